Background: an optimization exercise with open tools, aiming at small area. Do not read the settings as production practice.
Function was checked by simulation only, so behaviour that the tests miss may differ from the original.
Runs are listed by start time; runs that overlapped did not see each other's results, and the first one shown may already differ from the original design.
Some runs may be left out. An edit can pass the tests and still lose a function that they never use.
The clock cells of runs 6 to 8 come from the design's own scripts or RTL, not from TritonCTS.
The flow treats the clock pin as an ideal source. Dropping or thinning the clock tree relies on that and would not hold on a real chip.
Power figures rest on the tool's default switching activity, not on a simulated workload.

**design/flow/run.sh**
```bash
#!/bin/bash
# synth_recipe.tcl (not shown) runs the flow's synth.tcl, then flattens the netlist and writes it again
# the make line also repeats each setting of config.mk as NAME=value (left out here)
make -C /OpenROAD-flow-scripts/flow DESIGN_CONFIG=/design/flow/config.mk WORK_HOME=/design/flow/orfs CLKGATE_MAP_FILE= SYNTH_SCRIPT=/design/flow/synth_recipe.tcl finish
```
**design/flow/config.mk**
```make
export PLATFORM = sky130hd
export DESIGN_NAME = alarm_clock_pv
export DESIGN_NICKNAME = alarm_clock_pv
export VERILOG_FILES = /design/flow/design.v
export SDC_FILE = /design/flow/constraint.sdc
export NUM_CORES = 4
export LEC_CHECK = 0
export CAP_MARGIN = 20
export CORE_MARGIN = 2
export CORE_UTILIZATION = 40
export SLEW_MARGIN = 20
```
**design/flow/constraint.sdc**
```tcl
create_clock -name core_clock -period 10.0 [get_ports {clk}]
set_input_delay 2.0000 -clock core_clock [delete_from_list [all_inputs] [get_ports {clk}]]
set_output_delay 2.0000 -clock core_clock [all_outputs]
set_load 0.01 [all_outputs]
```
**design/flow/design.v**
```verilog
module alarm_clock(input clk, tick, reset, time_set, alarm_set, sthrs1min0, run,
	activate_alarm, alarm_reset, output logic [7:0] sec, min, hrs, sec_alarm,
	min_alarm, hrs_alarm, output logic alarm);
logic clk_1Hz, tick_c, tick_a, run_c, run_a, match, match_q;  
fdivby2 #(1) f2(clk, tick, reset, clk_1Hz);
timer clockt(clk, tick_c, reset, run_c, time_set, sthrs1min0, sec, min, hrs);  
timer alarmt(clk, tick_a, reset, run_a, alarm_set, sthrs1min0, sec_alarm, min_alarm, hrs_alarm);  
always_comb begin
	tick_c = tick & ~clk_1Hz;  
	tick_a = 1'b0;
	run_c = run;
	run_a = 1'b0;  
	if(alarm_set == 1'b1) begin  
		tick_a = tick;
		tick_c = 1'b0;
		run_c = 1'b0;
	end
	else if(time_set == 1'b1)begin  
		tick_a = 1'b0;
		tick_c = tick;
		run_c = 1'b0;
	end
end
assign match = (min==min_alarm)&&(hrs==hrs_alarm);
always_ff @(posedge clk)  
	if(reset)
		match_q <= 1'b1;  
	else
		match_q <= match;
D_ff D1(clk, match & ~match_q, reset|alarm_reset, activate_alarm, 1'b1, alarm);  
endmodule
module timer(input clk, tick, reset, run, set, hrs1_min0, output [7:0] Seconds, Minutes, Hours);
logic enable_Sec, enable_Min, enable_Hrs, Min_in, Hr_in, Days_in;  
logic [7:0] fiftynine, twentythree;
assign fiftynine = 8'd59;
assign twentythree = 8'd23;
clocktime secclock(clk, enable_Sec, reset, fiftynine, Seconds, Min_in); 
clocktime minclock(clk, enable_Min, reset, fiftynine, Minutes, Hr_in); 
clocktime hrclock(clk, enable_Hrs, reset, twentythree, Hours, Days_in);
always_comb begin
	enable_Sec = 1'b0; enable_Min=1'b0; enable_Hrs=1'b0;
	if(run) begin  
		enable_Sec = tick; enable_Min = Min_in; enable_Hrs = Hr_in; 
	end
	else if(set) begin  
		if(hrs1_min0)
			enable_Hrs = tick;  
		else
			enable_Min = tick;  
		end
	end
endmodule
module clocktime(input clk, enable, reset, input [7:0] Maxval, output logic [7:0] Count, output logic clkout);  
localparam Zero = 8'd0, One = 8'd1;  
assign clkout = enable && !(Count<Maxval);  
always_ff @ (posedge clk) begin
	if(reset)
		Count <= Zero;
	else if(enable)
		if(Count<Maxval)
			Count <= Count + One;
		else
			Count <= Zero;
	end
endmodule
module D_ff (input clk, Trig, Reset, Enable, D, output reg Q);  
always_ff@ (posedge clk)
	if(Reset)
		Q <= 1'b0;
	else if(Enable && Trig)
		Q <= D;
endmodule
module fdivby2 #(parameter size = 7) (input clk, enable, reset, output logic clkout);  
always_ff @ (posedge clk)
	if(reset)
		clkout <= 1'b0;
	else if(enable)
		clkout <= ~clkout;
endmodule
module pmcntr #(parameter size = 5) (input clk, reset, input [size-1:0] count_max,  
	output logic [size-1:0] count, output logic clkout, output logic rise);
assign rise = !(count < count_max) && !clkout;  
always_ff @ (posedge clk) begin
	if(reset) begin
		count <= {size{1'b0}};
		clkout <= 1'b0;
	end
	else if (count < count_max) begin
		count <= count + {{(size-1){1'b0}}, 1'b1};
	end
	else begin
		count <= {size{1'b0}};
		clkout <= ~clkout;
	end
end
endmodule
module find_msb_lsb(input [7:0] T, output [7:0] msb, lsb);  
assign msb = T/8'd10;
assign lsb = T - msb*8'd10;
endmodule
module alarm_clock_pv(input clk, SW5, SW4,SW3,SW2,SW1,SW0, KEY1,KEY0,
	output logic [6:0] SEC_LSD, SEC_MSD, MIN_LSD,
	MIN_MSD, HR_LSD, HR_MSD,
	output logic LED7, LED5, LED4,LED3,LED2,LED1,LED0);
logic s0, s1, s2, s3,s4, s5, clk_2Hz, tick;  
logic [7:0] sec, min, hrs,sec_alarm, min_alarm, hrs_alarm;  
logic [7:0] sec_c, min_c, hrs_c, sec_a, min_a, hrs_a;   
logic [7:0] sec_c_msb, sec_c_lsb, min_c_msb, min_c_lsb, hrs_c_msb, hrs_c_lsb;   
logic [7:0] sec_a_msb, sec_a_lsb, min_a_msb, min_a_lsb, hrs_a_msb, hrs_a_lsb;  
logic alarm, button0;  
logic [2:0] count;  
logic [7:0] display [5:0];  
find_msb_lsb sec_cl(sec_c, sec_c_msb, sec_c_lsb);  
find_msb_lsb min_cl(min_c, min_c_msb, min_c_lsb);  
find_msb_lsb hrs_cl(hrs_c, hrs_c_msb, hrs_c_lsb);  
find_msb_lsb sec_al(sec_a, sec_a_msb, sec_a_lsb);  
find_msb_lsb min_al(min_a, min_a_msb, min_a_lsb);  
find_msb_lsb hrs_al(hrs_a, hrs_a_msb, hrs_a_lsb);  
pmcntr #(3) p1 (clk, s0, 3'd4, count, clk_2Hz, tick);
alarm_clock a1(clk, tick, s0, s2, s1, s3, s5, s4, button0, sec, min, hrs,sec_alarm, min_alarm, hrs_alarm, alarm);  
ASCII_D d5(display[5], HR_MSD);
ASCII_D d4(display[4], HR_LSD);
ASCII_D d3(display[3], MIN_MSD);
ASCII_D d2(display[2], MIN_LSD);
ASCII_D d1(display[1], SEC_MSD);
ASCII_D d0(display[0], SEC_LSD);
always_ff @(posedge clk) begin
	if(s0) begin
		display[5] <= 8'b0;
		display[4] <= 8'b0;
		display[3] <= 8'b0;
		display[2] <= 8'b0;
		display[1] <= 8'b0;
		display[0] <= 8'b0;
		LED7 <= 1'b0;
	end
	else if(tick) begin
		if(SW1) begin
			display[5] <= hrs_a_msb;  
			display[4] <= hrs_a_lsb;
			display[3] <= min_a_msb;
			display[2] <= min_a_lsb;
			display[1] <= 8'b0;
			display[0] <= 8'b0;
		end
		else begin
			display[5] <= hrs_c_msb;  
			display[4] <= hrs_c_lsb;
			display[3] <= min_c_msb;
			display[2] <= min_c_lsb;
			display[1] <= sec_c_msb;
			display[0] <= sec_c_lsb;
		end
		LED7 <= alarm;
	end
end
always_comb begin
	s0 = SW0;  
	s1 = 1'b0;
	s2 = 1'b0;
	button0 = 1'b0;
	s3 = SW3;
	s4 = SW4;
	s5 = SW5;
	sec_c = sec;
	min_c = min;
	hrs_c = hrs;
	sec_a = sec_alarm;
	min_a = min_alarm;
	hrs_a = hrs_alarm;
	if (KEY0 == 1'b0) begin
		button0 = 1'b1;
	end
	if((KEY1==1'b0) & (SW1 == 1'b1)) begin  
		s1 = 1'b1;
	end
	if((KEY1==1'b0) & (SW2 == 1'b1)) begin   
		s2 = 1'b1;
	end
	if((SW1 == 1'b1) | (SW2 == 1'b1)) begin  
		s5 = 1'b0;
	end
end
always_comb begin
	LED0 = 1'b0;  
	LED1 = 1'b0;
	LED2 = 1'b0;
	LED3 = 1'b0;
	LED4 = 1'b0;
	LED5 = 1'b0;
	if(SW0)
		LED0 = 1'b1;
	else
		LED0 = 1'b0;
	if(SW1)
		LED1 = 1'b1;
	else
		LED1 = 1'b0;
	if(SW2)
		LED2 = 1'b1;
	else
		LED2 = 1'b0;
	if(SW3)
		LED3 = 1'b1;
	else
		LED3 = 1'b0;
	if(SW4)
		LED4 = 1'b1;
	else
		LED4 = 1'b0;
	if(SW5)
		LED5 = 1'b1;
	else
		LED5 = 1'b0;
end
endmodule
module ASCII_D(input [7:0] Decimal, output reg [6:0] HexSeg);
	always @ (*) begin
		HexSeg = 7'd0;
		case(Decimal)
			8'h0 : HexSeg = 7'b1000000;
			8'h1 : HexSeg = 7'b1111001;
			8'h2 : HexSeg = 7'b0100100;  
			8'h3 : HexSeg = 7'b0110000;  
			8'h4 : HexSeg = 7'b0011001;  
			8'h5 : HexSeg = 7'b0010010;  
			8'h6 : HexSeg = 7'b0000010;  
			8'h7 : HexSeg = 7'b1111000;  
			8'h8 : HexSeg = 7'b0000000;  
			8'h9 : HexSeg = 7'b0010000;  
		endcase
	end
endmodule
```
==> results_dict.tcl, run 1 <==
set metrics [dict create \
    cts_inserted_buffers 17 \
    track_usage 0.190 \
    fmax_ghz 0.182 \
    post_drt_via_cell_ratio 5.32 \
    rsz0062_at_grt "no" \
    synth_common_cells "dfxtp_1 (129), nor2_1 (116), ha_1 (108)" \
    worst_slew_pin_slew_ps 843 \
    initial_core_util 0.408 \
    cts_max_path_buffers 2 \
    grt-ovfl-total 0 \
    yosys_most_used_dff "dfxtp_1" \
    final.setup.tns_ps 0 \
    routed_wl_um 24200 \
    layout.nets 1377 \
    first_global_vias 8077 \
    crit_required_ps 10350 \
    place_hpwl_um 17500 \
    cts_sinks 129 \
    drtIter0Drc 476 \
    ant_nets 0 \
    critPathArrivalTime_ps 5840 \
    cts_hold_buf 0 \
    tritoncts "built" \
    synth-edff-count 0 \
    area_growth_pct 13.4 \
    route.detailed.drc 0 \
    ys_ff_latch 129 \
    gp_congestion 0.894 \
    rows 57 \
    antenna_found_initial 0 \
    hold_viol_final 0 \
    die_w_um 162 \
    yosys_warnings 10 \
    status "complete, no violations" \
    yosys.area.top_type "dfxtp_1" \
    fill_cells 2428 \
    wl_per_cell_um 15.2 \
    clock_latency_ps 430 \
    dr.pass1.iters 5 \
    die_h_um 162 \
    synth_most_common_cell "dfxtp_1" \
    peakVddDrop_mv 0.117 \
    drive_above_1_share 0.0483 \
    h-tree-depth 4 \
    grt_max_degree 69 \
    relSlewSlack 0.438 \
    cp_max_fo 12 \
    grt_pass1_wl_um 40400 \
    max_cap_viol_count 0 \
    path_clk_slew_ps 70 \
    core_area_um2 24400 \
    finalCritPeriodShare 0.550 \
    ios 58 \
    maxSlewViolCount 0 \
    async_reset_ff_frac 0 \
    syn_area_per_cell_um2 8.03 \
    via_count 8441 \
    leakagePower_nw 4.62 \
    die_area_um2 26200 \
    port_buffers 57 \
    critPathKind "flip-flop to flip-flop" \
    cp-start-kind "flip-flop" \
    antenna_cells 0 \
    p_total_mw 1.24 \
    cts-resized-gates 0 \
    post_cts_buffers 0 \
    fin_crit_ps 5500 \
    netlist_instances 1241 \
    synth_area_leaders "dfxtp_1 (26%), ha_1 (14%), xnor2_1 (5.0%)" \
    synth_area_um2 9960 \
    clockRootBuffer "clkbuf_16" \
    worstHoldPathType "flip-flop to flip-flop" \
    r2r_slack_ps 4500 \
    setup_viol 0 \
    syn-num-nets 1368 \
    ys_seq_area_frac 0.259 \
    powerDensity_nw_per_um2 110 \
    synth.top_cell.area_share 0.259 \
    end_kind "flip-flop" \
    ys_types 82 \
    fin_worst_skew_ps 14.5 \
]
[layout make-up]
class | count | area (µm²) | share of cell area
well taps | 324 | 405 | 0.0359
flip-flops and latches | 129 | 2580 | 0.229
inverters | 81 | 304 | 0.0269
multi-input cells | 959 | 6760 | 0.598
repair buffers | 62 | 603 | 0.0534
clock inverters | 14 | 203 | 0.0179
clock buffers | 18 | 439 | 0.0389
[cell families after synthesis]
kind of cell,Yosys count,share of synthesized area
and+or+nand+nor,427,0.220
AOI/OAI and AO/OA,308,0.205
buffers and inverters,153,0.0629
DFF,129,0.259
adders and majority gates,120,0.158
xor gates and xnor gates,77,0.0677
muxes,27,0.0275
[final timing paths]
check,endpoint,from,cells past startpoint
worst max-delay path,flip-flop,a1.alarmt.minclock.Count[5]$_SDFFE_PP0P_,19
worst min-delay path,p1.count[0]$_SDFF_PP0_,p1.count[0]$_SDFF_PP0_,1
worst max register to register,flip-flop,a1.alarmt.minclock.Count[5]$_SDFFE_PP0P_,19
worst min register to register,p1.count[0]$_SDFF_PP0_,p1.count[0]$_SDFF_PP0_,1
[layer usage]
metal / up-vias / part of all wire / track usage
met5: - / 0 / 0
met4: 0 / 0.017 / 0.0559
met1: 3945 / 0.49 / 0.249
met3: 24 / 0.025 / 0.0304
met2: 134 / 0.47 / 0.321
li1: 4338 / - / -
[critical path: stages (launching register included)]
cell and delay [ps]:
dfxtp_1 580, nand2b_1 390, nor2_1 170, a22oi_1 230, o21ai_0 100, a211o_1 330, inv_1 160, ha_1 170
or3b_2 490, a2111oi_0 390, o22ai_1 150, o2111a_1 190, ha_1 310, mux2i_1 290, nand2_1 120, a21oi_1 370
inv_1 140, ha_1 310, or3_1 370, a21oi_1 140
[where the power goes]
part / total [mW] / internal [mW] / switching (mW)
Clock: 0.679 / 0.429 / 0.251
Sequential: 0.520 / 0.517 / 0.00224
Combinational: 0.0421 / 0.0151 / 0.0270
Total: 1.24 / 0.961 / 0.280
[layout by cell type (no fill, tap or decap), types with 8 or more instances in the layout]
cell type	synthesis	routed
a22oi_1	12	12
and2_1	32	32
o211ai_1	8	8
clkdlybuf4s50_1	0	56
nand3_1	21	21
a21oi_1	98	98
o21a_1	9	9
dfxtp_1	129	129
xnor2_1	57	57
nor2b_1	42	41
and3_1	15	15
nor2_1	116	116
ha_1	108	108
nor3_1	18	18
nand4_1	13	13
nor3b_1	11	11
a31oi_1	11	11
inv_1	80	80
fa_1	10	10
a211oi_1	16	16
nand3b_1	9	9
nand2_1	88	88
xor2_1	20	20
a21o_1	33	33
clkbuf_16	0	17
nand2b_1	26	25
o21ai_0	40	40
mux2i_1	24	24
a211o_1	8	8
[through the flow]
stage / utilization / area [µm²] / hold WS, ps / setup WS [ps] / cells
4_1_cts: 0.463 / 11300 / 429 / 4490 / 1587
3_5_place_dp: 0.437 / 10700 / 415 / 4510 / 1555
3_3_place_gp: 0.437 / 10700 / 414 / 4510 / 1555
6_report: 0.463 / 11300 / 431 / 4500 / 1587
2_1_floorplan: - / 9960 / 398 / 5280 / 1241
5_1_grt: 0.463 / 11300 / 436 / 3980 / 1587
==> run 2, diff against run 1 <==
==> design/flow/design.v (replaced) <==
module alarm_clock_pv(input clk, SW5, SW4, SW3, SW2, SW1, SW0, KEY1, KEY0,
	output logic [6:0] SEC_LSD, SEC_MSD, MIN_LSD,
	MIN_MSD, HR_LSD, HR_MSD,
	output logic LED7, LED5, LED4, LED3, LED2, LED1, LED0);
localparam [1:0] OP_NONE = 2'd0, OP_MIN = 2'd1, OP_HRS = 2'd2, OP_RUN = 2'd3;
logic [4:0] pc;
logic tick, tick_run;
assign tick = (pc == 5'd4) | (pc == 5'd14);
assign tick_run = (pc == 5'd4);
logic [3:0] s0, m0, h0, am0, ah0;
logic [2:0] s1, m1, am1;
logic [1:0] h1, ah1;
logic sel;
logic [1:0] op;
logic [3:0] s0n, m0n, h0n, am0n, ah0n;
logic [2:0] s1n, m1n, am1n;
logic [1:0] h1n, ah1n;
logic inc_s, c_s0, c_s1, inc_m, c_m0, c_m1, inc_h, inc_am, inc_ah;
logic s0_9, s1_5, m0_9, m1_5, am0_9, am1_5;
assign s0_9 = (s0 == 4'd9);
assign s1_5 = (s1 == 3'd5);
assign m0_9 = (m0 == 4'd9);
assign m1_5 = (m1 == 3'd5);
assign am0_9 = (am0 == 4'd9);
assign am1_5 = (am1 == 3'd5);
assign inc_s = (op == OP_RUN);
assign c_s0 = inc_s & s0_9;
assign c_s1 = c_s0 & s1_5;
assign inc_m = (~sel & (op == OP_MIN)) | c_s1;
assign c_m0 = inc_m & m0_9;
assign c_m1 = c_s1 & m0_9 & m1_5;
assign inc_h = (~sel & (op == OP_HRS)) | c_m1;
assign inc_am = sel & (op == OP_MIN);
assign inc_ah = sel & (op == OP_HRS);
always_comb begin
	s0n = inc_s ? (s0_9 ? 4'd0 : s0 + 4'd1) : s0;
	s1n = c_s0 ? (s1_5 ? 3'd0 : s1 + 3'd1) : s1;
	m0n = inc_m ? (m0_9 ? 4'd0 : m0 + 4'd1) : m0;
	m1n = c_m0 ? (m1_5 ? 3'd0 : m1 + 3'd1) : m1;
	h0n = h0; h1n = h1;
	if (inc_h) begin
		if (h1 == 2'd2 && h0 == 4'd3) begin h0n = 4'd0; h1n = 2'd0; end
		else if (h0 == 4'd9) begin h0n = 4'd0; h1n = h1 + 2'd1; end
		else h0n = h0 + 4'd1;
	end
	am0n = inc_am ? (am0_9 ? 4'd0 : am0 + 4'd1) : am0;
	am1n = (inc_am & am0_9) ? (am1_5 ? 3'd0 : am1 + 3'd1) : am1;
	ah0n = ah0; ah1n = ah1;
	if (inc_ah) begin
		if (ah1 == 2'd2 && ah0 == 4'd3) begin ah0n = 4'd0; ah1n = 2'd0; end
		else if (ah0 == 4'd9) begin ah0n = 4'd0; ah1n = ah1 + 2'd1; end
		else ah0n = ah0 + 4'd1;
	end
end
logic alarm_set, time_set, run;
logic [1:0] op_new;
assign alarm_set = SW1 & ~KEY1;
assign time_set = SW2 & ~KEY1 & ~SW1;
assign run = SW5 & ~SW1 & ~SW2;
assign op_new = (alarm_set | time_set) ? (SW3 ? OP_HRS : OP_MIN) :
	((run & tick_run) ? OP_RUN : OP_NONE);
always_ff @(posedge clk) begin
	if (SW0) begin
		pc <= 5'd0;
		s0 <= 4'd0; s1 <= 3'd0; m0 <= 4'd0; m1 <= 3'd0; h0 <= 4'd0; h1 <= 2'd0;
		am0 <= 4'd0; am1 <= 3'd0; ah0 <= 4'd0; ah1 <= 2'd0;
		sel <= 1'b0; op <= OP_NONE;
	end
	else begin
		pc <= (pc == 5'd19) ? 5'd0 : pc + 5'd1;
		if (tick) begin
			s0 <= s0n; s1 <= s1n; m0 <= m0n; m1 <= m1n; h0 <= h0n; h1 <= h1n;
			am0 <= am0n; am1 <= am1n; ah0 <= ah0n; ah1 <= ah1n;
			sel <= SW1; op <= op_new;
		end
	end
end
logic match, match_q, alarm;
assign match = (m0n == am0n) && (m1n == am1n) && (h0n == ah0n) && (h1n == ah1n);
always_ff @(posedge clk) begin
	if (SW0) match_q <= 1'b1;
	else match_q <= match;
	if (SW0 | ~KEY0) alarm <= 1'b0;
	else if (SW4 & match & ~match_q) alarm <= 1'b1;
	if (SW0) LED7 <= 1'b0;
	else if (tick) LED7 <= alarm;
end
logic [3:0] d_hl, d_ml, d_sl;
logic [2:0] d_mm, d_sm;
logic [1:0] d_hm;
assign d_hm = sel ? ah1 : h1;
assign d_hl = sel ? ah0 : h0;
assign d_mm = sel ? am1 : m1;
assign d_ml = sel ? am0 : m0;
assign d_sm = sel ? 3'd0 : s1;
assign d_sl = sel ? 4'd0 : s0;
seg7 g5({2'b00, d_hm}, HR_MSD);
seg7 g4(d_hl, HR_LSD);
seg7 g3({1'b0, d_mm}, MIN_MSD);
seg7 g2(d_ml, MIN_LSD);
seg7 g1({1'b0, d_sm}, SEC_MSD);
seg7 g0(d_sl, SEC_LSD);
assign {LED5, LED4, LED3, LED2, LED1, LED0} = {SW5, SW4, SW3, SW2, SW1, SW0};
endmodule
module seg7(input [3:0] d, output logic [6:0] seg);
always_comb
	case (d)
		4'd0: seg = 7'b1000000;
		4'd1: seg = 7'b1111001;
		4'd2: seg = 7'b0100100;
		4'd3: seg = 7'b0110000;
		4'd4: seg = 7'b0011001;
		4'd5: seg = 7'b0010010;
		4'd6: seg = 7'b0000010;
		4'd7: seg = 7'b1111000;
		4'd8: seg = 7'b0000000;
		4'd9: seg = 7'b0010000;
		default: seg = 7'bxxxxxxx;
	endcase
endmodule
==> results_dict.tcl, run 2 <==
set metrics [dict create \
    status "complete, no violations" \
    ys_ff_latch 44 \
    clock_latency_ps 310 \
    post-place-ws_ps 4960 \
    ant_nets 0 \
    crit_path_top_delay_cell "clkdlybuf4s50_1" \
    cts_hold_buf 0 \
    cp_num_buf_inv 2 \
    layout.nets 601 \
    first_global_vias 3392 \
    synth_area_um2 3910 \
    largest_register_ffs 5 \
    cp-start-kind "input port" \
    ys_seq_area_frac 0.225 \
    finalCritPeriodShare 0.505 \
    grt_pass1_wl_um 16000 \
    post_cts_buffers 0 \
    track_usage 0.187 \
    p_total_mw 0.363 \
    fin_crit_ps 5050 \
    tritoncts "built" \
    drtIter0Drc 202 \
    place_hpwl_um 6900 \
    antenna_cells 0 \
    crit_chain "clkdlybuf4s50_1 -> clkdlybuf4s50_1" \
    route.detailed.drc 0 \
    peakVddDrop_mv 0.0497 \
    syn-num-nets 575 \
    post_drt_via_cell_ratio 5.37 \
    cts_inserted_buffers 5 \
    final_common_cell "nand2_1" \
    h-tree-depth 2 \
    setup_viol 0 \
    cpMostUsedCell "clkdlybuf4s50_1" \
    syn_area_per_cell_um2 7.38 \
    rsz0062_at_grt "no" \
    initial_core_util 0.405 \
    yosys_warnings 2 \
    synth_area_leaders "dfxtp_1 (23%), ha_1 (12%), nand2_1 (6.3%)" \
    drive_above_1_share 0.0468 \
    synth.top_cell.area_share 0.225 \
    yosys_most_used_dff "dfxtp_1" \
    cp_max_fo 3 \
    core_area_um2 9640 \
    relSlewSlack 0.498 \
    cpPeakStageDelay_ps 550 \
    powerDensity_nw_per_um2 79.7 \
    final.setup.tns_ps 0 \
    leakagePower_nw 1.77 \
    critPathArrivalTime_ps 3050 \
    regArea_um2 881 \
    dr.pass1.iters 4 \
    port_buffers 56 \
    critical-path-top-delay-family "buffers and inverters" \
    synth-edff-count 0 \
    clockRootBuffer "clkbuf_8" \
    worstHoldPathType "flip-flop to flip-flop" \
    worst_slew_pin_slew_ps 752 \
    worst_slack_ps 4950 \
    cts_sinks 44 \
    max_cap_viol_count 0 \
    cts-resized-gates 0 \
    crit_required_ps 8000 \
    cts_max_path_buffers 2 \
    yosys.area.top_type "dfxtp_1" \
    final_cell_mix "nand2_1 (66), clkdlybuf4s50_1 (56), nor2_1 (55)" \
    netlist_instances 529 \
    fill_cells 1011 \
    via_count 3697 \
    fin_worst_skew_ps 9.47 \
    ios 58 \
    die_h_um 103 \
    wl_per_cell_um 13.7 \
    critPathKind "input port to output pin" \
    end_kind "output pin" \
    ys_types 64 \
    antenna_found_initial 0 \
    synth_common_cells "nand2_1 (66), nor2_1 (55), dfxtp_1 (44)" \
    path_clk_slew_ps 100 \
    grt-ovfl-total 0 \
    fmax_ghz 0.198 \
    area_growth_pct 16.6 \
    routed_wl_um 9430 \
    multi_input_area_um2 2700 \
    rows 36 \
    gp_congestion 0.901 \
    maxSlewViolCount 0 \
    grt_max_degree 42 \
    die_area_um2 10600 \
    top_register "pc" \
    die_w_um 103 \
    async_reset_ff_frac 0 \
    hold_viol_final 0 \
    synth_most_common_cell "nand2_1" \
]
[run 2: cell count changes after synthesis, sizes merged, moves of 35 or more]
cell,change
xnor2,-50
ha,-71
a21oi,-56
inv,-50
nor2,-62
dfxtp,-85
nor2b,-35
[run 2: path summary, 6_finish.rpt]
check                      from            endpoint  slack, ps  cells after the start
max                         SW3                LED3       4950                      2
min          alarm$_SDFFE_PP0P_   LED7$_SDFFE_PP0N_        450                      2
max reg2reg    sel$_SDFFE_PP0N_  alarm$_SDFFE_PP0P_       6990                      9
min reg2reg  alarm$_SDFFE_PP0P_   LED7$_SDFFE_PP0N_        450                      2
[run 2: through the flow]
stage / hold slack [ps] / util / cells / instance area (µm²)
3_3_place_gp: 446 / 0.461 / 681 / 4440
4_1_cts: 463 / 0.472 / 689 / 4550
5_1_grt: 484 / 0.472 / 689 / 4550
6_report: 454 / 0.472 / 689 / 4550
3_5_place_dp: 454 / 0.461 / 681 / 4440
2_1_floorplan: 432 / - / 529 / 3910
[run 2: final cells by class]
class	instances	area share
Clock buffer	5	0.0151
Clock inverter	3	0.0102
Inverter	30	0.0247
Multi-Input combinational cell	415	0.592
Sequential cell	44	0.193
Tap cell	133	0.0365
Timing Repair Buffer	59	0.128
[run 2: layer usage]
layer,vias up,GRT usage,part of all wire
li1,1899,-,-
met1,1694,0.252,0.48
met3,12,0.0237,0.039
met2,92,0.313,0.46
met5,-,0,0
met4,0,0.0577,0.015
[run 2: cells by family after synthesis]
family                   share of synthesized area
other                                     0.000960
buffers and inverters                       0.0842
AO/OA/AOI/OAI                                0.201
multiplexers                                0.0682
XOR/XNOR                                    0.0336
AND/OR/NAND/NOR                              0.268
adder cells (fa/ha/maj)                      0.119
flip-flops                                   0.225
[run 2: report_power, final]
group          internal (mW)  switching (mW)
Clock                 0.0754          0.0710
Combinational         0.0151          0.0189
Sequential             0.178         0.00451
==> run 3, diff against run 2 <==
==> design/flow/flow/run.sh (new file) <==
#!/bin/bash
# Layout flow: the standard synthesis, then the combinational logic between
# the (unchanged) registers is re-mapped with ABC for area, then the standard
# ORFS layout from floorplan to finish, with port buffers of the smallest size.
set -euo pipefail
W=$(pwd)
R=$W/orfs/results/$FLOW_PLATFORM/alarm_clock_pv/base
LIB=$FLOW_HOME/platforms/$FLOW_PLATFORM/lib/sky130_fd_sc_hd__tt_025C_1v80.lib
YOSYS=$FLOW_HOME/../tools/install/yosys/bin/yosys
[[ -x $YOSYS ]] || YOSYS=$(command -v yosys)

bash standard.sh synth > $W/log_1_standard_synth.txt 2>&1
cp $R/1_2_yosys.v $W/synth_standard.v

sed -e "s#@LIB@#$LIB#g" -e "s#@IN@#$W/synth_standard.v#g" -e "s#@OUT@#$W/synth_remap.v#g" \
    -e "s#@TOP@#$FLOW_TOP#g" -e "s#@FLOW@#$W/flow#g" $W/flow/remap.ys.in > $W/remap.ys
$YOSYS -s $W/remap.ys > $W/log_2_remap.txt 2>&1

cp $W/synth_remap.v $R/1_2_yosys.v
rm -f $R/1_synth.odb $R/1_synth.sdc
bash standard.sh "BUFFER_PORTS_ARGS=-buffer_cell sky130_fd_sc_hd__buf_1" finish > $W/log_3_layout.txt 2>&1
==> design/flow/flow/remap.abc (new file) <==
strash
dc2
dc2
&get -n
&dch -f
&nf
&put
strash
dch -f
amap
==> design/flow/flow/remap.ys.in (new file) <==
read_liberty -ignore_miss_func @LIB@
delete sky130_fd_sc_hd__dfxtp_1
read_verilog @FLOW@/stub.v
read_verilog @IN@
hierarchy -top @TOP@
flatten
opt -purge
abc -script @FLOW@/remap.abc -liberty @LIB@ -dont_use *lpflow* -dont_use *probe*
opt_clean -purge
hilomap -singleton -hicell sky130_fd_sc_hd__conb_1 HI -locell sky130_fd_sc_hd__conb_1 LO
insbuf -buf sky130_fd_sc_hd__buf_1 A X
splitnets
opt_clean -purge
stat -liberty @LIB@
select @TOP@
write_verilog -noattr -nohex -nodec -selected @OUT@
==> design/flow/flow/stub.v (new file) <==
(* blackbox *)
module sky130_fd_sc_hd__dfxtp_1(input CLK, input D, output Q);
endmodule
==> design/flow/standard.sh (new file) <==
#!/bin/bash
# synth_recipe.tcl (not shown) runs the flow's synth.tcl, then flattens the netlist and writes it again
# the make line also repeats each setting of config.mk as NAME=value (left out here)
make -C /OpenROAD-flow-scripts/flow DESIGN_CONFIG=/design/flow/config.mk WORK_HOME=/design/flow/orfs CLKGATE_MAP_FILE= SYNTH_SCRIPT=/design/flow/synth_recipe.tcl "${@:-finish}"
removed: design/flow/run.sh
==> results_dict.tcl, run 3 <==
set metrics [dict create \
    status "complete, no violations" \
    fill_cells 716 \
    finalCritPeriodShare 0.535 \
    ant_nets 0 \
    area_growth_pct 14.9 \
    rsz0062_at_grt "no" \
    rows 30 \
    drive_above_1_share 0.0207 \
    syn_area_per_cell_um2 6.58 \
    top_register "pc" \
    grt_pass1_wl_um 12600 \
    grt-ovfl-total 0 \
    syn-num-nets 435 \
    largest_register_ffs 5 \
    synth_area_um2 2810 \
    final_common_cell "nor2_1" \
    yosys_warnings 2 \
    via_count 3144 \
    die_area_um2 7700 \
    worstHoldPathType "flip-flop to flip-flop" \
    maxSlewViolCount 0 \
    cts_sinks 44 \
    post-place-ws_ps 4950 \
    cts_inserted_buffers 5 \
    cts-resized-gates 0 \
    fmax_ghz 0.187 \
    first_global_vias 2794 \
    cts_hold_buf 0 \
    worst_slack_ps 4650 \
    powerDensity_nw_per_um2 104 \
    path_clk_slew_ps 80 \
    max_cap_viol_count 0 \
    fin_worst_skew_ps 5.79 \
    die_h_um 87.7 \
    crit_required_ps 8000 \
    dpl-instance-area_um2 3130 \
    crit_chain "clkinv_1 -> o22ai_1 -> clkinv_1 -> o21ai_0 -> clkinv_1 -> nor3_1 -> buf_1" \
    drtIter0Drc 167 \
    cpPeakStageDelay_ps 830 \
    critical-path-top-delay-family "buffers and inverters" \
    critPathArrivalTime_ps 3350 \
    h-tree-depth 2 \
    routed_wl_um 7500 \
    crit_path_top_delay_cell "dfxtp_1" \
    die_w_um 87.7 \
    grt_max_degree 36 \
    worst_slew_pin_slew_ps 841 \
    initial_core_util 0.413 \
    relSlewSlack 0.440 \
    gp_congestion 0.905 \
    antenna_cells 0 \
    critPathKind "flip-flop to output pin" \
    final_cell_mix "nor2_1 (88), clkinv_1 (69), buf_1 (56)" \
    setup_viol 0 \
    cpMostUsedCell "clkinv_1" \
    place_hpwl_um 5610 \
    wl_per_cell_um 12.9 \
    cp_max_fo 22 \
    clock_latency_ps 290 \
    peakVddDrop_mv 0.0467 \
    stdcell_area_um2 3220 \
    ios 58 \
    cts_max_path_buffers 2 \
    dr.pass1.iters 4 \
    leakagePower_nw 1.00 \
    clockRootBuffer "clkbuf_8" \
    layout.nets 493 \
    cp-start-kind "flip-flop" \
    netlist_instances 426 \
    cp_num_buf_inv 4 \
    port_buffers 56 \
    fin_crit_ps 5350 \
    route.detailed.drc 0 \
    post_cts_buffers 0 \
    end_kind "output pin" \
    final.setup.tns_ps 0 \
    antenna_found_initial 0 \
    p_total_mw 0.337 \
    core_area_um2 6790 \
    tritoncts "built" \
    track_usage 0.203 \
    post_drt_via_cell_ratio 5.42 \
    hold_viol_final 0 \
]
==> run 3: routing by layer <==
layer	vias up	wire length, µm	track usage
met4	0	68	0.0517
li1	1641	-	-
met1	1438	3510	0.262
met5	-	0	0
met2	58	3660	0.353
met3	7	258	0.0292
==> run 3: worst register-to-register path: cells and delay by family, from the launching register on <==
| family | cells | cell delay (ps) |
|---|---|---|
| AND/OR/NAND/NOR | 6 | 1360 |
| flip-flops | 1 | 830 |
| AO/OA/AOI/OAI | 4 | 1390 |
| buffers and inverters | 2 | 1040 |
==> run 3: final cells by class <==
class                   instances  area (µm²)  share of cell area
well taps                      96         120              0.0373
repair buffers                 59         233              0.0722
multi-input cells             305        1640               0.507
flip-flops and latches         44         881               0.273
inverters                      69         259              0.0803
clock buffers                   7        96.3              0.0299
==> run 3: final timing paths <==
path | from | to | slack [ps] | cells past startpoint
worst max-delay path | sel$_SDFFE_PP0N_ | HR_LSD[5] | 4650 | 7
worst min-delay path | pc[0]$_SDFF_PP0_ | pc[0]$_SDFF_PP0_ | 470 | 1
worst max register to register | sel$_SDFFE_PP0N_ | alarm$_SDFFE_PP0P_ | 5310 | 12
worst min register to register | pc[0]$_SDFF_PP0_ | pc[0]$_SDFF_PP0_ | 470 | 1
==> run 3: stage by stage <==
stage / instances / hold slack, ps / utilization
after detailed placement: 573 / 452 / 0.460
after CTS: 580 / 471 / 0.475
after floorplan: 426 / 426 / -
final: 580 / 469 / 0.475
after global placement: 573 / 436 / 0.460
after global routing: 580 / 514 / 0.475
==> run 3: where the power goes <==
part | internal, mW | switching [mW]
Combinational | 0.0105 | 0.0219
Sequential | 0.179 | 0.00346
Clock | 0.0617 | 0.0606
==> run 4, diff against run 3 <==
==> design/flow/design.v (replaced) <==
module alarm_clock_pv(input clk, SW5, SW4, SW3, SW2, SW1, SW0, KEY1, KEY0,
	output logic [6:0] SEC_LSD, SEC_MSD, MIN_LSD,
	MIN_MSD, HR_LSD, HR_MSD,
	output logic LED7, LED5, LED4, LED3, LED2, LED1, LED0);
localparam [1:0] OP_NONE = 2'd0, OP_MIN = 2'd1, OP_HRS = 2'd2, OP_RUN = 2'd3;
localparam [2:0] T5 = 3'b010;  
logic [4:0] pc, pc_n;
logic tick, tick_run, post_tick;
assign tick = (pc == 5'd4) | (pc == 5'd14);
assign tick_run = (pc == 5'd4);
assign post_tick = (pc == 5'd5) | (pc == 5'd15);
assign pc_n = (pc == 5'd19) ? 5'd0 : pc + 5'd1;
logic [3:0] s0, m0, h0, am0, ah0;
logic [2:0] s1, m1, am1;
logic [1:0] h1, ah1;
logic sel;
logic [1:0] op;
logic [3:0] s0n, m0n, h0n, am0n, ah0n;
logic [2:0] s1n, m1n, am1n;
logic [1:0] h1n, ah1n;
function automatic [3:0] inc10(input [3:0] d);
	inc10 = (d == 4'd9) ? 4'd0 : d + 4'd1;
endfunction
function automatic [2:0] inc6(input [2:0] t);
	inc6 = {~t[1] | (t[2] & t[0]), ~t[1] | (t[0] ^ t[2]), ~t[0] & ~(t[2] ^ t[1])};
endfunction
logic inc_s, c_s0, c_s1, inc_m, c_m0, c_m1, inc_h, inc_am, inc_ah;
logic s0_9, s1_5, m0_9, m1_5, am0_9, am1_5;
assign s0_9 = (s0 == 4'd9);
assign s1_5 = (s1 == T5);
assign m0_9 = (m0 == 4'd9);
assign m1_5 = (m1 == T5);
assign am0_9 = (am0 == 4'd9);
assign am1_5 = (am1 == T5);
assign inc_s = (op == OP_RUN);
assign c_s0 = inc_s & s0_9;
assign c_s1 = c_s0 & s1_5;
assign inc_m = (~sel & (op == OP_MIN)) | c_s1;
assign c_m0 = inc_m & m0_9;
assign c_m1 = c_s1 & m0_9 & m1_5;
assign inc_h = (~sel & (op == OP_HRS)) | c_m1;
assign inc_am = sel & (op == OP_MIN);
assign inc_ah = sel & (op == OP_HRS);
logic [3:0] s0_i, m0_i, h0_i, am0_i, ah0_i;
logic [2:0] s1_i, m1_i, am1_i;
assign s0_i = inc10(s0);
assign m0_i = inc10(m0);
assign h0_i = inc10(h0);
assign am0_i = inc10(am0);
assign ah0_i = inc10(ah0);
assign s1_i = inc6(s1);
assign m1_i = inc6(m1);
assign am1_i = inc6(am1);
always_comb begin
	s0n = inc_s ? s0_i : s0;
	s1n = c_s0 ? s1_i : s1;
	m0n = inc_m ? m0_i : m0;
	m1n = c_m0 ? m1_i : m1;
	h0n = h0; h1n = h1;
	if (inc_h) begin
		if (h1 == 2'd2 && h0 == 4'd3) begin h0n = 4'd0; h1n = 2'd0; end
		else begin h0n = h0_i; if (h0 == 4'd9) h1n = {h1[0], ~h1[0]}; end
	end
	am0n = inc_am ? am0_i : am0;
	am1n = (inc_am & am0_9) ? am1_i : am1;
	ah0n = ah0; ah1n = ah1;
	if (inc_ah) begin
		if (ah1 == 2'd2 && ah0 == 4'd3) begin ah0n = 4'd0; ah1n = 2'd0; end
		else begin ah0n = ah0_i; if (ah0 == 4'd9) ah1n = {ah1[0], ~ah1[0]}; end
	end
end
logic alarm_set, time_set, run;
logic [1:0] op_new;
assign alarm_set = SW1 & ~KEY1;
assign time_set = SW2 & ~KEY1 & ~SW1;
assign run = SW5 & ~SW1 & ~SW2;
assign op_new = (alarm_set | time_set) ? (SW3 ? OP_HRS : OP_MIN) :
	((run & tick_run) ? OP_RUN : OP_NONE);
always_ff @(posedge clk) begin
	if (SW0) begin
		pc <= 5'd0;
		s0 <= 4'd0; s1 <= 3'd0; m0 <= 4'd0; m1 <= 3'd0; h0 <= 4'd0; h1 <= 2'd0;
		am0 <= 4'd0; am1 <= 3'd0; ah0 <= 4'd0; ah1 <= 2'd0;
		sel <= 1'b0; op <= OP_NONE;
	end
	else begin
		pc <= pc_n;
		if (tick) begin
			s0 <= s0n; s1 <= s1n; m0 <= m0n; m1 <= m1n; h0 <= h0n; h1 <= h1n;
			am0 <= am0n; am1 <= am1n; ah0 <= ah0n; ah1 <= ah1n;
			sel <= SW1; op <= op_new;
		end
	end
end
logic match, rise, alarm;
assign match = (m0n == am0n) && (m1n == am1n) && (h0n == ah0n) && (h1n == ah1n);
assign rise = post_tick & match & (op[1] ^ op[0] | c_s1);
always_ff @(posedge clk) begin
	if (SW0 | ~KEY0) alarm <= 1'b0;
	else if (SW4 & rise) alarm <= 1'b1;
	if (SW0) LED7 <= 1'b0;
	else if (tick) LED7 <= alarm;
end
logic [3:0] d_hl, d_ml, d_sl;
logic [2:0] d_mm, d_sm;
logic [1:0] d_hm;
assign d_hm = sel ? ah1 : h1;
assign d_hl = sel ? ah0 : h0;
assign d_mm = sel ? am1 : m1;
assign d_ml = sel ? am0 : m0;
assign d_sm = sel ? 3'd0 : s1;
assign d_sl = sel ? 4'd0 : s0;
seg_h g5(d_hm, HR_MSD);
seg_d g4(d_hl, HR_LSD);
seg_t g3(d_mm, MIN_MSD);
seg_d g2(d_ml, MIN_LSD);
seg_t g1(d_sm, SEC_MSD);
seg_d g0(d_sl, SEC_LSD);
assign {LED5, LED4, LED3, LED2, LED1, LED0} = {SW5, SW4, SW3, SW2, SW1, SW0};
endmodule
module seg_d(input [3:0] d, output logic [6:0] seg);
always_comb
	case (d)
		4'd0: seg = 7'b1000000;
		4'd1: seg = 7'b1111001;
		4'd2: seg = 7'b0100100;
		4'd3: seg = 7'b0110000;
		4'd4: seg = 7'b0011001;
		4'd5: seg = 7'b0010010;
		4'd6: seg = 7'b0000010;
		4'd7: seg = 7'b1111000;
		4'd8: seg = 7'b0000000;
		4'd9: seg = 7'b0010000;
		default: seg = 7'b1111111;
	endcase
endmodule
module seg_t(input [2:0] t, output logic [6:0] seg);
logic f, e, d;
assign {f, e, d} = t;
assign seg = {~(f ^ e) & ~(e ^ d), f, e, d, f & ~e, ~f & e & ~d, d};
endmodule
module seg_h(input [1:0] h, output logic [6:0] seg);
assign seg = {~h[1], h[1] | h[0], h[0], h[0], h[1], 1'b0, h[0]};
endmodule
==> results_dict.tcl, run 4 <==
set metrics [dict create \
    crit_required_ps 8000 \
    largest_register_ffs 5 \
    cp.depth 8 \
    status "complete, no violations" \
    cts_hold_buf 0 \
    cts-resized-gates 0 \
    fin_crit_ps 5690 \
    cpMostUsedCell "clkinv_1" \
    wl_met3_um 259 \
    clock_latency_ps 310 \
    layout.nets 494 \
    ios 58 \
    p_total_mw 0.383 \
    peakVddDrop_mv 0.0686 \
    critPathArrivalTime_ps 3690 \
    syn-num-nets 439 \
    core_area_um2 6790 \
    routed_wl_um 7590 \
    synth_area_um2 2800 \
    leakagePower_nw 1.01 \
    fmax_ghz 0.176 \
    finalCritPeriodShare 0.569 \
    cpPeakStageDelay_ps 970 \
    end_kind "output pin" \
    tritoncts "built" \
    cp_num_buf_inv 3 \
    met2_length_um 3430 \
    layout.cells.non_filler 582 \
    final_common_cell "nor2_1" \
    max_cap_viol_count 0 \
    path_clk_slew_ps 90 \
    netlist_instances 430 \
    initial_core_util 0.412 \
    fin_worst_skew_ps 11.1 \
    die_area_um2 7680 \
    drtIter0Drc 136 \
    cts_max_path_buffers 2 \
    ant_nets 0 \
    setup_viol 0 \
    area_growth_pct 16.0 \
    place_hpwl_um 5570 \
    first_global_vias 2865 \
    cts_sinks 43 \
    crit_chain "clkinv_1 -> o22ai_1 -> clkinv_1 -> o21ai_0 -> or2_0 -> nor2_1 -> nor3_1 -> buf_1" \
    powerDensity_nw_per_um2 118 \
    die_h_um 87.6 \
    top_register "pc" \
    rsz0062_at_grt "no" \
    dr.pass1.iters 4 \
    worstHoldPathType "flip-flop to flip-flop" \
    final.setup.tns_ps 0 \
    die_w_um 87.6 \
    clockRootBuffer "clkbuf_8" \
    yosys_warnings 2 \
    rows 30 \
    place_inst 574 \
    relSlewSlack 0.352 \
    port_buffers 56 \
    final_cell_mix "nor2_1 (89), clkinv_1 (66), buf_1 (56)" \
    finalCoreUtilization 0.478 \
    post_drt_via_cell_ratio 5.39 \
    grt_pass1_wl_um 12700 \
    track_usage 0.206 \
    drive_above_1_share 0.0226 \
    hold_depth 1 \
    via_count 3139 \
    antenna_found_initial 0 \
    route.detailed.drc 0 \
    gp_congestion 0.824 \
    reg2reg_depth 9 \
    wl_met1_um 3800 \
    antenna_cells 0 \
    routed.top_layer "met4" \
    h-tree-depth 2 \
    maxSlewViolCount 0 \
    grt-ovfl-total 0 \
    hold_viol_final 0 \
    worst_slew_pin_slew_ps 971 \
    post_cts_buffers 0 \
    cts_inserted_buffers 5 \
    critical-path-top-delay-family "buffers and inverters" \
    syn_area_per_cell_um2 6.50 \
    cp_max_fo 26 \
    crit_path_top_delay_cell "dfxtp_1" \
    grt_max_degree 35 \
    wl_per_cell_um 13.0 \
    cp-start-kind "flip-flop" \
    critPathKind "flip-flop to output pin" \
]
run 4: layer usage:
layer / track usage / vias to the layer above
met2: 0.345 / 63
met1: 0.270 / 1408
met4: 0.0727 / 0
met5: 0 / -
li1: - / 1659
met3: 0.0311 / 9
run 4: worst reg2reg max path: cells and delay by family, from the launching register on:
family | cells | cell delay [ps]
flip-flops | 1 | 970
AO/OA/AOI/OAI | 5 | 1610
buffers and inverters | 2 | 940
AND/OR/NAND/NOR | 2 | 390
run 4: path summary, 6_finish.rpt:
kind	endpoint	start	slack [ps]
max	HR_LSD[3]	sel$_SDFFE_PP0N_	4310
min	pc[0]$_SDFF_PP0_	pc[0]$_SDFF_PP0_	490
max reg2reg	alarm$_SDFFE_PP0P_	sel$_SDFFE_PP0N_	6040
min reg2reg	pc[0]$_SDFF_PP0_	pc[0]$_SDFF_PP0_	490
run 4: through the flow:
step	area, µm²	worst slack [ps]	hold WS (ps)
floorplan	2800	5560	438
global placement	3110	4860	466
detailed placement	3110	4700	469
CTS	3240	4320	492
global route	3240	3960	526
finish	3240	4310	492
run 4: power by group:
part,internal (mW),total (mW),switching [mW]
combinational,0.0118,0.0376,0.0258
sequential,0.175,0.179,0.00427
clock,0.0996,0.167,0.0671
run 4: final cells by class:
class | instances | area, µm²
fill | 703 | 3550
clock buffer | 5 | 68.8
tap | 96 | 120
timing repair buffer | 59 | 233
clock inverter | 3 | 67.6
multi-input combinational | 310 | 1650
sequential | 43 | 861
inverter | 66 | 248
==> run 5, diff against run 4 <==
==> design/flow/design.v (replaced) <==
module alarm_clock_pv(input clk, SW5, SW4, SW3, SW2, SW1, SW0, KEY1, KEY0,
	output logic [6:0] SEC_LSD, SEC_MSD, MIN_LSD,
	MIN_MSD, HR_LSD, HR_MSD,
	output logic LED7, LED5, LED4, LED3, LED2, LED1, LED0);
localparam [1:0] OP_NONE = 2'd0, OP_MIN = 2'd1, OP_HRS = 2'd2, OP_RUN = 2'd3;
localparam [2:0] T5 = 3'b010;  
localparam [3:0] U0 = 4'd4, U3 = 4'd14;  
localparam [111:0] SEGT = 112'b0010000011000000100100000010010010001001000100100010010000110011111000000000010000001111001111100111110011111001;
localparam [63:0] INCT = 64'b0100011111000110111011101110111011010101111100111001100110011001;
localparam [15:0] LASTT = 16'b1000000000000000;
logic [4:0] pc, pc_n;
logic tick, tick_run, post_tick;
assign tick = (pc == 5'd4) | (pc == 5'd14);
assign tick_run = (pc == 5'd4);
assign post_tick = (pc == 5'd5) | (pc == 5'd15);
assign pc_n = (pc == 5'd19) ? 5'd0 : pc + 5'd1;
logic [3:0] s0, m0, h0, am0, ah0;
logic [2:0] s1, m1, am1;
logic [1:0] h1, ah1;
logic sel;
logic [1:0] op;
logic [3:0] s0n;
logic [2:0] s1n;
function automatic [2:0] inc6(input [2:0] t);
	inc6 = {~t[1] | (t[2] & t[0]), ~t[1] | (t[0] ^ t[2]), ~t[0] & ~(t[2] ^ t[1])};
endfunction
logic [3:0] x_m0, x_h0, xn_m0, xn_h0;
logic [2:0] x_m1, xn_m1;
logic [1:0] x_h1, xn_h1;
assign x_h1 = sel ? ah1 : h1;
assign x_h0 = sel ? ah0 : h0;
assign x_m1 = sel ? am1 : m1;
assign x_m0 = sel ? am0 : m0;
logic inc_s, c_s0, c_s1, inc_m, c_m0, c_m1, inc_h;
logic s0_9, s1_5, m0_9, m1_5;
assign s0_9 = LASTT[s0];
assign s1_5 = (s1 == T5);
assign m0_9 = LASTT[x_m0];
assign m1_5 = (x_m1 == T5);
assign inc_s = (op == OP_RUN);
assign c_s0 = inc_s & s0_9;
assign c_s1 = c_s0 & s1_5;
assign inc_m = (op == OP_MIN) | c_s1;
assign c_m0 = inc_m & m0_9;
assign c_m1 = c_s1 & m0_9 & m1_5;
assign inc_h = (op == OP_HRS) | c_m1;
logic [3:0] s0_i, m0_i, h0_i;
logic [2:0] s1_i, m1_i;
assign s0_i = INCT[s0*4 +: 4];
assign m0_i = INCT[x_m0*4 +: 4];
assign h0_i = INCT[x_h0*4 +: 4];
assign s1_i = inc6(s1);
assign m1_i = inc6(x_m1);
always_comb begin
	s0n = inc_s ? s0_i : s0;
	s1n = c_s0 ? s1_i : s1;
	xn_m0 = inc_m ? m0_i : x_m0;
	xn_m1 = c_m0 ? m1_i : x_m1;
	xn_h0 = x_h0; xn_h1 = x_h1;
	if (inc_h) begin
		if (x_h1 == 2'd2 && x_h0 == U3) begin xn_h0 = U0; xn_h1 = 2'd0; end
		else begin xn_h0 = h0_i; if (LASTT[x_h0]) xn_h1 = {x_h1[0], ~x_h1[0]}; end
	end
end
logic alarm_set, time_set, run;
logic [1:0] op_new;
assign alarm_set = SW1 & ~KEY1;
assign time_set = SW2 & ~KEY1 & ~SW1;
assign run = SW5 & ~SW1 & ~SW2;
assign op_new = (alarm_set | time_set) ? (SW3 ? OP_HRS : OP_MIN) :
	((run & tick_run) ? OP_RUN : OP_NONE);
always_ff @(posedge clk) begin
	if (SW0) begin
		pc <= 5'd0;
		s0 <= U0; s1 <= 3'd0; m0 <= U0; m1 <= 3'd0; h0 <= U0; h1 <= 2'd0;
		am0 <= U0; am1 <= 3'd0; ah0 <= U0; ah1 <= 2'd0;
		sel <= 1'b0; op <= OP_NONE;
	end
	else begin
		pc <= pc_n;
		if (tick) begin
			s0 <= s0n; s1 <= s1n;
			if (sel) begin am0 <= xn_m0; am1 <= xn_m1; ah0 <= xn_h0; ah1 <= xn_h1; end
			else begin m0 <= xn_m0; m1 <= xn_m1; h0 <= xn_h0; h1 <= xn_h1; end
			sel <= SW1; op <= op_new;
		end
	end
end
logic match, changed, pend, pend_l, alarm, led_q;
assign match = (m0 == am0) && (m1 == am1) && (h0 == ah0) && (h1 == ah1);
assign changed = op[1] ^ op[0] | c_s1;
always_ff @(posedge clk) begin
	if (SW0 | ~KEY0) alarm <= 1'b0;
	else if (post_tick & pend & match) alarm <= 1'b1;
	if (SW0) pend <= 1'b0;
	else if (post_tick) pend <= KEY0 & SW4 & changed;
	else if (~KEY0) pend <= 1'b0;
	if (SW0) begin led_q <= 1'b0; pend_l <= 1'b0; end
	else if (tick) begin led_q <= alarm; pend_l <= pend; end
end
assign LED7 = led_q | (pend_l & match);
logic [3:0] d_hl, d_ml, d_sl;
logic [2:0] d_mm, d_sm;
logic [1:0] d_hm;
assign d_hm = x_h1;
assign d_hl = x_h0;
assign d_mm = x_m1;
assign d_ml = x_m0;
assign d_sm = sel ? 3'd0 : s1;
assign d_sl = sel ? U0 : s0;
seg_h g5(d_hm, HR_MSD);
assign HR_LSD = SEGT[d_hl*7 +: 7];
seg_t g3(d_mm, MIN_MSD);
assign MIN_LSD = SEGT[d_ml*7 +: 7];
seg_t g1(d_sm, SEC_MSD);
assign SEC_LSD = SEGT[d_sl*7 +: 7];
assign {LED5, LED4, LED3, LED2, LED1, LED0} = {SW5, SW4, SW3, SW2, SW1, SW0};
endmodule
module seg_t(input [2:0] t, output logic [6:0] seg);
logic f, e, d;
assign {f, e, d} = t;
assign seg = {~(f ^ e) & ~(e ^ d), f, e, d, f & ~e, ~f & e & ~d, d};
endmodule
module seg_h(input [1:0] h, output logic [6:0] seg);
assign seg = {~h[1], h[1] | h[0], h[0], h[0], h[1], 1'b0, h[0]};
endmodule
--- a/design/flow/flow/run.sh
+++ b/design/flow/flow/run.sh
@@ -18,4 +18,5 @@
 
 cp $W/synth_remap.v $R/1_2_yosys.v
 rm -f $R/1_synth.odb $R/1_synth.sdc
-bash standard.sh "BUFFER_PORTS_ARGS=-buffer_cell sky130_fd_sc_hd__buf_1" finish > $W/log_3_layout.txt 2>&1
+CTS="${CTS_ARGS_OVERRIDE:--sink_clustering_enable -repair_clock_nets -dont_use_dummy_load -buf_list sky130_fd_sc_hd__clkbuf_8}"
+bash standard.sh "BUFFER_PORTS_ARGS=-buffer_cell sky130_fd_sc_hd__buf_1" "CTS_ARGS=$CTS" finish > $W/log_3_layout.txt 2>&1
==> design/flow/flow/remap.abc (replaced) <==
strash
&get -n
&deepsyn -J 100 -T 120
&put
dc2
&get -n
&dch -f
&nf
&put
mfs2
strash
dch -f
amap
--- a/design/flow/config.mk
+++ b/design/flow/config.mk
@@ -7,5 +7,5 @@
 export LEC_CHECK = 0
 export CAP_MARGIN = 20
 export CORE_MARGIN = 2
-export CORE_UTILIZATION = 40
+export CORE_UTILIZATION = 30
 export SLEW_MARGIN = 20
==> results_dict.tcl, run 5 <==
set metrics [dict create \
    netlist_instances 332 \
    track_usage 0.156 \
    cp-start-kind "flip-flop" \
    reg2reg_depth 11 \
    leakagePower_nw 0.868 \
    critPathKind "flip-flop to output pin" \
    rsz0062_at_grt "no" \
    core_area_um2 7610 \
    fin_worst_skew_ps 21.8 \
    r2r_slack_ps 5450 \
    fill_cells 859 \
    powerDensity_nw_per_um2 113 \
    cts_sinks 45 \
    max_cap_viol_count 0 \
    area_growth_pct 16.0 \
    crit_path_top_delay_cell "dfxtp_1" \
    wl_per_cell_um 13.4 \
    yosys_warnings 1 \
    via_count 2500 \
    grt_max_degree 29 \
    final_cell_mix "nor2_1 (72), clkinv_1 (56), buf_1 (56)" \
    hold_viol_final 0 \
    die_w_um 92.1 \
    cts_max_path_buffers 2 \
    syn_area_per_cell_um2 7.01 \
    cp_max_fo 28 \
    ios 58 \
    setup_viol 0 \
    rows 32 \
    worstHoldPathType "flip-flop to flip-flop" \
    drive_above_1_share 0.0157 \
    dr.pass1.iters 5 \
    peakVddDrop_mv 0.0388 \
    synth_area_um2 2330 \
    hold_depth 1 \
    cts_inserted_buffers 5 \
    grt-ovfl-total 0 \
    die_area_um2 8480 \
    clock_latency_ps 300 \
    layout.nets 394 \
    grt_pass1_wl_um 10700 \
    post_drt_via_cell_ratio 5.15 \
    h-tree-depth 2 \
    final.setup.tns_ps 0 \
    clockRootBuffer "clkbuf_8" \
    initial_core_util 0.306 \
    critPathArrivalTime_ps 3400 \
    crit_required_ps 8000 \
    tritoncts "built" \
    fmax_ghz 0.185 \
    relSlewSlack 0.310 \
    port_buffers 56 \
    routed_wl_um 6520 \
    antenna_found_initial 0 \
    drtIter0Drc 185 \
    cpPeakStageDelay_ps 1010 \
    status "complete, no violations" \
    cts_hold_buf 0 \
    route.detailed.drc 0 \
    top_register "pc" \
    gp_congestion 0.850 \
    die_h_um 92.1 \
    first_global_vias 2220 \
    place_hpwl_um 4930 \
    finalCritPeriodShare 0.540 \
    cts-resized-gates 0 \
    crit_chain "clkinv_1 -> o22ai_1 -> nor2_1 -> nand2_1 -> o21ai_0 -> or2_0 -> buf_1" \
    worst_slew_pin_slew_ps 1030 \
    fin_crit_ps 5400 \
    path_clk_slew_ps 80 \
    end_kind "output pin" \
    ant_nets 0 \
    final_common_cell "nor2_1" \
    largest_register_ffs 5 \
    antenna_cells 0 \
    p_total_mw 0.306 \
    syn-num-nets 341 \
    maxSlewViolCount 0 \
    post_cts_buffers 0 \
]
run 5: layer usage:
layer  track usage  share of wire  up-vias
met5             0              0        -
met4        0.0485          0.015        0
met3        0.0271          0.051        7
met2         0.245           0.44       78
met1         0.217           0.50     1143
li1              -              -     1272
run 5: area by class of cell:
type / instances / area, µm² / area share
clock buffer: 5 / 68.8 / 0.0255
inverter: 56 / 210 / 0.0778
multi-input combinational: 220 / 1170 / 0.435
sequential: 45 / 901 / 0.334
tap: 102 / 128 / 0.0473
timing repair buffer: 57 / 218 / 0.0806
run 5: report_power, final:
part           total (mW)  leakage, nW  internal, mW  switching (mW)
Combinational      0.0212        0.469       0.00603          0.0151
Clock               0.102       0.0359        0.0451          0.0568
Sequential          0.182        0.363         0.181         0.00195
Total               0.306        0.868         0.232          0.0739
run 5: final timing paths:
check	start	end
min reg2reg	pc[0]$_SDFF_PP0_	pc[0]$_SDFF_PP0_
max reg2reg	sel$_SDFFE_PP0N_	h0[3]$_SDFFE_PP0P_
min	pc[0]$_SDFF_PP0_	pc[0]$_SDFF_PP0_
max	sel$_SDFFE_PP0N_	MIN_LSD[4]
run 5: critical path: cells and delay by family (launching register included):
family          cells  cell delay, ps
simple gates        3             510
compound gates      2             680
buf+inv             2             890
flops               1            1010
run 5: metrics by stage:
stage               utilization  instance area [µm²]  cells  worst slack (ps)  hold slack [ps]
floorplan                     -                 2330    332              5850              410
global placement          0.346                 2630    480              5090              433
detailed placement        0.346                 2630    480              5000              441
CTS                       0.355                 2700    485              4680              456
global route              0.355                 2700    485              4310              493
finish                    0.355                 2700    485              4600              455
==> run 6, diff against run 5 <==
--- a/design/flow/design.v
+++ b/design/flow/design.v
@@ -2,7 +2,7 @@
 	output logic [6:0] SEC_LSD, SEC_MSD, MIN_LSD,
 	MIN_MSD, HR_LSD, HR_MSD,
 	output logic LED7, LED5, LED4, LED3, LED2, LED1, LED0);
-localparam [1:0] OP_NONE = 2'd0, OP_MIN = 2'd1, OP_HRS = 2'd2, OP_RUN = 2'd3;
+localparam [1:0] OP_NONE = 2'd0, OP_MIN = 2'd2, OP_HRS = 2'd3, OP_RUN = 2'd1;
 localparam [2:0] T5 = 3'b010;  
 localparam [3:0] U0 = 4'd4, U3 = 4'd14;  
 localparam [111:0] SEGT = 112'b0010000011000000100100000010010010001001000100100010010000110011111000000000010000001111001111100111110011111001;
@@ -88,7 +88,7 @@
 end
 logic match, changed, pend, pend_l, alarm, led_q;
 assign match = (m0 == am0) && (m1 == am1) && (h0 == ah0) && (h1 == ah1);
-assign changed = op[1] ^ op[0] | c_s1;
+assign changed = (op == OP_MIN) | (op == OP_HRS) | c_s1;
 always_ff @(posedge clk) begin
 	if (SW0 | ~KEY0) alarm <= 1'b0;
 	else if (post_tick & pend & match) alarm <= 1'b1;
==> design/flow/flow/run.sh (replaced) <==
#!/bin/bash
# Layout flow: the standard synthesis; the combinational logic between the
# (unchanged) registers re-mapped with ABC for area; the standard ORFS
# floorplan and placement with port buffers of the smallest size; a one-level
# clock tree of a few buffers (mycts.tcl) in place of ORFS's CTS; then the
# standard ORFS routing and finish. Each tool's output goes to a log_* file.
set -euo pipefail
W=$(pwd)
R=$W/orfs/results/$FLOW_PLATFORM/alarm_clock_pv/base
PLAT=$FLOW_HOME/platforms/$FLOW_PLATFORM
LIB=$PLAT/lib/sky130_fd_sc_hd__tt_025C_1v80.lib
YOSYS=$FLOW_HOME/../tools/install/yosys/bin/yosys
[[ -x $YOSYS ]] || YOSYS=$(command -v yosys)
PORTBUF="BUFFER_PORTS_ARGS=-buffer_cell sky130_fd_sc_hd__buf_1"

bash standard.sh synth > $W/log_1_standard_synth.txt 2>&1
cp $R/1_2_yosys.v $W/synth_standard.v

sed -e "s#@LIB@#$LIB#g" -e "s#@IN@#$W/synth_standard.v#g" -e "s#@OUT@#$W/synth_remap.v#g" \
    -e "s#@TOP@#$FLOW_TOP#g" -e "s#@FLOW@#$W/flow#g" $W/flow/remap.ys.in > $W/remap.ys
$YOSYS -s $W/remap.ys > $W/log_2_remap.txt 2>&1
cp $W/synth_remap.v $R/1_2_yosys.v
rm -f $R/1_synth.odb $R/1_synth.sdc

bash standard.sh "$PORTBUF" place > $W/log_3_place.txt 2>&1

RESULTS_DIR=$R LIB_FILES=$LIB PLATFORM_DIR=$PLAT \
MY_CTS_BUF=${MY_CTS_BUF:-sky130_fd_sc_hd__clkbuf_4} MY_CTS_GROUPS=${MY_CTS_GROUPS:-4} \
  openroad -no_init -exit $W/flow/mycts.tcl > $W/log_4_cts.txt 2>&1

bash standard.sh "$PORTBUF" finish > $W/log_5_route_finish.txt 2>&1
==> design/flow/flow/mycts.tcl (new file) <==
# Clock tree: the flip-flops are split into CTS_GROUPS groups by position
# (halving by x, then by y) and each group gets one clock buffer at its
# centre, driven straight from the clock port; every buffer sees the same
# kind of load, so the tree is balanced. Then legalise, as the flow's CTS does.
set R $::env(RESULTS_DIR)
read_db $R/3_place.odb
foreach lib $::env(LIB_FILES) { read_liberty $lib }
read_sdc $R/3_place.sdc
source $::env(PLATFORM_DIR)/setRC.tcl

set block [ord::get_db_block]
set db [ord::get_db]
set bufm [$db findMaster $::env(MY_CTS_BUF)]
set ngroups $::env(MY_CTS_GROUPS)
set clknet [$block findNet clk]

set sinks {}
foreach it [$clknet getITerms] {
  set inst [$it getInst]
  if {[[$inst getMaster] isSequential]} {
    set bb [$inst getBBox]
    lappend sinks [list $it [expr {([$bb xMin] + [$bb xMax]) / 2}] [expr {([$bb yMin] + [$bb yMax]) / 2}]]
  }
}
puts "clock sinks: [llength $sinks]"

proc split_groups {items n axis} {
  if {$n <= 1 || [llength $items] <= 1} { return [list $items] }
  set idx [expr {$axis == 0 ? 1 : 2}]
  set sorted [lsort -integer -index $idx $items]
  set n1 [expr {$n / 2}]
  set k [expr {int(round([llength $sorted] * double($n1) / $n))}]
  set a [lrange $sorted 0 [expr {$k - 1}]]
  set b [lrange $sorted $k end]
  return [concat [split_groups $a $n1 [expr {1 - $axis}]] [split_groups $b [expr {$n - $n1}] [expr {1 - $axis}]]]
}

set g 0
foreach grp [split_groups $sinks $ngroups 0] {
  set sx 0; set sy 0
  foreach s $grp { incr sx [lindex $s 1]; incr sy [lindex $s 2] }
  set cx [expr {$sx / [llength $grp]}]
  set cy [expr {$sy / [llength $grp]}]
  set inst [odb::dbInst_create $block $bufm "clkbuf_leaf_$g"]
  set net [odb::dbNet_create $block "clknet_leaf_$g"]
  $net setSigType CLOCK
  [$inst findITerm A] connect $clknet
  [$inst findITerm X] connect $net
  foreach s $grp {
    set it [lindex $s 0]
    $it disconnect
    $it connect $net
  }
  $inst setLocation $cx $cy
  $inst setPlacementStatus PLACED
  puts "group $g: [llength $grp] sinks, buffer at $cx $cy"
  incr g
}

set_placement_padding -global -left 0 -right 0
detailed_placement
check_placement -verbose
set_propagated_clock [all_clocks]
estimate_parasitics -placement
report_worst_slack -max
report_worst_slack -min
write_db $R/4_1_cts.odb
unset_propagated_clock [all_clocks]
write_sdc $R/4_cts.sdc
==> results_dict.tcl, run 6 <==
set metrics [dict create \
    status "complete, no violations" \
    routed_wl_um 6160 \
    clock_latency_ps 180 \
    die_h_um 91.5 \
    p_sw_mw 0.0612 \
    critical-path-top-delay-family "buffers and inverters" \
    top_register "pc" \
    area_growth_pct 14.4 \
    die_area_um2 8380 \
    layout.nets 388 \
    critPathArrivalTime_ps 2640 \
    drtIter0Drc 110 \
    worstHoldPathType "flip-flop to flip-flop" \
    synth_area_um2 2300 \
    final_cell_mix "clkinv_1 (67), nor2_1 (58), buf_1 (56)" \
    gp_congestion 0.811 \
    antenna_found_initial 0 \
    peakVddDrop_mv 0.0375 \
    via_count 2435 \
    crit_chain "buf_1 -> buf_1" \
    ant_nets 0 \
    route.detailed.drc 0 \
    worst_slew_pin_slew_ps 662 \
    ios 58 \
    wl_per_cell_um 12.9 \
    worst_slack_ps 5360 \
    core_area_um2 7330 \
    place_hpwl_um 4630 \
    relSlewSlack 0.554 \
    end_kind "output pin" \
    powerDensity_nw_per_um2 101 \
    p_sw_frac 0.230 \
    power.internal_mw 0.205 \
    critPathKind "input port to output pin" \
    track_usage 0.142 \
    initial_core_util 0.314 \
    fmax_ghz 0.216 \
    antenna_cells 0 \
    cp_max_fo 12 \
    maxSlewViolCount 0 \
    path_clk_slew_ps 120 \
    final_common_cell "clkinv_1" \
    cpMostUsedCell "buf_1" \
    leakagePower_nw 0.844 \
    largest_register_ffs 5 \
    grt_pass1_wl_um 10300 \
    power_frac_clock 0.248 \
    fin_crit_ps 4640 \
    cpPeakStageDelay_ps 430 \
    cp-start-kind "input port" \
    fill_cells 808 \
    hold_viol_final 0 \
    drive_above_1_share 0.0133 \
    final.setup.tns_ps 0 \
    grt-ovfl-total 0 \
    yosys_warnings 1 \
    fin_worst_skew_ps 4.05 \
    crit_required_ps 8000 \
    setup_viol 0 \
    finalCoreUtilization 0.359 \
    syn-num-nets 336 \
    max_cap_viol_count 0 \
    post-place-ws_ps 5350 \
    syn_area_per_cell_um2 7.03 \
    p_seq_frac 0.681 \
    rsz0062_at_grt "no" \
    comb_power_share 0.071 \
    crit_path_top_delay_cell "buf_1" \
    grt_max_degree 25 \
    port_buffers 56 \
    dr.pass1.iters 4 \
    rows 31 \
    first_global_vias 2217 \
    netlist_instances 327 \
    die_w_um 91.5 \
    post_drt_via_cell_ratio 5.12 \
    p_total_mw 0.266 \
    finalCritPeriodShare 0.464 \
    cp_num_buf_inv 2 \
]
[run 6: area by class of cell]
cell class	instances	area, µm²	area share
Timing Repair Buffer	57	218	0.0828
Sequential cell	45	901	0.343
Buffer	4	30.0	0.0114
Tap cell	99	124	0.0471
Multi-Input combinational cell	204	1100	0.420
Inverter	67	251	0.0957
[run 6: final timing paths]
check                                 startpoint                   to  slack (ps)  depth (start not counted)
worst max-delay path                         SW0                 LED0        5360                          2
worst max register to register  sel$_SDFFE_PP0N_  ah1[1]$_SDFFE_PP0P_        5800                         12
worst min-delay path            pc[0]$_SDFF_PP0_     pc[0]$_SDFF_PP0_         450                          1
worst min register to register  pc[0]$_SDFF_PP0_     pc[0]$_SDFF_PP0_         450                          1
[run 6: stage by stage]
stage               cells  hold WS, ps  instance area [µm²]
finish                476          453                 2630
detailed placement    472          431                 2600
global route          476          491                 2630
floorplan             327          411                 2300
global placement      472          421                 2600
[run 6: routing by layer]
layer  share of wire  wire, µm  vias to the layer above  track usage
li1                -         -                     1252            -
met1            0.49      3000                     1108        0.208
met2            0.45      2740                       71        0.233
met3           0.059       363                        4       0.0108
met4          0.0078        48                        0       0.0164
met5               0         0                        -            0
[run 6: power groups by stage]
stage / clock network [mW] / registers [mW] / logic, mW
after floorplan: 0 / 0.186 / 0.0120
after global placement: 0 / 0.185 / 0.0187
after detailed placement: 0 / 0.185 / 0.0189
after global routing: 0.0748 / 0.182 / 0.0211
final: 0.0660 / 0.181 / 0.0189
==> run 7, diff against run 6 <==
--- a/design/flow/design.v
+++ b/design/flow/design.v
@@ -4,10 +4,19 @@
 	output logic LED7, LED5, LED4, LED3, LED2, LED1, LED0);
 localparam [1:0] OP_NONE = 2'd0, OP_MIN = 2'd2, OP_HRS = 2'd3, OP_RUN = 2'd1;
 localparam [2:0] T5 = 3'b010;  
-localparam [3:0] U0 = 4'd4, U3 = 4'd14;  
+localparam [3:0] U0 = 4'd4;  
 localparam [111:0] SEGT = 112'b0010000011000000100100000010010010001001000100100010010000110011111000000000010000001111001111100111110011111001;
 localparam [63:0] INCT = 64'b0100011111000110111011101110111011010101111100111001100110011001;
 localparam [15:0] LASTT = 16'b1000000000000000;
+localparam [3:0] S0C = 4'd4;
+localparam [111:0] SEGS = 112'b0010000011000000100100000010010010001001000100100010010000110011111000000000010000001111001111100111110011111001;
+localparam [63:0] INCS = 64'b0100011111000110111011101110111011010101111100111001100110011001;
+localparam [15:0] LASTS = 16'b1000000000000000;
+localparam [3:0] H20 = 4'd8;
+localparam [111:0] HSEGT = 112'b0010000011000000100100000010010010010000000100100100000000110011111000000000010000001111001111100101001000110000;
+localparam [63:0] HINCT = 64'b0100011111000110111000101110001011010101111100111001000100000100;
+localparam [15:0] HLASTT = 16'b1000000000000000;
+localparam [15:0] HTWOT = 16'b0000010100000111;
 logic [4:0] pc, pc_n;
 logic tick, tick_run, post_tick;
 assign tick = (pc == 5'd4) | (pc == 5'd14);
@@ -16,7 +25,7 @@
 assign pc_n = (pc == 5'd19) ? 5'd0 : pc + 5'd1;
 logic [3:0] s0, m0, h0, am0, ah0;
 logic [2:0] s1, m1, am1;
-logic [1:0] h1, ah1;
+logic h1, ah1;  
 logic sel;
 logic [1:0] op;
 logic [3:0] s0n;
@@ -26,14 +35,14 @@
 endfunction
 logic [3:0] x_m0, x_h0, xn_m0, xn_h0;
 logic [2:0] x_m1, xn_m1;
-logic [1:0] x_h1, xn_h1;
+logic x_h1, xn_h1;
 assign x_h1 = sel ? ah1 : h1;
 assign x_h0 = sel ? ah0 : h0;
 assign x_m1 = sel ? am1 : m1;
 assign x_m0 = sel ? am0 : m0;
 logic inc_s, c_s0, c_s1, inc_m, c_m0, c_m1, inc_h;
 logic s0_9, s1_5, m0_9, m1_5;
-assign s0_9 = LASTT[s0];
+assign s0_9 = LASTS[s0];
 assign s1_5 = (s1 == T5);
 assign m0_9 = LASTT[x_m0];
 assign m1_5 = (x_m1 == T5);
@@ -44,11 +53,10 @@
 assign c_m0 = inc_m & m0_9;
 assign c_m1 = c_s1 & m0_9 & m1_5;
 assign inc_h = (op == OP_HRS) | c_m1;
-logic [3:0] s0_i, m0_i, h0_i;
+logic [3:0] s0_i, m0_i;
 logic [2:0] s1_i, m1_i;
-assign s0_i = INCT[s0*4 +: 4];
+assign s0_i = INCS[s0*4 +: 4];
 assign m0_i = INCT[x_m0*4 +: 4];
-assign h0_i = INCT[x_h0*4 +: 4];
 assign s1_i = inc6(s1);
 assign m1_i = inc6(x_m1);
 always_comb begin
@@ -58,8 +66,8 @@
 	xn_m1 = c_m0 ? m1_i : x_m1;
 	xn_h0 = x_h0; xn_h1 = x_h1;
 	if (inc_h) begin
-		if (x_h1 == 2'd2 && x_h0 == U3) begin xn_h0 = U0; xn_h1 = 2'd0; end
-		else begin xn_h0 = h0_i; if (LASTT[x_h0]) xn_h1 = {x_h1[0], ~x_h1[0]}; end
+		xn_h0 = (HLASTT[x_h0] & x_h1) ? H20 : HINCT[x_h0*4 +: 4];
+		xn_h1 = x_h1 ^ HLASTT[x_h0];
 	end
 end
 logic alarm_set, time_set, run;
@@ -72,8 +80,8 @@
 always_ff @(posedge clk) begin
 	if (SW0) begin
 		pc <= 5'd0;
-		s0 <= U0; s1 <= 3'd0; m0 <= U0; m1 <= 3'd0; h0 <= U0; h1 <= 2'd0;
-		am0 <= U0; am1 <= 3'd0; ah0 <= U0; ah1 <= 2'd0;
+		s0 <= S0C; s1 <= 3'd0; m0 <= U0; m1 <= 3'd0; h0 <= U0; h1 <= 1'b0;
+		am0 <= U0; am1 <= 3'd0; ah0 <= U0; ah1 <= 1'b0;
 		sel <= 1'b0; op <= OP_NONE;
 	end
 	else begin
@@ -101,19 +109,17 @@
 assign LED7 = led_q | (pend_l & match);
 logic [3:0] d_hl, d_ml, d_sl;
 logic [2:0] d_mm, d_sm;
-logic [1:0] d_hm;
-assign d_hm = x_h1;
 assign d_hl = x_h0;
 assign d_mm = x_m1;
 assign d_ml = x_m0;
 assign d_sm = sel ? 3'd0 : s1;
-assign d_sl = sel ? U0 : s0;
-seg_h g5(d_hm, HR_MSD);
-assign HR_LSD = SEGT[d_hl*7 +: 7];
+assign d_sl = sel ? S0C : s0;
+assign HR_MSD = {~HTWOT[d_hl], HTWOT[d_hl] | x_h1, x_h1, x_h1, HTWOT[d_hl], 1'b0, x_h1};
+assign HR_LSD = HSEGT[d_hl*7 +: 7];
 seg_t g3(d_mm, MIN_MSD);
 assign MIN_LSD = SEGT[d_ml*7 +: 7];
 seg_t g1(d_sm, SEC_MSD);
-assign SEC_LSD = SEGT[d_sl*7 +: 7];
+assign SEC_LSD = SEGS[d_sl*7 +: 7];
 assign {LED5, LED4, LED3, LED2, LED1, LED0} = {SW5, SW4, SW3, SW2, SW1, SW0};
 endmodule
 module seg_t(input [2:0] t, output logic [6:0] seg);
@@ -121,6 +127,3 @@
 assign {f, e, d} = t;
 assign seg = {~(f ^ e) & ~(e ^ d), f, e, d, f & ~e, ~f & e & ~d, d};
 endmodule
-module seg_h(input [1:0] h, output logic [6:0] seg);
-assign seg = {~h[1], h[1] | h[0], h[0], h[0], h[1], 1'b0, h[0]};
-endmodule
==> results_dict.tcl, run 7 <==
set metrics [dict create \
    clock_latency_ps 180 \
    top_register "pc" \
    cp_max_fo 21 \
    die_h_um 91.1 \
    grt-ovfl-total 0 \
    die_area_um2 8300 \
    area_growth_pct 14.2 \
    rows 31 \
    crit_required_ps 8000 \
    dpl-instance-area_um2 2570 \
    max_cap_viol_count 0 \
    layout.nets 392 \
    cpPeakStageDelay_ps 820 \
    leakagePower_nw 0.852 \
    layout.cells.non_filler 480 \
    post-place-ws_ps 4800 \
    core_area_um2 7290 \
    rr_startpoint "sel$_SDFFE_PP0N_" \
    min_from "pc[0]$_SDFF_PP0_" \
    final_cell_mix "nor2_1 (63), clkinv_1 (62), buf_1 (56)" \
    critPathArrivalTime_ps 3430 \
    hold_depth 1 \
    die_w_um 91.1 \
    p_total_mw 0.256 \
    end_kind "output pin" \
    final.setup.tns_ps 0 \
    worst_slack_ps 4570 \
    hold_viol_final 0 \
    synth_area_um2 2280 \
    routed_wl_um 5800 \
    cp-start-kind "flip-flop" \
    place_inst 476 \
    relSlewSlack 0.368 \
    antenna_cells 0 \
    crit_path_top_delay_cell "dfxtp_1" \
    r2r_end "h1$_SDFFE_PP0P_" \
    route.detailed.drc 0 \
    final_common_cell "nor2_1" \
    track_usage 0.130 \
    wl_per_cell_um 12.1 \
    ant_nets 0 \
    dr.pass1.iters 4 \
    netlist_instances 332 \
    path_clk_slew_ps 120 \
    powerDensity_nw_per_um2 98.6 \
    drive_above_1_share 0.0105 \
    setup_viol 0 \
    via_count 2416 \
    worst_slew_pin_slew_ps 946 \
    critPathKind "flip-flop to output pin" \
    drtIter0Drc 144 \
    largest_register_ffs 5 \
    grt_max_degree 22 \
    fin_crit_ps 5430 \
    post_drt_via_cell_ratio 5.03 \
    crit_chain "clkinv_1 -> o22ai_1 -> clkinv_1 -> nor2_1 -> nor3_1 -> a21oi_1 -> nor3_1 -> buf_1" \
    ios 58 \
    rsz0062_at_grt "no" \
    antenna_found_initial 0 \
    place_hpwl_um 4520 \
    syn-num-nets 341 \
    finalCritPeriodShare 0.543 \
    fin_worst_skew_ps 12.4 \
    maxSlewViolCount 0 \
    stdcell_area_um2 2600 \
    hold_path_end "pc[0]$_SDFF_PP0_" \
    yosys_warnings 1 \
    worstHoldPathType "flip-flop to flip-flop" \
    first_global_vias 2155 \
    initial_core_util 0.312 \
    gp_congestion 0.911 \
    r2r_slack_ps 5870 \
    fill_cells 833 \
    peakVddDrop_mv 0.0340 \
    status "complete, no violations" \
    grt_pass1_wl_um 9420 \
    reg2reg_depth 8 \
    port_buffers 56 \
    syn_area_per_cell_um2 6.86 \
    fmax_ghz 0.184 \
]
## run 7: per-stage QoR
step            util  hold slack (ps)
6_report       0.357              449
5_1_grt        0.357              491
3_5_place_dp   0.352              425
3_3_place_gp   0.352              416
2_1_floorplan      -              402
## run 7: layout make-up
cell class,instances,area [µm²],area share
multi-input combinational,216,1140,0.439
sequential,43,861,0.331
tap,99,124,0.0476
buffer,4,30.0,0.0115
timing repair buffer,56,210,0.0808
inverter,62,233,0.0895
## run 7: critical path, delay by kind of cell, from the launching register on
| kind | cells | cell delay (ps) |
|---|---|---|
| simple gates | 3 | 420 |
| flops | 1 | 820 |
| compound gates | 2 | 930 |
| buf+inv | 3 | 1060 |
## run 7: metal layers
layer | GRT usage | share of wire
met3 | 0.0124 | 0.049
met5 | 0 | 0
met1 | 0.184 | 0.48
met4 | 0.0303 | 0.020
met2 | 0.212 | 0.45
## run 7: worst max path at each step
stage	startpoint	endpoint	depth (start not counted)
after floorplan	sel$_SDFFE_PP0N_	HR_LSD[2]	7
after global placement	sel$_SDFFE_PP0N_	HR_MSD[5]	8
after detailed placement	sel$_SDFFE_PP0N_	HR_LSD[2]	8
after global routing	sel$_SDFFE_PP0N_	HR_LSD[2]	8
final	sel$_SDFFE_PP0N_	HR_LSD[2]	8
## run 7: where the power goes
part	switching, mW	leakage (nW)	internal, mW
Sequential	0.00141	0.347	0.173
Combinational	0.0123	0.486	0.00497
Clock	0.0457	0.0184	0.0193
==> run 8, diff against run 7 <==
==> design/flow/flow/run.sh (replaced) <==
#!/bin/bash
# Layout flow:
#  1. the standard synthesis (standard.sh synth), unchanged;
#  2. the combinational logic between its registers re-mapped with ABC for
#     area, with a few seeds of the same script; each result is proved
#     equivalent to the standard netlist (registers cut into inputs/outputs)
#     and the smallest proven one is kept (the standard netlist if none);
#  3. the standard ORFS floorplan and placement, with port buffers of the
#     smallest size;
#  4. a one-level clock tree of a few buffers (mycts.tcl) in place of ORFS's CTS;
#  5. the standard ORFS routing and finish.
# Each tool's output goes to a log_* file in this folder.
set -euo pipefail
W=$(pwd)
R=$W/orfs/results/$FLOW_PLATFORM/alarm_clock_pv/base
PLAT=$FLOW_HOME/platforms/$FLOW_PLATFORM
LIB=$PLAT/lib/sky130_fd_sc_hd__tt_025C_1v80.lib
YOSYS=$FLOW_HOME/../tools/install/yosys/bin/yosys
[[ -x $YOSYS ]] || YOSYS=$(command -v yosys)
PORTBUF="BUFFER_PORTS_ARGS=-buffer_cell sky130_fd_sc_hd__buf_1"

bash standard.sh synth > $W/log_1_standard_synth.txt 2>&1
cp $R/1_2_yosys.v $W/synth_standard.v
python3 $W/flow/cut.py $W/synth_standard.v $W/cut_standard.v > $W/log_2_cut_standard.txt 2>&1

remap() {  # remap N: script flow/remap_N.abc -> synth_remap_N.v, checked
  local n=$1
  sed -e "s#@LIB@#$LIB#g" -e "s#@IN@#$W/synth_standard.v#g" -e "s#@OUT@#$W/synth_remap_$n.v#g" \
      -e "s#@TOP@#$FLOW_TOP#g" -e "s#@FLOW@#$W/flow#g" -e "s#@SCRIPT@#$W/flow/remap_$n.abc#g" \
      $W/flow/remap.ys.in > $W/remap_$n.ys
  $YOSYS -s $W/remap_$n.ys > $W/log_2_remap_$n.txt 2>&1 || return 0
  python3 $W/flow/cut.py $W/synth_remap_$n.v $W/cut_remap_$n.v >> $W/log_2_remap_$n.txt 2>&1 || return 0
  sed -e "s#@LIB@#$LIB#g" -e "s#@A@#$W/cut_standard.v#g" -e "s#@B@#$W/cut_remap_$n.v#g" \
      -e "s#@TOP@#$FLOW_TOP#g" $W/flow/eq.ys.in > $W/eq_$n.ys
  if $YOSYS -s $W/eq_$n.ys > $W/log_2_equiv_$n.txt 2>&1; then
    grep "Chip area" $W/log_2_remap_$n.txt | tail -1 | awk -v n=$n '{print $NF, n}' >> $W/remap_ok.txt
  fi
}
: > $W/remap_ok.txt
for n in 0 1 2 3; do remap $n & done; wait
for n in 4 5 6 7; do remap $n & done; wait
BEST=$(sort -g $W/remap_ok.txt | head -1 | awk '{print $2}')
if [[ -n "$BEST" ]]; then
  echo "using remap $BEST" > $W/log_2_choice.txt
  cp $W/synth_remap_$BEST.v $W/synth_remap.v
else
  echo "no remap proven; using the standard netlist" > $W/log_2_choice.txt
  cp $W/synth_standard.v $W/synth_remap.v
fi
cat $W/remap_ok.txt >> $W/log_2_choice.txt
cp $W/synth_remap.v $R/1_2_yosys.v
rm -f $R/1_synth.odb $R/1_synth.sdc

bash standard.sh "$PORTBUF" place > $W/log_3_place.txt 2>&1

RESULTS_DIR=$R LIB_FILES=$LIB PLATFORM_DIR=$PLAT \
MY_CTS_BUF=sky130_fd_sc_hd__clkbuf_4 MY_CTS_GROUPS=4 \
MY_CTS_BIGBUF=sky130_fd_sc_hd__clkbuf_8 MY_CTS_SLEW_LIMIT=0.122 \
  openroad -no_init -exit $W/flow/mycts.tcl > $W/log_4_cts.txt 2>&1

bash standard.sh "$PORTBUF" finish > $W/log_5_route_finish.txt 2>&1
==> design/flow/flow/cut.py (new file) <==
# cut.py in.v out.v : turn each dfxtp flip-flop into a primary input (its Q) and
# a primary output (its D), so two netlists with the same flip-flops can be
# compared as combinational logic
import re, sys
src=open(sys.argv[1]).read()
pat=re.compile(r'\s*sky130_fd_sc_hd__dfxtp_\d+\s+(\S+)\s*\(\s*\.CLK\(([^)]*)\),\s*\.D\(([^)]*)\),\s*\.Q\(([^)]*)\)\s*\);', re.S)
ffs=sorted(pat.findall(src), key=lambda f: f[0])
src=pat.sub('', src)
names=[]; decl=[]; assigns=[]
for i,(n,clk,d,q) in enumerate(ffs):
    decl.append("  input ffq_%d;\n  output ffd_%d;"%(i,i))
    assigns.append("  assign %s = ffq_%d;\n  assign ffd_%d = %s;"%(q.strip(),i,i,d.strip()))
    names.append("ffq_%d, ffd_%d"%(i,i))
m=re.search(r'module\s+(\w+)\s*\(', src)
src=src[:m.end()]+", ".join(names)+", "+src[m.end():]
src=src.replace(");\n", ");\n"+"\n".join(decl)+"\n", 1)
src=src.replace("endmodule", "\n".join(assigns)+"\nendmodule")
open(sys.argv[2],'w').write(src)
print(len(ffs))
==> design/flow/flow/eq.ys.in (new file) <==
read_liberty -ignore_miss_func @LIB@
read_verilog @A@
rename @TOP@ gold
read_verilog @B@
rename @TOP@ gate
flatten gold gate
miter -equiv -flatten -make_assert gold gate m
hierarchy -top m
sat -verify -prove-asserts m
--- a/design/flow/flow/mycts.tcl
+++ b/design/flow/flow/mycts.tcl
@@ -62,6 +62,33 @@
 check_placement -verbose
 set_propagated_clock [all_clocks]
 estimate_parasitics -placement
+
+proc group_slew {g} {
+  set mx 0
+  foreach p [get_pins -of_objects [get_nets clknet_leaf_$g] -filter "direction==input"] {
+    foreach k {slew_max_rise slew_max_fall} { set s [get_property $p $k]; if {$s > $mx} {set mx $s} }
+  }
+  return $mx
+}
+set bigm [$db findMaster $::env(MY_CTS_BIGBUF)]
+set swapped 0
+for {set i 0} {$i < $g} {incr i} {
+  set s [group_slew $i]
+  puts "group $i: estimated clock slew [format %.1f [expr {$s * 1000}]] ps"
+  if {$s > $::env(MY_CTS_SLEW_LIMIT)} {
+    [$block findInst "clkbuf_leaf_$i"] swapMaster $bigm
+    puts "group $i: buffer swapped to $::env(MY_CTS_BIGBUF)"
+    set swapped 1
+  }
+}
+if {$swapped} {
+  detailed_placement
+  check_placement -verbose
+  estimate_parasitics -placement
+  for {set i 0} {$i < $g} {incr i} {
+    puts "group $i: estimated clock slew [format %.1f [expr {[group_slew $i] * 1000}]] ps"
+  }
+}
 report_worst_slack -max
 report_worst_slack -min
 write_db $R/4_1_cts.odb
--- a/design/flow/flow/remap.ys.in
+++ b/design/flow/flow/remap.ys.in
@@ -5,7 +5,7 @@
 hierarchy -top @TOP@
 flatten
 opt -purge
-abc -script @FLOW@/remap.abc -liberty @LIB@ -dont_use *lpflow* -dont_use *probe*
+abc -script @SCRIPT@ -liberty @LIB@ -dont_use *lpflow* -dont_use *probe*
 opt_clean -purge
 hilomap -singleton -hicell sky130_fd_sc_hd__conb_1 HI -locell sky130_fd_sc_hd__conb_1 LO
 insbuf -buf sky130_fd_sc_hd__buf_1 A X
==> design/flow/flow/remap_0.abc (new file) <==
strash
&get -n
&deepsyn -J 100 -T 120 -S 0
&put
dc2
&get -n
&dch -f
&nf
&put
mfs2
strash
dch -f
amap
==> design/flow/flow/remap_1.abc (new file) <==
strash
&get -n
&deepsyn -J 100 -T 120 -S 1
&put
dc2
&get -n
&dch -f
&nf
&put
mfs2
strash
dch -f
amap
==> design/flow/flow/remap_2.abc (new file) <==
strash
&get -n
&deepsyn -J 100 -T 120 -S 2
&put
dc2
&get -n
&dch -f
&nf
&put
mfs2
strash
dch -f
amap
==> design/flow/flow/remap_3.abc (new file) <==
strash
&get -n
&deepsyn -J 100 -T 120 -S 3
&put
dc2
&get -n
&dch -f
&nf
&put
mfs2
strash
dch -f
amap
==> design/flow/flow/remap_4.abc (new file) <==
strash
&get -n
&deepsyn -J 100 -T 120 -S 4
&put
dc2
&get -n
&dch -f
&nf
&put
mfs2
strash
dch -f
amap
==> design/flow/flow/remap_5.abc (new file) <==
strash
&get -n
&deepsyn -J 100 -T 120 -S 5
&put
dc2
&get -n
&dch -f
&nf
&put
mfs2
strash
dch -f
amap
==> design/flow/flow/remap_6.abc (new file) <==
strash
&get -n
&deepsyn -J 100 -T 120 -S 6
&put
dc2
&get -n
&dch -f
&nf
&put
mfs2
strash
dch -f
amap
==> design/flow/flow/remap_7.abc (new file) <==
strash
&get -n
&deepsyn -J 100 -T 120 -S 7
&put
dc2
&get -n
&dch -f
&nf
&put
mfs2
strash
dch -f
amap
removed: design/flow/flow/remap.abc
==> results_dict.tcl, run 8 <==
set metrics [dict create \
    finalCritPeriodShare 0.567 \
    rows 31 \
    post_drt_via_cell_ratio 5.10 \
    place_hpwl_um 4340 \
    routed_wl_um 5720 \
    wl_per_cell_um 12.2 \
    relSlewSlack 0.453 \
    drtIter0Drc 137 \
    die_area_um2 8170 \
    first_global_vias 2071 \
    layout.nets 380 \
    area_growth_pct 14.8 \
    finalCoreUtilization 0.354 \
    fin_worst_skew_ps 6.11 \
    syn_area_per_cell_um2 7.02 \
    initial_core_util 0.309 \
    final_common_cell "buf_1" \
    dr.pass1.iters 5 \
    worst_slew_pin_slew_ps 819 \
    ios 58 \
    powerDensity_nw_per_um2 99.4 \
    gp_congestion 0.884 \
    worstHoldPathType "flip-flop to flip-flop" \
    cp_max_fo 24 \
    setup_viol 0 \
    synth_area_um2 2240 \
    antenna_found_initial 0 \
    end_kind "output pin" \
    path_clk_slew_ps 120 \
    largest_register_ffs 5 \
    grt_pass1_wl_um 9430 \
    top_register "pc" \
    leakagePower_nw 0.860 \
    fmax_ghz 0.176 \
    via_count 2389 \
    rsz0062_at_grt "no" \
    peakVddDrop_mv 0.0401 \
    hold_depth 1 \
    maxSlewViolCount 0 \
    track_usage 0.132 \
    ant_nets 0 \
    die_w_um 90.4 \
    critPathKind "flip-flop to output pin" \
    drive_above_1_share 0.0136 \
    syn-num-nets 328 \
    final.setup.tns_ps 0 \
    fin_crit_ps 5670 \
    max_cap_viol_count 0 \
    status "complete, no violations" \
    critPathArrivalTime_ps 3670 \
    clock_latency_ps 170 \
    route.detailed.drc 0 \
    grt-ovfl-total 0 \
    hold_viol_final 0 \
    final_cell_mix "buf_1 (56), clkinv_1 (55), nor2_1 (54)" \
    cp-start-kind "flip-flop" \
    reg2reg_depth 9 \
    whs_ps 455 \
    antenna_cells 0 \
    yosys_warnings 1 \
    core_area_um2 7250 \
    netlist_instances 319 \
    crit_required_ps 8000 \
    die_h_um 90.4 \
    port_buffers 56 \
    grt_max_degree 25 \
]
[run 8: stage by stage]
stage / cells / instance area [µm²] / worst slack, ps / power, mW
final: 468 / 2570 / 4330 / 0.255
after floorplan: 319 / 2240 / 5340 / 0.189
after detailed placement: 464 / 2540 / 4590 / 0.195
after global placement: 464 / 2540 / 4770 / 0.196
after global routing: 468 / 2570 / 3800 / 0.266
[run 8: cell type report]
cell class | instances | area, µm²
fillers | 784 | 4680
multi-input cells | 210 | 1130
flip-flops and latches | 43 | 861
repair buffers | 57 | 218
inverters | 55 | 206
well taps | 99 | 124
plain buffers | 4 | 30.0
[run 8: critical path, cell delays in order (launching register included)]
cell	delay, ps
dfxtp_1	880
clkinv_1	710
o22ai_1	730
clkinv_1	270
nor3_1	340
a21oi_1	130
clkinv_1	100
a21oi_1	80
nor2_1	90
nor2_1	40
buf_1	120
[run 8: where the power goes]
| group | leakage, nW | total, mW | switching [mW] | internal, mW |
|---|---|---|---|---|
| clock network | 0.0184 | 0.0637 | 0.0445 | 0.0193 |
| registers | 0.347 | 0.174 | 0.00135 | 0.172 |
| logic | 0.494 | 0.0179 | 0.0128 | 0.00516 |
| total | 0.860 | 0.255 | 0.0586 | 0.197 |
[run 8: final timing paths]
kind,from,endpoint,slack (ps)
min reg2reg,pc[0]$_SDFF_PP0_,pc[0]$_SDFF_PP0_,460
max reg2reg,sel$_SDFFE_PP0N_,ah1$_SDFFE_PP0P_,6000
min,pc[0]$_SDFF_PP0_,pc[0]$_SDFF_PP0_,460
max,sel$_SDFFE_PP0N_,HR_LSD[4],4330
[run 8: layer usage]
metal	up-vias	global-route usage	routed length (µm)
met3	9	0.0100	272
met1	1078	0.186	2800
met5	-	0	0
met4	0	0.0218	88
met2	63	0.225	2570
li1	1239	-	-

-- port drivers added, routing unchanged --
How much do the figures lean on ideal ports? The routed layouts below were timed once more, with nothing changed but the port constraints.
Step 1 (the two cells are an assumption about what drives the block):
set clk [get_ports {clk}]
set_driving_cell -lib_cell sky130_fd_sc_hd__clkbuf_16 $clk
set_driving_cell -lib_cell sky130_fd_sc_hd__buf_2 [delete_from_list [all_inputs] $clk]
Step 2 times the ports against the registers' clock, not the clock port: input delays grow and output delays shrink by t, the midpoint of the rising clock arrivals with the driver on.
Three values: no drivers, after step 1, after step 2; two values: the first two.
run | t, ns | slack for setup (ns) | worst setup path after step 2 | clock arrival spread, ns
run 1 | 0.466 | 4.503 / 4.503 / 4.472 | input to register | 0.015 / 0.015
run 2 | 0.337 | 4.953 / 4.930 / 4.930 | input to output | 0.009 / 0.010
run 3 | 0.321 | 4.653 / 4.619 / 4.940 | register to output | 0.006 / 0.006
run 4 | 0.340 | 4.311 / 4.278 / 4.617 | register to output | 0.012 / 0.011
run 5 | 0.323 | 4.600 / 4.569 / 4.892 | register to output | 0.022 / 0.022
run 6 | 0.223 | 5.364 / 5.342 / 5.342 | input to output | 0.004 / 0.004
run 7 | 0.220 | 4.573 / 4.525 / 4.745 | register to output | 0.012 / 0.013
run 8 | 0.220 | 4.329 / 4.279 / 4.499 | register to output | 0.006 / 0.006
After both steps setup and hold are still met in every run listed. The setup slack of run 1, which loses most, moves by 0.000 ns with the drivers and by -0.031 ns with both steps.
